Context: an optimization exercise on an open-source flow, tuned for small area. The choices shown serve that exercise and are no tape-out recipe.
Where RTL was checked, it was by simulation tests only, not by an equivalence proof against the original.
The runs stand in the order in which they began. Some may have run side by side, so a run need not build on the results above it, and the first need not be the original design.
Some runs may be left out. An edit can pass the tests and still lose a function that they never use.
No functional check of the RTL was part of run 1.
The flow treats the clock pin as an ideal source. Dropping or thinning the clock tree relies on that and would not hold on a real chip.
Power and IR drop assume default switching activity.

==> design/flow/design.v <==
`timescale 1ns / 1ps
module parking_meter(
    input add1,
    input add2,
    input add3,
    input add4,
    input rst1,
    input rst2,
    input clk,
    input rst,
    output [6:0] led_seg,
    output a0,
    output a1,
    output a2,
    output a3,
    output [3:0] val0,
    output [3:0] val1,
    output [3:0] val2,
    output [3:0] val3
    );
	parameter ZERO = 2'b00;
	parameter LESSTHAN180 = 2'b01;
	parameter GREATERTHAN180 = 2'b10;
	reg [1:0] current_state;
	reg [1:0] next_state;
	reg OneHzClk;
	reg HalfHzClk;
	reg DisplayClk;
	reg [13:0] counter;
	reg [4:0] clkCounter;
	reg [1:0] digitCounter;
	wire OneHzTick = (clkCounter == 24) && (OneHzClk == 0);
	wire DisplayTick = (DisplayClk == 0);
	reg [3:0] valReg[0:3];
	assign val0 = valReg[0];
	assign val1 = valReg[1];
	assign val2 = valReg[2];
	assign val3 = valReg[3];
	reg [3:0] aReg;
	assign a0 = aReg[0];
	assign a1 = aReg[1];
	assign a2 = aReg[2];
	assign a3 = aReg[3];
	reg [6:0] sevenSeg;
	assign led_seg = sevenSeg;
	always@(posedge clk) begin
		if (rst) begin
			clkCounter <= 0;
			OneHzClk <= 0;
			HalfHzClk <= 0;
			DisplayClk <= 0;
		end
		else begin
			DisplayClk <= ~DisplayClk;
			if (clkCounter == 24) begin
				OneHzClk <= ~OneHzClk;
				clkCounter <= 0;
				if (OneHzClk == 0)
					HalfHzClk <= ~HalfHzClk;
			end
			else
				clkCounter <= clkCounter + 1;
		end
	end
	always @(*) begin
		if (counter == 0)
			next_state = ZERO;
		else if (counter <= 180)
			next_state = LESSTHAN180;
		else
			next_state = GREATERTHAN180;
	end
	function [13:0] min (input [13:0] a, input [13:0] b);
		begin
			if (a < b)
				min = a;
			else
				min = b;
		end
	endfunction
	always@(posedge clk) begin
		if (rst) begin
			current_state <= ZERO;
			counter <= 0;
		end 
		else if (rst1)
			counter <= 15;
		else if (rst2)
			counter <= 149;
		else if (OneHzTick) begin
			current_state <= next_state;
			if (add1) begin
				counter <= min(counter+59, 9999);
			end
			else if (add2) begin
				counter <= min(counter+119, 9999);
			end
			else if (add3) begin
				counter <= min(counter+179, 9999);
			end
			else if (add4) begin
				counter <= min(counter+299, 9999);
			end
			else if (counter != 0)
				counter <= counter - 1;
		end
	end
	function [6:0] numToSegment (input [3:0] a);
		begin
			 case(a)  
				 4'b0001: numToSegment = 7'b1001111;  
				 4'b0010: numToSegment = 7'b0010010;  
				 4'b0011: numToSegment = 7'b0000110;  
				 4'b0100: numToSegment = 7'b1001100;  
				 4'b0101: numToSegment = 7'b0100100;  
				 4'b0110: numToSegment = 7'b0100000;  
				 4'b0111: numToSegment = 7'b0001111;  
				 4'b1000: numToSegment = 7'b0000000;  
				 4'b1001: numToSegment = 7'b0000100;  
				 default: numToSegment = 7'b0000001;  
			endcase
		end
	endfunction
	function [3:0] stateToAVal(input [1:0] state);
		begin
			case (state)
				2'b00: stateToAVal = 4'b0001;
				2'b01: stateToAVal = 4'b0010;
				2'b10: stateToAVal = 4'b0100;
				2'b11: stateToAVal = 4'b1000;
				default: stateToAVal = 0;
			endcase
		end	
	endfunction
	always@(posedge clk) begin
		if (rst) begin
			digitCounter <= 0;
		end
		else if (DisplayTick) begin
			digitCounter <= digitCounter + 1;
		end
	end
	always @(*) begin 
		valReg[0] = (((counter % 1000) % 100) % 10);
		valReg[1] = ((counter % 1000) % 100) / 10;
		valReg[2] = (counter % 1000) / 100;
		valReg[3] = counter / 1000;
		case(current_state)
			ZERO : begin
				if (OneHzClk) begin
					aReg = stateToAVal(digitCounter);
					sevenSeg = numToSegment(valReg[digitCounter]);
				end else begin
					aReg = 4'b0000;
					sevenSeg = 0;
				end
			end
			LESSTHAN180 : begin
				if (HalfHzClk) begin
					aReg = stateToAVal(digitCounter);
					sevenSeg = numToSegment(valReg[digitCounter]);
				end else begin
					aReg = 0;
					sevenSeg = 0;
				end
			end
			default : begin
				aReg = stateToAVal(digitCounter);
				sevenSeg = numToSegment(valReg[digitCounter]);
			end
		endcase
	end
endmodule
==> design/flow/run.sh <==
#!/bin/bash
# synth_recipe.tcl (not shown) runs the flow's synth.tcl, then flattens the netlist and writes it again
# the make line also repeats each setting of config.mk as NAME=value (left out here)
make -C /OpenROAD-flow-scripts/flow DESIGN_CONFIG=/design/flow/config.mk WORK_HOME=/design/flow/orfs CLKGATE_MAP_FILE= SYNTH_SCRIPT=/design/flow/synth_recipe.tcl finish
==> design/flow/config.mk <==
export PLATFORM = sky130hd
export DESIGN_NAME = parking_meter
export DESIGN_NICKNAME = parking_meter
export VERILOG_FILES = /design/flow/design.v
export SDC_FILE = /design/flow/constraint.sdc
export NUM_CORES = 4
export LEC_CHECK = 0
export CAP_MARGIN = 20
export CORE_MARGIN = 2
export CORE_UTILIZATION = 40
export SLEW_MARGIN = 20
==> design/flow/constraint.sdc <==
create_clock -name core_clock -period 18.0 [get_ports {clk}]
set_input_delay 3.6000 -clock core_clock [delete_from_list [all_inputs] [get_ports {clk}]]
set_output_delay 3.6000 -clock core_clock [all_outputs]
set_load 0.01 [all_outputs]
==> notes.md, run 1 <==
residual DRC count=0; largest net degree at the start of global routing=36; area leader, netlist=dfxtp_1; Util after Layout=44.7%; via-per-instance ratio=6.36; Hold Crit Class=flop to flop; I/O Buffers=34; RR Endpoint=counter[4]; maxcap violations=0; synth unique cells=102; Hold Vio Cnt, Final=0; Post-Syn Nets=979; CP required=14.40 ns; final clock skew=0.00169 ns; post-CTS setup buffer count=0; synth warn=2; Clock Path Buffers=2; CP arrival=12.98 ns; hold path endpoint=clkCounter[0]; cell area after synthesis=0.00628 mm2; Die Y=129 um; proportion of layout cells with a drive suffix above 1=7.04%; # diodes=0; DRT iter0 DRCs=703; wirelength, routed=20.2 mm; synthesized area per cell=6.59 um2; most frequent cell after synthesis=nor2_1; via count=7306; TritonCTS clock tree=yes; endpoints failing setup=0; site row count=45; DIE WIDTH=129 um; ys flop type=dfxtp_1; first-pass GRT wire length=33.0 mm; run status=finished clean; most used cell, CP=a31oi_1; Synth async-reset ratio=0%; hold path depth=1; top cell type's share of synthesized area=8.29%; wire per inst=17.6 um; RD Place Congestion=0.885; EDFF count, synth=0; hold buffer count at cts=0; Critical Path Sink Type=primary output; CP Max Fanout=25; clock slew at reported path FFs=0.06 ns; total negative slack=0 ns; Detail Route Antenna Nets=0; Worst slew margin=38.7%; clk sinks=26; area delta synth->final=8.57%; Min Clock Period, post-route=16.58 ns; CP Launch Type=flop; final worst-path cycle share=92.1%; r2r startpoint=counter[2]; static leakage=2.28 nW; vias in the first global route=6430; initial antenna violation count=0; worst-skew pair later-pin latency=0.26 ns; CTS Buf Count=3; Final nets=966; Core ar.=0.0153 mm2; Pre-Repair DR Iteration Count=8; Initial Utilization=41.1%; post-DP HPWL=15.1 mm; worst r2r path cells=22; Max Slew Vio Count=0; CTS Root Cell=clkbuf_16; main area contributors after synthesis=dfxtp_1, nor2_1, a21oi_1; register area share after synthesis=8.29%; total grt overflow=0; die area=0.0167 mm2; worst slew pin tran=0.918 ns; Slowest cell on crit path=dfxtp_1; Syn Inst Count=952; Yosys reg bits=26; RSZ-0062 raised after global routing=false; GRT Util Overall=23.6%; Setup CP Type=flop to primary output; Commonest cells post-synth=nor2_1, nand2_1, a21oi_1, o21ai_0, clkbuf_1; Resize count post-CTS=0; power density cells=34.7 mW/mm2; crit-path max cell delay=0.93 ns; worst vdd ir=0.0000580 V; H-tree Lvls=1; fmax=60.3 MHz; hold path start=clkCounter[0]; Boundary Pins=35; internal reg-to-reg setup slack=13.19 ns
-- critical path, delay by kind of cell, from the launching register on --
kind | cells | cell delay, ns
fa+ha+maj | 2 | 0.46
compound gates | 19 | 6.26
buf+inv | 3 | 0.86
mux | 1 | 0.34
flops | 1 | 0.93
xor+xnor | 1 | 0.40
simple gates | 10 | 3.45
-- through the flow --
stage               std cells  total power [mW]  cell area, um2  hold WS, ns  setup WS (ns)
global placement         1145             0.172            6710        0.447           2.19
finish                   1149             0.237            6820        0.465           1.42
detailed placement       1145             0.171            6710        0.456           1.93
CTS                      1149             0.237            6820        0.471           1.59
global route             1149             0.252            6820        0.491          0.543
floorplan                 952             0.144            6280        0.430           4.48
-- registers in the layout, indices dropped and copies added, names as in the netlist --
signal / cells
DisplayClk: 1
HalfHzClk: 1
OneHzClk: 1
clkCounter: 5
counter: 14
current_state: 2
digitCounter: 2
-- how the worst max path moves through the flow --
| stage | startpoint | to | slack, ns | depth (start not counted) |
|---|---|---|---|---|
| final | counter[9] | led_seg[2] | 1.42 | 36 |
| after global placement | counter[9] | led_seg[2] | 2.19 | 36 |
| after global routing | counter[9] | led_seg[2] | 0.54 | 36 |
| after CTS | counter[9] | led_seg[2] | 1.59 | 36 |
| after detailed placement | counter[9] | led_seg[2] | 1.93 | 36 |
| after floorplan | counter[11] | led_seg[2] | 4.48 | 39 |
-- layer usage --
layer	up-vias	GRT usage, %	wire length [um]
met5	-	0	0
met4	0	4.86	364
met3	31	1.45	1130
met2	296	38.2	9020
met1	3386	34.5	9690
li1	3593	-	-
-- cell families after synthesis --
group	count (synthesis)	share of synthesized area, %
AOI/OAI and AO/OA	354	40.8
xor gates and xnor gates	50	6.98
adders and majority gates	21	4.11
buffers and inverters	93	5.90
DFF	26	8.29
muxes	10	1.81
and+or+nand+nor	398	32.1
-- area by class of cell --
class                           count  area, um2
Sequential cell                    26        520
Fill cell                        1573       8440
Clock buffer                        3       75.1
Tap cell                          211        264
Multi-Input combinational cell    833       5390
Timing Repair Buffer               46        430
Inverter                           29        109
Clock inverter                      1       30.0
-- layout by cell type (no fill, tap or decap), types with 5 or more instances in the layout --
| cell | n |
|---|---|
| nor2_1 | 119 |
| nand2_1 | 88 |
| a21oi_1 | 74 |
| o21ai_0 | 52 |
| nand3_1 | 38 |
| xnor2_1 | 36 |
| clkdlybuf4s50_1 | 34 |
| nor3_1 | 33 |
| a211oi_1 | 28 |
| dfxtp_1 | 26 |
| inv_1 | 25 |
| a31oi_1 | 21 |
| or3_1 | 20 |
| ha_1 | 19 |
| and2_1 | 14 |
| o22ai_1 | 14 |
| xor2_1 | 14 |
| o211ai_1 | 13 |
| o21a_1 | 12 |
| buf_4 | 12 |
| o221ai_1 | 11 |
| a21o_1 | 10 |
| and3_1 | 9 |
| nor4_1 | 9 |
| nand2b_1 | 9 |
| or2_2 | 8 |
| mux2i_1 | 8 |
| o31a_1 | 7 |
| o21ai_1 | 7 |
| a221oi_1 | 7 |
| nor2b_1 | 6 |
| o32ai_1 | 6 |
| or4_1 | 6 |
| a221o_1 | 6 |
| o311a_1 | 5 |
| a31o_2 | 5 |
| a41oi_1 | 5 |
| nand4_1 | 5 |
-- report_power, final --
group | switching (mW) | internal, mW | total, mW
clock | 0.0201 | 0.0442 | 0.0643
combinational | 0.0677 | 0.0425 | 0.110
sequential | 0.00240 | 0.0597 | 0.0621
total | 0.0902 | 0.146 | 0.237
==> run 2: changes to the inputs <==
==> design/flow/design.v (replaced) <==
`timescale 1ns / 1ps
module parking_meter(
    input add1,
    input add2,
    input add3,
    input add4,
    input rst1,
    input rst2,
    input clk,
    input rst,
    output [6:0] led_seg,
    output a0,
    output a1,
    output a2,
    output a3,
    output [3:0] val0,
    output [3:0] val1,
    output [3:0] val2,
    output [3:0] val3
    );
	reg [2:0] scan;
	reg [4:0] div;
	reg [1:0] mode;      
	reg [3:0] d0, d1, d2, d3;
	wire disp = ~scan[0];
	wire [1:0] digit = scan[2:1];
	wire [1:0] j = scan[1:0] - div[1:0] - 2'd1;
	wire one = j[0];
	wire half = j[1] ^ j[0];
	wire wrap = div[4] & div[3];
	wire tick = wrap & ~disp;
	always @(posedge clk) begin
		if (rst) begin
			scan <= 1;
			div <= 0;
		end else begin
			scan <= scan + 1;
			div <= wrap ? 5'd0 : div + 1;
		end
	end
	wire tz = (d0 == 0) && (d1 == 0) && (d2 == 0) && (d3 == 0);
	wire le180 = (d3 == 0) && ((d2 == 0) || ((d2 == 1) && ((d1 < 8) || ((d1 == 8) && (d0 == 0)))));
	wire add = add1 | add2 | add3 | add4;
	wire c0 = |d0;
	wire [3:0] k1a = add1 ? 4'd5 : add2 ? 4'd1 : add3 ? 4'd7 : 4'd9;
	wire [3:0] k2a = add1 ? 4'd0 : (add2 | add3) ? 4'd1 : add4 ? 4'd2 : 4'd9;
	wire [3:0] k3a = add ? 4'd0 : 4'd9;
	wire [4:0] s1 = d1 + k1a + c0;
	wire k1 = s1 >= 10;
	wire [3:0] r1 = k1 ? s1 - 10 : s1[3:0];
	wire [4:0] s2 = d2 + k2a + k1;
	wire k2 = s2 >= 10;
	wire [3:0] r2 = k2 ? s2 - 10 : s2[3:0];
	wire [4:0] s3 = d3 + k3a + k2;
	wire k3 = s3 >= 10;
	wire [3:0] r3 = k3 ? s3 - 10 : s3[3:0];
	wire [3:0] r0 = c0 ? d0 - 1 : 4'd9;
	wire sat = add & k3;
	wire stay0 = ~add & ~k3;
	always @(posedge clk) begin
		if (rst) begin
			mode <= 0;
			{d3, d2, d1, d0} <= 0;
		end else if (rst1)
			{d3, d2, d1, d0} <= 16'h0015;
		else if (rst2)
			{d3, d2, d1, d0} <= 16'h0149;
		else if (tick) begin
			mode <= tz ? 2'b00 : le180 ? 2'b01 : 2'b10;
			if (sat)
				{d3, d2, d1, d0} <= 16'h9999;
			else if (stay0)
				{d3, d2, d1, d0} <= 16'h0000;
			else
				{d3, d2, d1, d0} <= {r3, r2, r1, r0};
		end
	end
	wire on = mode[1] | (mode[0] ? half : one);
	reg [3:0] sel;
	always @(*) begin
		case (digit)
			2'd0: sel = d0;
			2'd1: sel = d1;
			2'd2: sel = d2;
			default: sel = d3;
		endcase
	end
	reg [6:0] seg;
	always @(*) begin
		case (sel)
			4'd1: seg = 7'b1001111;
			4'd2: seg = 7'b0010010;
			4'd3: seg = 7'b0000110;
			4'd4: seg = 7'b1001100;
			4'd5: seg = 7'b0100100;
			4'd6: seg = 7'b0100000;
			4'd7: seg = 7'b0001111;
			4'd8: seg = 7'b0000000;
			4'd9: seg = 7'b0000100;
			default: seg = 7'b0000001;
		endcase
	end
	assign led_seg = on ? seg : 7'b0;
	assign {a3, a2, a1, a0} = on ? (4'b0001 << digit) : 4'b0000;
	assign val0 = d0;
	assign val1 = d1;
	assign val2 = d2;
	assign val3 = d3;
endmodule
==> run 2 against run 1 <==
  * Still clean
  * Cell area decreased by 62%
  * Sequential share of layout area increased by 12 points
  * Global-route usage decreased by 5.5 points
  * Clock skew increased by 0.0055 ns
  * Routed wire length decreased by 74%
  * Cell count decreased by 69%
  * Sequential power increased by 3%
  * Non-clock buffer count decreased by 12
  * Utilization increased by 6.0 points
  * Maximum frequency increased by 76%
  * Combinational power decreased by 63%
  * Die area decreased by 64%
  * Critical path type is now input port to flop
==> notes.md, run 2 <==
Detail Route Antenna Nets=0 (unchanged); commonest non-fill, non-tap cells in the layout=clkdlybuf4s50_1, nor2_1, dfxtp_1; Core ar.=0.00517 mm2 (-66%); max FFs per register=5 (-9); via-per-instance ratio=5.46 (-14%); site row count=26 (-42%); I/O Buffers=34 (unchanged); residual DRC count=0 (unchanged); Die Y=77.6 um (-40%); Most Crowded Layer GR=met2; Commonest cells post-synth=nor2_1, dfxtp_1, inv_1, ha_1, a21oi_1; RD Place Congestion=0.846 (-4.4%); static leakage=1.04 nW (-54%); Setup CP Type=input port to flop; Max Slew Vio Count=0 (unchanged); Syn Inst Count=256 (-73%); RR Endpoint=d0[2]; CP required=18.18 ns (+3.78 ns); final worst-path cycle share=52.4% (-40 points); run status=finished clean; dpl cells=353 (-69%); GR met2 Demand/Resource=28.4% (-9.9 points); TritonCTS clock tree=yes; worst vdd ir=0.0000310 V (-46%); Hold Crit Class=flop to flop; Final nets=322 (-67%); Worst slew margin=62.2% (+23 points); worst-skew pair later-pin latency=0.27 ns (about the same); initial antenna violation count=0 (unchanged); GR Util met3=1.63% (+0.18 points); total grt overflow=0 (unchanged); clk sinks=26 (unchanged); maxcap violations=0 (unchanged); Yosys reg bits=26 (unchanged); top cell type's share of synthesized area=24.0% (+16 points); H-tree Lvls=1 (unchanged); Reg power frac=44.8% (+19 points); CP startpoint=add2; Post-Syn Nets=290 (-70%); CP Max Fanout=5 (-80%); Clock Path Buffers=2 (unchanged); DRT iter0 DRCs=170 (-76%); # diodes=0 (unchanged); internal power=101 uW (-31%); Fillers=488 (-69%); GRT Util Overall=18.1% (-5.5 points); Clock Power Share=26.4% (-0.8 points); vias in the first global route=1819 (-72%); proportion of layout cells with a drive suffix above 1=6.97% (-0.068 points); post-DP HPWL=4.08 mm (-73%); synthesized area per cell=8.47 um2 (+28%); internal reg-to-reg setup slack=11.32 ns (-1.87 ns); Pre-Repair DR Iteration Count=4 (-4); die area=0.00603 mm2 (-64%); Boundary Pins=35 (unchanged); synth unique cells=55 (-46%); cell area after synthesis=0.00217 mm2 (-65%); CP arrival=9.62 ns (-3.36 ns); first-pass GRT wire length=9.00 mm (-73%); worst setup path endpoint=d0[2]; Min Clock Period, post-route=9.44 ns (-7.15 ns); via count=1951 (-73%); Resize count post-CTS=0 (unchanged); synth warn=1 (-1); total negative slack=0 ns (unchanged); worst r2r path cells=30 (+36%); Reg with most FFs=div; most frequent cell after synthesis=nor2_1; DIE WIDTH=77.6 um (-40%); EDFF count, synth=0 (unchanged); final non-filler cell total=357 (-69%); CTS Root Cell=clkbuf_8; endpoints failing setup=0 (unchanged); largest net degree at the start of global routing=16 (-56%); power density cells=54.4 mW/mm2 (+57%); wire per inst=14.6 um (-17%); fmax=106 MHz (+76%); post-CTS setup buffer count=0 (unchanged); hold buffer count at cts=0 (unchanged); main area contributors after synthesis=dfxtp_1, ha_1, nor2_1; RSZ-0062 raised after global routing=false; met1 GRT Util=27.3% (-7.2 points); worst slew pin tran=0.565 ns (-0.352 ns); CP Launch Type=input port; Initial Utilization=41.9% (+0.78 points); wirelength, routed=5.23 mm (-74%); hold path depth=1 (unchanged); r2r startpoint=d0[0]; area leader, netlist=dfxtp_1; commonest non-fill, non-tap cell in the layout=clkdlybuf4s50_1; clock slew at reported path FFs=0.09 ns (+0.03 ns); switching component of the power=41.8 uW (-54%); Synth async-reset ratio=0% (unchanged); Comb pwr share=28.8% (-18 points); CTS Buf Count=3 (unchanged); Critical Path Sink Type=flop; ys flop type=dfxtp_1; final clock skew=0.00719 ns (+0.00550 ns); Hold Vio Cnt, Final=0 (unchanged); Switching Fraction=29.3% (-8.8 points); register area share after synthesis=24.0% (+16 points); area delta synth->final=20.8%
[run 2: cell types whose count changed in the layout (fill, tap and decap cells not counted), sizes merged, moves of 15 or more]
cell	previous run	this run
nand2	90	12
a21oi	75	18
nand3	39	5
a211oi	30	1
nor3	34	7
xnor2	36	8
a31oi	21	4
o211ai	15	0
o21ai	62	16
or3	20	2
nor2	122	32
[run 2: area by class of cell]
type / count / area (um2) / share of cell area, %
Clock buffer: 4 / 55.1 / 2.10
Timing Repair Buffer: 34 / 340 / 13.0
Tap cell: 70 / 87.6 / 3.34
Multi-Input combinational cell: 199 / 1530 / 58.2
Sequential cell: 26 / 520 / 19.9
Inverter: 24 / 90.1 / 3.44
[run 2: kinds of logic after synthesis]
group | after synthesis | share of synthesized area (%)
AO/OA/AOI/OAI | 65 | 20.0
AND/OR/NAND/NOR | 82 | 18.6
XOR/XNOR | 13 | 6.23
flip-flops | 26 | 24.0
adder cells (fa/ha/maj) | 28 | 17.3
buffers and inverters | 31 | 5.66
multiplexers | 11 | 8.19
[run 2: power groups by stage]
stage	clock, mW	sequential, mW	combinational, mW
2_1_floorplan	0	0.0630	0.0291
3_3_place_gp	0	0.0650	0.0409
3_5_place_dp	0	0.0651	0.0412
4_1_cts	0.0385	0.0638	0.0414
5_1_grt	0.0406	0.0643	0.0463
6_report	0.0376	0.0638	0.0411
[run 2: layer usage]
metal / up-vias / routed length (um) / part of all wire (%)
met5: - / 0 / 0
met4: 0 / 40 / 0.77
met3: 4 / 202 / 3.9
met2: 52 / 2350 / 45
met1: 928 / 2630 / 50
li1: 967 / - / -
[run 2: how the worst min path moves through the flow]
stage	to	start	slack [ns]
floorplan	scan[0]	scan[0]	0.41
global placement	scan[0]	scan[0]	0.44
detailed placement	scan[0]	scan[0]	0.45
CTS	scan[0]	scan[0]	0.47
global route	scan[0]	scan[0]	0.49
finish	scan[0]	scan[0]	0.46
[run 2: critical path, cell delays in order]
cell and delay [ns]:
clkdlybuf4s50_1 0.47, nor2_1 0.12, nand2_1 0.09, fa_1 0.44
xor2_1 0.30, ha_1 0.27, inv_1 0.07, a31o_2 0.22
nand3b_1 0.10, o2111ai_2 0.19, fa_1 0.43, inv_1 0.08
fa_1 0.21, xor2_1 0.23, ha_1 0.22, a21boi_0 0.17
o21ai_0 0.20, fa_1 0.45, ha_1 0.24, xnor2_2 0.18
ha_1 0.20, inv_1 0.06, a31oi_1 0.22, o21a_2 0.25
mux2i_4 0.32, o21ai_2 0.09, a221oi_2 0.21
[run 2: stage by stage]
step / power (mW) / hold WS (ns) / cell area, um2 / worst slack [ns] / util [%]
2_1_floorplan: 0.0921 / 0.412 / 2170 / 9.33 / -
3_5_place_dp: 0.106 / 0.448 / 2560 / 8.33 / 49.6
4_1_cts: 0.144 / 0.472 / 2620 / 8.58 / 50.6
5_1_grt: 0.151 / 0.489 / 2620 / 8.04 / 50.6
6_report: 0.142 / 0.465 / 2620 / 8.56 / 50.6
3_3_place_gp: 0.106 / 0.442 / 2560 / 8.52 / 49.6
==> run 3: changes to the inputs <==
==> design/flow/design.v (replaced) <==
`timescale 1ns / 1ps
module parking_meter(
    input add1,
    input add2,
    input add3,
    input add4,
    input rst1,
    input rst2,
    input clk,
    input rst,
    output [6:0] led_seg,
    output a0,
    output a1,
    output a2,
    output a3,
    output [3:0] val0,
    output [3:0] val1,
    output [3:0] val2,
    output [3:0] val3
    );
	reg [2:0] scan;
	reg [4:0] div;
	reg [1:0] mode;      
	reg [3:0] d0, d1, d2, d3;
	wire [1:0] j = scan[1:0] + ~div[1:0];
	wire one = j[0];
	wire half = j[1] ^ j[0];
	wire wrap = div[4] & div[3];
	wire tick = wrap & scan[0];
	wire [4:0] div_n;
	assign div_n[0] = ~div[0] & ~wrap;
	assign div_n[1] = div[0] ^ div[1];
	assign div_n[2] = div[2] ^ (div[1] & div[0]);
	assign div_n[3] = (div[0] & div[1] & div[2] & ~div[3]) | (~div[1] & div[3] & ~div[4]) | (div[1] & ~div[2] & div[3]) | (~div[0] & div[1] & div[3]);
	assign div_n[4] = (div[0] & div[1] & div[2] & div[3]) | (~div[3] & div[4]);
	always @(posedge clk) begin
		if (rst) begin
			scan <= 3'd1;
			div <= 5'd0;
		end else begin
			scan <= {scan[2] ^ (scan[1] & scan[0]), scan[1] ^ scan[0], ~scan[0]};
			div <= div_n;
		end
	end
	wire z0 = ~|d0, z1 = ~|d1, z2 = ~|d2, z3 = ~|d3;
	wire tz = z0 & z1 & z2 & z3;
	wire le180 = z3 & ~d2[3] & ~d2[2] & ~d2[1] & (~d2[0] | ~d1[3] | (~d1[0] & z0));
	wire add = add1 | add2 | add3 | add4;
	wire c0 = ~z0;
	wire [3:0] k1a = add1 ? 4'd5 : add2 ? 4'd1 : add3 ? 4'd7 : 4'd9;
	wire [3:0] k2a = add1 ? 4'd0 : (add2 | add3) ? 4'd1 : add4 ? 4'd2 : 4'd9;
	wire [3:0] k3a = add ? 4'd0 : 4'd9;
	wire [4:0] s1 = d1 + k1a + c0;
	wire k1 = s1 >= 10;
	wire [3:0] r1 = k1 ? s1 - 10 : s1[3:0];
	wire [4:0] s2 = d2 + k2a + k1;
	wire k2 = s2 >= 10;
	wire [3:0] r2 = k2 ? s2 - 10 : s2[3:0];
	wire [4:0] s3 = d3 + k3a + k2;
	wire k3 = s3 >= 10;
	wire [3:0] r3 = k3 ? s3 - 10 : s3[3:0];
	wire [3:0] r0;
	assign r0[0] = ~d0[0];
	assign r0[1] = (~d0[0] & d0[3]) | (d0[0] & d0[1]) | (~d0[0] & ~d0[1] & d0[2]);
	assign r0[2] = (~d0[0] & d0[3]) | (d0[0] & d0[2]) | (d0[1] & d0[2]);
	assign r0[3] = z0 | (d0[0] & d0[3]);
	wire sat = add & k3;
	wire stay0 = ~add & ~k3;
	wire [15:0] r = {r3, r2, r1, r0};
	wire [15:0] nine = 16'h9999;
	wire [15:0] tn = sat ? nine : (r & ~{16{stay0}});
	always @(posedge clk) begin
		if (rst) begin
			mode <= 2'b00;
			{d3, d2, d1, d0} <= 16'h0000;
		end else if (rst1)
			{d3, d2, d1, d0} <= 16'h0015;
		else if (rst2)
			{d3, d2, d1, d0} <= 16'h0149;
		else if (tick) begin
			mode <= {~le180, le180 & ~tz};
			{d3, d2, d1, d0} <= tn;
		end
	end
	wire on = mode[1] | (j[0] ^ (mode[0] & j[1]));
	wire [3:0] an;
	assign an[0] = on & ~scan[2] & ~scan[1];
	assign an[1] = on & ~scan[2] & scan[1];
	assign an[2] = on & scan[2] & ~scan[1];
	assign an[3] = on & scan[2] & scan[1];
	wire [3:0] sel = ({4{an[0]}} & d0) | ({4{an[1]}} & d1) | ({4{an[2]}} & d2) | ({4{an[3]}} & d3);
	wire [6:0] sg;
	assign sg[0] = on & ((~sel[1] & ~sel[2] & ~sel[3]) | (sel[0] & sel[1] & sel[2]));
	assign sg[1] = (sel[0] & ~sel[2] & ~sel[3]) | (sel[1] & ~sel[2]) | (sel[0] & sel[1]);
	assign sg[2] = sel[0] | (~sel[1] & sel[2]);
	assign sg[3] = (sel[0] & ~sel[1] & ~sel[2] & ~sel[3]) | (~sel[0] & ~sel[1] & sel[2]) | (sel[0] & sel[1] & sel[2]);
	assign sg[4] = ~sel[0] & sel[1] & ~sel[2];
	assign sg[5] = (sel[0] & ~sel[1] & sel[2]) | (~sel[0] & sel[1] & sel[2]);
	assign sg[6] = (sel[0] & ~sel[1] & ~sel[2] & ~sel[3]) | (~sel[0] & ~sel[1] & sel[2]);
	assign led_seg = sg;
	assign {a3, a2, a1, a0} = an;
	assign val0 = d0;
	assign val1 = d1;
	assign val2 = d2;
	assign val3 = d3;
endmodule
==> design/flow/flow/run.sh (new file) <==
#!/bin/bash
# Standard synthesis, then the combinational logic re-mapped for area with a
# deeper ABC script (registers untouched), then the standard layout with
# minimum-size port buffers.
set -euo pipefail
W=$(pwd)
R=$W/orfs/results/$FLOW_PLATFORM/parking_meter/base
LIB=$FLOW_HOME/platforms/$FLOW_PLATFORM/lib/sky130_fd_sc_hd__tt_025C_1v80.lib

bash standard.sh synth > std_synth.log 2>&1

mkdir -p resyn
cp $R/1_2_yosys.v resyn/std_synth.v
cp $LIB resyn/lib.lib
python3 flow/lib2v.py $LIB resyn/cells.v > resyn/lib2v.log 2>&1
DU=""; for c in $(cat flow/dontuse.txt); do DU="$DU -dont_use $c"; done
echo "yosys abc -liberty lib.lib $DU -script $W/flow/abc.script" > resyn/resyn_abc.tcl
( cd resyn && yosys -s $W/flow/resyn.ys ) > resyn.log 2>&1
cp resyn/resyn.v $R/1_2_yosys.v
rm -f $R/1_synth.odb $R/1_synth.sdc

bash standard.sh "BUFFER_PORTS_ARGS=-buffer_cell sky130_fd_sc_hd__buf_1" finish > layout.log 2>&1
==> design/flow/flow/abc.script (new file) <==
strash
&get -n
&deepsyn -T 60
&put
dch -f
amap
topo
==> design/flow/flow/dontuse.txt (new file) <==
sky130_fd_sc_hd__probe_p_8 sky130_fd_sc_hd__probec_p_8 sky130_fd_sc_hd__lpflow_bleeder_1 sky130_fd_sc_hd__lpflow_clkbufkapwr_1 sky130_fd_sc_hd__lpflow_clkbufkapwr_16 sky130_fd_sc_hd__lpflow_clkbufkapwr_2 sky130_fd_sc_hd__lpflow_clkbufkapwr_4 sky130_fd_sc_hd__lpflow_clkbufkapwr_8 sky130_fd_sc_hd__lpflow_clkinvkapwr_1 sky130_fd_sc_hd__lpflow_clkinvkapwr_16 sky130_fd_sc_hd__lpflow_clkinvkapwr_2 sky130_fd_sc_hd__lpflow_clkinvkapwr_4 sky130_fd_sc_hd__lpflow_clkinvkapwr_8 sky130_fd_sc_hd__lpflow_decapkapwr_12 sky130_fd_sc_hd__lpflow_decapkapwr_3 sky130_fd_sc_hd__lpflow_decapkapwr_4 sky130_fd_sc_hd__lpflow_decapkapwr_6 sky130_fd_sc_hd__lpflow_decapkapwr_8 sky130_fd_sc_hd__lpflow_inputiso0n_1 sky130_fd_sc_hd__lpflow_inputiso0p_1 sky130_fd_sc_hd__lpflow_inputiso1n_1 sky130_fd_sc_hd__lpflow_inputiso1p_1 sky130_fd_sc_hd__lpflow_inputisolatch_1 sky130_fd_sc_hd__lpflow_isobufsrc_1 sky130_fd_sc_hd__lpflow_isobufsrc_16 sky130_fd_sc_hd__lpflow_isobufsrc_2 sky130_fd_sc_hd__lpflow_isobufsrc_4 sky130_fd_sc_hd__lpflow_isobufsrc_8 sky130_fd_sc_hd__lpflow_isobufsrckapwr_16 sky130_fd_sc_hd__lpflow_lsbuf_lh_hl_isowell_tap_1 sky130_fd_sc_hd__lpflow_lsbuf_lh_hl_isowell_tap_2 sky130_fd_sc_hd__lpflow_lsbuf_lh_hl_isowell_tap_4 sky130_fd_sc_hd__lpflow_lsbuf_lh_isowell_4 sky130_fd_sc_hd__lpflow_lsbuf_lh_isowell_tap_1 sky130_fd_sc_hd__lpflow_lsbuf_lh_isowell_tap_2 sky130_fd_sc_hd__lpflow_lsbuf_lh_isowell_tap_4 sky130_fd_sc_hd__fill_1 sky130_fd_sc_hd__fill_2 sky130_fd_sc_hd__fill_4 sky130_fd_sc_hd__fill_8 
==> design/flow/flow/lib2v.py (new file) <==
# Write Verilog models of the combinational cells of a liberty file.
import re, sys
txt = open(sys.argv[1]).read()
out = []
for p in re.split(r'\n\s*cell\s*\(', txt)[1:]:
    name = re.match(r'\s*"?(\w+)"?', p).group(1)
    seq = re.search(r'\b(ff|latch|statetable)\s*\(', p)
    pins = []
    for m in re.finditer(r'\n\s*pin\s*\(\s*"?(\w+)"?\s*\)\s*\{', p):
        body = p[m.end():]
        # find end of this pin group (balanced braces)
        d = 1; i = 0
        while d:
            if body[i] == '{': d += 1
            elif body[i] == '}': d -= 1
            i += 1
        body = body[:i]
        dirm = re.search(r'direction\s*:\s*"?(\w+)"?', body)
        fm = re.search(r'function\s*:\s*"([^"]*)"', body)
        tri = re.search(r'three_state', body)
        pins.append((m.group(1), dirm.group(1) if dirm else None, fm.group(1) if fm else None, tri))
    seen = set(); pins = [x for x in pins if not (x[0] in seen or seen.add(x[0]))]
    if seq:
        ps = [x for x in pins if x[1] in ('input', 'output')]
        s = "(* blackbox *)\nmodule %s(%s);\n" % (name, ', '.join(x[0] for x in ps))
        for x in ps: s += "  %s %s;\n" % (x[1], x[0])
        out.append(s + "endmodule\n"); continue
    seen = set(); pins = [x for x in pins if not (x[0] in seen or seen.add(x[0]))]
    outs = [x for x in pins if x[1] == 'output']
    ins = [x for x in pins if x[1] == 'input']
    if not outs or any(o[2] is None or o[3] for o in outs): continue
    if any('VPWR' in (o[2] or '') for o in outs): continue
    ports = [x[0] for x in ins] + [o[0] for o in outs]
    s = f"module {name}({', '.join(ports)});\n"
    for x in ins: s += f"  input {x[0]};\n"
    for o in outs:
        f = o[2].replace('!', '~').replace('*', '&').replace('+', '|')
        s += f"  output {o[0]};\n  assign {o[0]} = {f};\n"
    s += "endmodule\n"
    out.append(s)
open(sys.argv[2], 'w').write("".join(out))
print(len(out), "cells")
==> design/flow/flow/resyn.ys (new file) <==
# re-map the combinational logic of the standard synthesis; registers are kept as they are
read_verilog cells.v
read_verilog std_synth.v
hierarchy -top parking_meter
flatten
proc
techmap
opt -fast
opt_clean -purge
tcl resyn_abc.tcl
opt_clean -purge
hilomap -singleton -hicell sky130_fd_sc_hd__conb_1 HI -locell sky130_fd_sc_hd__conb_1 LO
splitnets
opt_clean -purge
tee -o resyn_stat.txt stat -liberty lib.lib
write_verilog -noattr -noexpr -nohex -nodec resyn.v
==> design/flow/standard.sh (new file) <==
#!/bin/bash
# synth_recipe.tcl (not shown) runs the flow's synth.tcl, then flattens the netlist and writes it again
# the make line also repeats each setting of config.mk as NAME=value (left out here)
make -C /OpenROAD-flow-scripts/flow DESIGN_CONFIG=/design/flow/config.mk WORK_HOME=/design/flow/orfs CLKGATE_MAP_FILE= SYNTH_SCRIPT=/design/flow/synth_recipe.tcl "${@:-finish}"
removed: design/flow/run.sh
==> run 3 against run 2 <==
  * Sequential power fell by 3.4%
  * Power fell by 5.8%
  * Maximum frequency rose by 31%
  * Die area fell by 26%
  * Cell count fell by 8.7%
  * Critical endpoint is now d3[3]
  * Clock power rose by about 30%
  * Synthesized area fell by 28%
  * Clock skew fell by 0.0011 ns
==> notes.md, run 3 <==
residual DRC count=0 (unchanged); hold path start=scan[0]; r2r startpoint=d0[2]; Critical Path Sink Type=flop; post-DP HPWL=3.31 mm (-19%); Final nets=287 (-11%); CTS Buf Count=3 (unchanged); Worst slew margin=36.7% (-25 points); crit-path max cell delay=0.50 ns (+0.03 ns); hold buffer count at cts=0 (unchanged); static leakage=0.614 nW (-41%); die area=0.00444 mm2 (-26%); total grt overflow=0 (unchanged); Pre-Repair DR Iteration Count=4 (unchanged); proportion of layout cells with a drive suffix above 1=1.44% (-5.5 points); worst vdd ir=0.0000584 V (+88%); largest net degree at the start of global routing=16 (unchanged); Resize count post-CTS=0 (unchanged); top layer in use=met4; RSZ-0062 raised after global routing=false; final clock skew=0.00605 ns (-0.00114 ns); dpl cells=322 (-8.8%); worst r2r path cells=15 (-50%); H-tree Lvls=1 (unchanged); Setup CP Type=input port to flop; area delta synth->final=16.5%; CTS Root Cell=clkbuf_8; post-CTS setup buffer count=0 (unchanged); Min Clock Period, post-route=7.19 ns (-2.25 ns); Boundary Pins=35 (unchanged); final non-filler cell total=326 (-8.7%); first-pass GRT wire length=6.80 mm (-24%); Syn Inst Count=240 (-6.3%); Crit path max-delay family=compound AO/OA/AOI/OAI gates; maxcap violations=0 (unchanged); commonest non-fill, non-tap cell in the layout=nor2_1; DRT iter0 DRCs=90 (-47%); CP required=18.23 ns (+0.05 ns); final worst-path cycle share=39.9% (-12 points); Util after Layout=49.2% (-1.5 points); wire per inst=12.8 um (-13%); RD Place Congestion=0.882 (+4.2%); synth warn=1 (unchanged); worst path bufs/invs=2 (-2); critical path, cell by cell=buf_1 > or2_0 > nor2b_1 > nor2_1 > a21oi_1 > a21oi_1 > nand2_1 > nor2_1 > o21ai_0 > nor2_1 > o21ai_0 > clkinv_1 > a21oi_1 > o21ai_0 > o21bai_1 > nor4_1 > o22ai_1 > nor2_1 > o221a_1; CP arrival=7.41 ns (-2.21 ns); commonest non-fill, non-tap cells in the layout=nor2_1, buf_1, clkinv_1; synthesized area per cell=6.53 um2 (-23%); GRT Util Overall=20.1% (+2.0 points); DIE WIDTH=66.6 um (-14%); Max Slew Vio Count=0 (unchanged); cell area after synthesis=0.00157 mm2 (-28%); worst-skew pair later-pin latency=0.28 ns (about the same); run status=finished clean; clk sinks=26 (unchanged); Clock Path Buffers=2 (unchanged); Slowest cell on crit path=nor4_1; # diodes=0 (unchanged); Hold Crit Class=flop to flop; Die Y=66.6 um (-14%); Detail Route Antenna Nets=0 (unchanged); CP Launch Type=input port; CP Max Fanout=5 (unchanged); Post-Syn Nets=248 (-14%); met3 WL=176 um (-13%); clock slew at reported path FFs=0.09 ns (about the same); hold path endpoint=scan[0]; wirelength, routed=4.17 mm (-20%); via count=1731 (-11%); site row count=22 (-15%); total negative slack=0 ns (unchanged); Core ar.=0.00372 mm2 (-28%); most used cell, CP=nor2_1; power density cells=73.4 mW/mm2 (+35%); via-per-instance ratio=5.31 (-2.8%); vias in the first global route=1491 (-18%); hold path depth=1 (unchanged); worst slew pin tran=0.942 ns (+0.376 ns); Initial Utilization=42.2% (+0.27 points); initial antenna violation count=0 (unchanged); Hold Vio Cnt, Final=0 (unchanged); endpoints failing setup=0 (unchanged); TritonCTS clock tree=yes; RR Endpoint=d3[3]; wl on met1=1.93 mm (-26%); fmax=139 MHz (+31%); WHS=0.418 ns (-0.0471 ns); WL met2=1.93 mm (-18%); I/O Buffers=34 (unchanged); internal reg-to-reg setup slack=13.96 ns (+2.64 ns)
-- run 3: changes by cell type in the layout (fill, tap and decap cells not counted), sizes merged, moves of 8 or more --
cell           previous run  this run
nand2                    12        24
clkdlybuf4s50            34         0
nor3                      7        16
buf                       0        34
nor2                     32        53
a211oi                    1         9
ha                       22         0
inv                      24         0
clkinv                    0        33
xnor2                     8         0
-- run 3: worst max path at each step --
stage	start	endpoint	slack, ns	cells after the start
floorplan	add1	d3[3]	11.22	17
global route	add1	d3[3]	10.23	19
global placement	add1	d3[3]	10.63	19
finish	add1	d3[3]	10.81	19
CTS	add1	d3[3]	10.87	19
detailed placement	add1	d3[3]	10.59	19
-- run 3: metal layers --
layer	global-route usage (%)	vias up
li1	-	917
met1	25.6	763
met2	32.9	40
met3	3.89	11
met4	8.42	0
met5	0	-
-- run 3: power breakdown --
part	internal (mW)	switching (mW)	leakage (nW)	total [mW]
logic	0.00813	0.0154	0.366	0.0235
registers	0.0594	0.00225	0.212	0.0616
clock network	0.0298	0.0193	0.0357	0.0490
-- run 3: cell type report --
class                   instances  area, um2
flip-flops and latches         26        520
repair buffers                 34        128
clock inverters                 1       30.0
well taps                      48       60.1
inverters                      33        124
clock buffers                   3       41.3
fillers                       416       1890
multi-input cells             181        923
-- run 3: per-stage QoR --
step	power, mW	instance area (um2)	setup WS [ns]
2_1_floorplan	0.0792	1570	11.22
3_3_place_gp	0.0864	1760	10.63
3_5_place_dp	0.0864	1760	10.59
4_1_cts	0.135	1830	10.87
5_1_grt	0.142	1830	10.23
6_report	0.134	1830	10.81
==> run 4: changes to the inputs <==
--- a/design/flow/flow/run.sh
+++ b/design/flow/flow/run.sh
@@ -19,4 +19,4 @@
 cp resyn/resyn.v $R/1_2_yosys.v
 rm -f $R/1_synth.odb $R/1_synth.sdc
 
-bash standard.sh "BUFFER_PORTS_ARGS=-buffer_cell sky130_fd_sc_hd__buf_1" finish > layout.log 2>&1
+bash standard.sh "BUFFER_PORTS_ARGS=-buffer_cell sky130_fd_sc_hd__buf_1" "CTS_ARGS=-sink_clustering_enable -repair_clock_nets -dont_use_dummy_load" finish > layout.log 2>&1
==> run 4 against run 3 <==
  * Still clean
  * Clock power down 33%
  * Synthesized cell count unchanged
  * Die area stayed put
  * Cell count shrank 0.31%
  * Cell area shrank 1.6%
  * Power decreased by 12%
  * Routed wire length down 1.5%
  * Largest power group unchanged
  * Highest routed layer unchanged
==> notes.md, run 4 <==
RR Endpoint=d3[3]; residual DRC count=0 (unchanged); hold buffer count at cts=0 (unchanged); internal reg-to-reg setup slack=13.97 ns (about the same); Hold Crit Class=flop to flop; CP arrival=7.41 ns (about the same); total negative slack=0 ns (unchanged); r2r startpoint=d0[2]; RD Place Congestion=0.882 (unchanged); H-tree Lvls=1 (unchanged); vias in the first global route=1484 (-0.47%); worst vdd ir=0.0000584 V (about the same); via count=1730 (-0.058%); endpoints failing setup=0 (unchanged); proportion of layout cells with a drive suffix above 1=1.08% (-0.36 points); Hold Vio Cnt, Final=0 (unchanged); Die Y=66.6 um (unchanged); final clock skew=0.00692 ns (+0.000868 ns); Initial Utilization=42.2% (unchanged); hold path start=scan[0]; site row count=22 (unchanged); power density cells=65.6 mW/mm2 (-11%); total power=118 uW (-12%); commonest non-fill, non-tap cell in the layout=nor2_1; design area=0.00180 mm2 (-1.6%); dpl cell area=0.00176 mm2 (unchanged); hold path depth=1 (unchanged); Fillers=420 (+0.96%); dpl cells=322 (unchanged); static leakage=0.600 nW (-2.3%); synthesized area per cell=6.53 um2 (unchanged); CTS Root Cell=clkbuf_8; wirelength, routed=4.11 mm (-1.5%); Final nets=287 (unchanged); post-CTS setup buffer count=0 (unchanged); Syn Inst Count=240 (unchanged); CTS Buf Count=3 (unchanged); area delta synth->final=14.6%; CP required=18.21 ns (-0.02 ns); wire per inst=12.6 um (-1.2%); Detail Route Antenna Nets=0 (unchanged); total grt overflow=0 (unchanged); CP Launch Type=input port; Core ar.=0.00372 mm2 (unchanged); maxcap violations=0 (unchanged); clk sinks=26 (unchanged); clock slew at reported path FFs=0.09 ns (about the same); Resize count post-CTS=0 (unchanged); hold path endpoint=scan[0]; DIE WIDTH=66.6 um (unchanged); DRT iter0 DRCs=113 (+26%); first-pass GRT wire length=6.72 mm (-1.2%); via-per-instance ratio=5.32 (+0.25%); post-DP HPWL=3.31 mm (unchanged); Setup CP Type=input port to flop; Post-Syn Nets=248 (unchanged); commonest non-fill, non-tap cells in the layout=nor2_1, buf_1, clkinv_1; Min Clock Period, post-route=7.20 ns (+0.0103 ns); Max Slew Vio Count=0 (unchanged); Worst slew margin=37.0% (+0.28 points); synth warn=1 (unchanged); TritonCTS clock tree=yes; Pre-Repair DR Iteration Count=4 (unchanged); run status=finished clean; initial antenna violation count=0 (unchanged); Boundary Pins=35 (unchanged); fmax=139 MHz (-0.14%); I/O Buffers=34 (unchanged); worst-skew pair later-pin latency=0.27 ns (about the same); final worst-path cycle share=40.0% (+0.057 points); final non-filler cell total=325 (-0.31%); largest net degree at the start of global routing=16 (unchanged); die area=0.00444 mm2 (unchanged); worst r2r path cells=16 (+1); Critical Path Sink Type=flop; # diodes=0 (unchanged); cell area after synthesis=0.00157 mm2 (unchanged); CP Max Fanout=5 (unchanged); RSZ-0062 raised after global routing=false; worst slew pin tran=0.937 ns (-0.00418 ns); Clock Path Buffers=2 (unchanged); GRT Util Overall=19.8% (-0.32 points)
run 4: critical path, cell delays in order:
cell and delay, ns:
buf_1 0.10, or2_0 0.26, nor2b_1 0.16, nor2_1 0.07, a21oi_1 0.18, a21oi_1 0.11
nand2_1 0.11, nor2_1 0.06, o21ai_0 0.32, nor2_1 0.09, o21ai_0 0.49, clkinv_1 0.24
a21oi_1 0.17, o21ai_0 0.15, o21bai_1 0.26, nor4_1 0.51, o22ai_1 0.19, nor2_1 0.15
o221a_1 0.18
run 4: worst max path at each step:
| stage | start | end | depth (start not counted) |
|---|---|---|---|
| global route | add1 | d3[3] | 19 |
| CTS | add1 | d3[3] | 19 |
| global placement | add1 | d3[3] | 19 |
| finish | add1 | d3[3] | 19 |
| floorplan | add1 | d3[3] | 17 |
| detailed placement | add1 | d3[3] | 19 |
run 4: routing by layer:
| layer | track usage, % | vias to the layer above | part of all wire (%) |
|---|---|---|---|
| met5 | 0 | - | 0 |
| met4 | 7.40 | 0 | 2.9 |
| met3 | 3.89 | 12 | 4.6 |
| met2 | 32.3 | 43 | 45 |
| met1 | 25.6 | 758 | 47 |
| li1 | - | 917 | - |
run 4: power by group:
part	switching [mW]	internal, mW	leakage, nW
logic	0.0154	0.00813	0.366
registers	0.00224	0.0594	0.212
clock network	0.0177	0.0150	0.0216
total	0.0353	0.0825	0.600
run 4: final cells by class:
| class | instances | area (um2) | share of cell area, % |
|---|---|---|---|
| Sequential cell | 26 | 520 | 29.0 |
| Inverter | 33 | 124 | 6.89 |
| Multi-Input combinational cell | 181 | 923 | 51.4 |
| Tap cell | 48 | 60.1 | 3.34 |
| Clock buffer | 3 | 41.3 | 2.30 |
| Timing Repair Buffer | 34 | 128 | 7.10 |
run 4: through the flow:
stage / util [%] / hold WS, ns / worst slack, ns
after global placement: 47.2 / 0.396 / 10.63
after CTS: 48.4 / 0.422 / 10.86
after global routing: 48.4 / 0.469 / 10.22
final: 48.4 / 0.418 / 10.80
after floorplan: - / 0.375 / 11.22
after detailed placement: 47.2 / 0.399 / 10.59
==> run 5: changes to the inputs <==
--- a/design/flow/design.v
+++ b/design/flow/design.v
@@ -46,29 +46,24 @@
 	wire tz = z0 & z1 & z2 & z3;
 	wire le180 = z3 & ~d2[3] & ~d2[2] & ~d2[1] & (~d2[0] | ~d1[3] | (~d1[0] & z0));
 	wire add = add1 | add2 | add3 | add4;
-	wire c0 = ~z0;
-	wire [3:0] k1a = add1 ? 4'd5 : add2 ? 4'd1 : add3 ? 4'd7 : 4'd9;
+	wire [3:0] r0;
+	assign r0[0] = ~d0[0];
+	assign r0[1] = ~(d0[1] ^ d0[0]) & ~z0;
+	assign r0[2] = (d0[2] & (d0[1] | d0[0])) | (d0[3] & ~d0[0]);
+	assign r0[3] = z0 | (d0[3] & d0[0]);
+	wire cc = d1[0] | ~z0;
+	wire [2:0] ap = add1 ? 3'd2 : add2 ? 3'd0 : add3 ? 3'd3 : 3'd4;
+	wire [3:0] hs = d1[3:1] + ap + cc;
+	wire k1 = hs >= 5;
+	wire [2:0] hr = k1 ? hs - 5 : hs[2:0];
+	wire [3:0] r1 = {hr, d1[0] ^ z0};
 	wire [3:0] k2a = add1 ? 4'd0 : (add2 | add3) ? 4'd1 : add4 ? 4'd2 : 4'd9;
-	wire [3:0] k3a = add ? 4'd0 : 4'd9;
-	wire [4:0] s1 = d1 + k1a + c0;
-	wire k1 = s1 >= 10;
-	wire [3:0] r1 = k1 ? s1 - 10 : s1[3:0];
 	wire [4:0] s2 = d2 + k2a + k1;
 	wire k2 = s2 >= 10;
 	wire [3:0] r2 = k2 ? s2 - 10 : s2[3:0];
-	wire [4:0] s3 = d3 + k3a + k2;
-	wire k3 = s3 >= 10;
-	wire [3:0] r3 = k3 ? s3 - 10 : s3[3:0];
-	wire [3:0] r0;
-	assign r0[0] = ~d0[0];
-	assign r0[1] = (~d0[0] & d0[3]) | (d0[0] & d0[1]) | (~d0[0] & ~d0[1] & d0[2]);
-	assign r0[2] = (~d0[0] & d0[3]) | (d0[0] & d0[2]) | (d0[1] & d0[2]);
-	assign r0[3] = z0 | (d0[0] & d0[3]);
-	wire sat = add & k3;
-	wire stay0 = ~add & ~k3;
-	wire [15:0] r = {r3, r2, r1, r0};
-	wire [15:0] nine = 16'h9999;
-	wire [15:0] tn = sat ? nine : (r & ~{16{stay0}});
+	wire [3:0] r3 = add ? d3 + k2 : d3 - !k2;
+	wire sat = add & k2 & d3[3] & d3[0];
+	wire upd = add | ~tz;
 	always @(posedge clk) begin
 		if (rst) begin
 			mode <= 2'b00;
@@ -79,7 +74,10 @@
 			{d3, d2, d1, d0} <= 16'h0149;
 		else if (tick) begin
 			mode <= {~le180, le180 & ~tz};
-			{d3, d2, d1, d0} <= tn;
+			if (sat)
+				{d3, d2, d1, d0} <= 16'h9999;
+			else if (upd)
+				{d3, d2, d1, d0} <= {r3, r2, r1, r0};
 		end
 	end
 	wire on = mode[1] | (j[0] ^ (mode[0] & j[1]));
==> design/flow/flow/run.sh (replaced) <==
#!/bin/bash
# Standard synthesis, then the combinational logic re-mapped for area with
# ABC's deepsyn (four seeds, the smallest mapping is kept; registers are
# untouched), then the standard layout with minimum-size port buffers and no
# CTS dummy loads.
set -euo pipefail
W=$(pwd)
R=$W/orfs/results/$FLOW_PLATFORM/parking_meter/base
LIB=$FLOW_HOME/platforms/$FLOW_PLATFORM/lib/sky130_fd_sc_hd__tt_025C_1v80.lib

bash standard.sh synth > std_synth.log 2>&1

DU=""; for c in $(cat flow/dontuse.txt); do DU="$DU -dont_use $c"; done
for S in 1 2 3 4; do
  D=$W/resyn$S
  mkdir -p $D
  cp $R/1_2_yosys.v $D/std_synth.v
  cp $LIB $D/lib.lib
  python3 flow/lib2v.py $LIB $D/cells.v > $D/lib2v.log 2>&1
  printf 'strash\n&get -n\n&deepsyn -T 90 -S %d\n&put\ndch -f\namap\ntopo\n' $S > $D/abc.script
  echo "yosys abc -liberty lib.lib $DU -script $D/abc.script" > $D/resyn_abc.tcl
  ( cd $D && yosys -s $W/flow/resyn.ys > $W/resyn$S.log 2>&1 ) &
done
wait
best=""; besta=""
for S in 1 2 3 4; do
  a=$(awk '/Chip area/ {print $NF}' $W/resyn$S/resyn_stat.txt 2>/dev/null || true)
  echo "seed $S: $a" >> resyn_summary.log
  if [[ -n "$a" ]] && { [[ -z "$besta" ]] || awk -v a="$a" -v b="$besta" 'BEGIN{exit !(a<b)}'; }; then best=$S; besta=$a; fi
done
echo "kept seed $best: $besta" >> resyn_summary.log
cp $W/resyn$best/resyn.v $R/1_2_yosys.v
rm -f $R/1_synth.odb $R/1_synth.sdc

bash standard.sh "BUFFER_PORTS_ARGS=-buffer_cell sky130_fd_sc_hd__buf_1" "CTS_ARGS=-sink_clustering_enable -repair_clock_nets -dont_use_dummy_load" finish > layout.log 2>&1
removed: design/flow/flow/abc.script
==> run 5 against run 4 <==
  * Still clean
  * First-iteration DRC count rose by 35%
  * Die area shrank 2.1%
  * Count of clock-buffer cells in the layout did not move
  * Critical endpoint is now d3[2]
  * Largest cell class unchanged
  * Largest power group unchanged
  * Highest routed layer unchanged
==> notes.md, run 5 <==
first-pass GRT wire length=6.71 mm (-0.10%); # diodes=0 (unchanged); wire per inst=12.8 um (+1.7%); via count=1739 (+0.52%); WHS=0.441 ns (+0.0236 ns); final non-filler cell total=319 (-1.8%); r2r startpoint=d0[1]; hold path depth=1 (unchanged); worst slew pin tran=0.703 ns (-0.234 ns); final worst-path cycle share=38.4% (-1.6 points); Clock Power Share=27.4% (-0.4 points); post-CTS setup buffer count=0 (unchanged); Comb pwr share=19.6% (-0.3 points); hold path endpoint=scan[0]; commonest non-fill, non-tap cell in the layout=nor2_1; Final nets=281 (-2.1%); critical path, cell by cell=buf_1 > or3_1 > o21a_1 > o21ai_0 > nor2_1 > nor2_1 > clkinv_1 > nor2_1 > nor2_1 > a21oi_1 > nor3_1 > nor2_1 > nor2_1 > a21oi_1 > nand3_1 > clkinv_1 > nand2_1 > clkinv_1 > nor2_1 > clkinv_1 > nor3_1 > a31o_1; fmax=145 MHz (+4.2%); CTS Buf Count=3 (unchanged); Boundary Pins=35 (unchanged); Max Slew Vio Count=0 (unchanged); CP required=18.16 ns (-0.05 ns); crit-path max cell delay=0.44 ns (-0.07 ns); Hold Crit Class=flop to flop; Syn Inst Count=234 (-2.5%); clock slew at reported path FFs=0.09 ns (about the same); site row count=22 (unchanged); RD Place Congestion=0.900 (+2.0%); Min Clock Period, post-route=6.90 ns (-0.293 ns); Die Y=65.9 um (-1.1%); total negative slack=0 ns (unchanged); Resize count post-CTS=0 (unchanged); endpoints failing setup=0 (unchanged); maxcap violations=0 (unchanged); Setup CP Type=input port to flop; worst r2r path cells=22 (+6); proportion of layout cells with a drive suffix above 1=1.11% (+0.024 points); Worst slew margin=53.1% (+16 points); post-DP HPWL=3.26 mm (-1.5%); run status=finished clean; largest net degree at the start of global routing=15 (-1); RR Endpoint=d3[2]; via-per-instance ratio=5.45 (+2.4%); static leakage=0.606 nW (+1.1%); worst path bufs/invs=5 (+3); design area=0.00176 mm2 (-1.9%); internal power=82.4 uW (-0.15%); residual DRC count=0 (unchanged); Switching Fraction=29.2% (-0.73 points); power density cells=66.1 mW/mm2 (+0.78%); Post-Syn Nets=242 (-2.4%); Critical Path Sink Type=flop; commonest non-fill, non-tap cells in the layout=nor2_1, buf_1, clkinv_1; DIE WIDTH=65.9 um (-1.1%); switching component of the power=34.0 uW (-3.6%); internal reg-to-reg setup slack=13.82 ns (-0.15 ns); TritonCTS clock tree=yes; GRT Util Overall=20.0% (+0.23 points); cell area after synthesis=0.00153 mm2 (-2.2%); worst-skew pair later-pin latency=0.27 ns (about the same); most used cell, CP=nor2_1; Detail Route Antenna Nets=0 (unchanged); die area=0.00434 mm2 (-2.1%); clk sinks=26 (unchanged); Crit path max-delay family=simple AND/OR/NAND/NOR gates; worst vdd ir=0.0000575 V (-1.6%); total grt overflow=0 (unchanged); synth warn=1 (unchanged); CP Max Fanout=5 (unchanged); vias in the first global route=1459 (-1.7%); CP Launch Type=input port; wirelength, routed=4.10 mm (-0.15%); hold buffer count at cts=0 (unchanged); synthesized area per cell=6.55 um2 (+0.27%); RSZ-0062 raised after global routing=false; initial antenna violation count=0 (unchanged); I/O Buffers=34 (unchanged); Slowest cell on crit path=or3_1; hold path start=scan[0]; Pre-Repair DR Iteration Count=5 (+1); dpl cells=316 (-1.9%); Reg power frac=53.0% (+0.7 points); H-tree Lvls=1 (unchanged); Clock Path Buffers=2 (unchanged); Initial Utilization=41.9% (-0.32 points); CTS Root Cell=clkbuf_8; CP arrival=7.07 ns (-0.34 ns); Hold Vio Cnt, Final=0 (unchanged); dpl cell area=0.00172 mm2 (-2.0%); Core ar.=0.00366 mm2 (-1.5%); final clock skew=0.00685 ns (-0.0000664 ns); DRT iter0 DRCs=152 (+35%); area delta synth->final=14.9%
-- run 5: cell types whose count changed in the layout (fill, tap and decap cells not counted), sizes merged, moves of 4 or more --
cell    previous run  this run
a211oi             9         3
a21oi             16        24
nand2             24        16
nand3              1         5
nor2              53        62
nor3              16        24
o21ai             18         5
or2                6         1
-- run 5: power groups by stage --
stage | clock, mW | combinational (mW) | sequential (mW)
floorplan | 0 | 0.0161 | 0.0627
global placement | 0 | 0.0226 | 0.0631
detailed placement | 0 | 0.0226 | 0.0630
CTS | 0.0330 | 0.0228 | 0.0617
global route | 0.0354 | 0.0261 | 0.0621
finish | 0.0319 | 0.0228 | 0.0617
-- run 5: worst max-delay path by stage --
stage,start,slack (ns),depth (start not counted),endpoint
final,add1,11.10,22,d3[2]
after CTS,add1,11.15,22,d3[2]
after detailed placement,add1,10.88,22,d3[2]
after global placement,add1,10.96,22,d3[2]
after floorplan,add1,11.56,21,d3[2]
after global routing,add1,10.68,22,d3[2]
-- run 5: layer usage --
| metal | part of all wire, % | vias up | wire (um) | global-route usage (%) |
|---|---|---|---|---|
| li1 | - | 897 | - | - |
| met5 | 0 | - | 0 | 0 |
| met1 | 49 | 773 | 2010 | 28.7 |
| met4 | 1.1 | 0 | 47 | 6.51 |
| met2 | 43 | 64 | 1760 | 30.4 |
| met3 | 7.0 | 5 | 285 | 3.07 |
-- run 5: final cells by class --
| type | instances | area, um2 |
|---|---|---|
| multi-input combinational | 178 | 900 |
| fill | 408 | 1900 |
| tap | 48 | 60.1 |
| sequential | 26 | 520 |
| inverter | 30 | 113 |
| timing repair buffer | 34 | 128 |
| clock buffer | 3 | 41.3 |
-- run 5: worst register-to-register path, delay by kind of cell (launching register included) --
family / cells / cell delay [ns]
flops: 1 / 0.36
compound gates: 5 / 0.61
simple gates: 13 / 2.54
buf+inv: 4 / 0.61
-- run 5: per-stage QoR --
| step | total power, mW | setup WS (ns) | util (%) |
|---|---|---|---|
| floorplan | 0.0788 | 11.56 | - |
| global placement | 0.0857 | 10.96 | 47.0 |
| detailed placement | 0.0857 | 10.88 | 47.0 |
| CTS | 0.117 | 11.15 | 48.1 |
| global route | 0.124 | 10.68 | 48.1 |
| finish | 0.116 | 11.10 | 48.1 |
==> run 6: changes to the inputs <==
==> design/flow/flow/run.sh (replaced) <==
#!/bin/bash
# Standard synthesis, then the combinational logic re-mapped for area with
# ABC's deepsyn (eight seeds, the smallest mapping is kept; registers are
# untouched), then the standard layout with minimum-size port buffers, and
# the clock tree replaced by a single clock buffer after CTS.
set -euo pipefail
W=$(pwd)
R=$W/orfs/results/$FLOW_PLATFORM/parking_meter/base
LIB=$FLOW_HOME/platforms/$FLOW_PLATFORM/lib/sky130_fd_sc_hd__tt_025C_1v80.lib
ARGS=("BUFFER_PORTS_ARGS=-buffer_cell sky130_fd_sc_hd__buf_1" "CTS_ARGS=-sink_clustering_enable -repair_clock_nets -dont_use_dummy_load")

bash standard.sh synth > std_synth.log 2>&1

DU=""; for c in $(cat flow/dontuse.txt); do DU="$DU -dont_use $c"; done
resyn() {
  local S=$1 D=$W/resyn$1
  mkdir -p $D
  cp $R/1_2_yosys.v $D/std_synth.v
  cp $LIB $D/lib.lib
  python3 flow/lib2v.py $LIB $D/cells.v > $D/lib2v.log 2>&1
  printf 'strash\n&get -n\n&deepsyn -T 90 -S %d\n&put\ndch -f\namap\ntopo\n' $S > $D/abc.script
  echo "yosys abc -liberty lib.lib $DU -script $D/abc.script" > $D/resyn_abc.tcl
  ( cd $D && yosys -s $W/flow/resyn.ys > $W/resyn$S.log 2>&1 ) || true
}
for S in 1 2 3 4; do resyn $S & done; wait
for S in 5 6 7 8; do resyn $S & done; wait
best=""; besta=""
for S in 1 2 3 4 5 6 7 8; do
  a=$(awk '/Chip area/ {print $NF}' $W/resyn$S/resyn_stat.txt 2>/dev/null || true)
  echo "seed $S: $a" >> resyn_summary.log
  if [[ -n "$a" ]] && { [[ -z "$besta" ]] || awk -v a="$a" -v b="$besta" 'BEGIN{exit !(a<b)}'; }; then best=$S; besta=$a; fi
done
echo "kept seed $best: $besta" >> resyn_summary.log
cp $W/resyn$best/resyn.v $R/1_2_yosys.v
rm -f $R/1_synth.odb $R/1_synth.sdc

bash standard.sh "${ARGS[@]}" cts > layout_cts.log 2>&1
IN_ODB=$R/4_cts.odb OUT_ODB=$R/4_cts_merged.odb ROOT_CELL=sky130_fd_sc_hd__clkbuf_16 \
  openroad -no_init -exit flow/clk_merge.tcl > clk_merge.log 2>&1
cp $R/4_cts_merged.odb $R/4_cts.odb
bash standard.sh "${ARGS[@]}" finish > layout.log 2>&1
==> design/flow/flow/clk_merge.tcl (new file) <==
# Replace the clock tree that CTS built (a root buffer and two leaf buffers)
# by one larger buffer at the root that drives every clock sink directly.
read_db $::env(IN_ODB)
set db [ord::get_db]
set block [ord::get_db_block]
set root ""
set leaves {}
foreach inst [$block getInsts] {
  set m [[$inst getMaster] getName]
  if {![string match "sky130_fd_sc_hd__clkbuf*" $m]} continue
  set net [[$inst findITerm A] getNet]
  if {[llength [$net getBTerms]] > 0} { set root $inst } else { lappend leaves $inst }
}
set rootnet [[$root findITerm X] getNet]
foreach leaf $leaves {
  set onet [[$leaf findITerm X] getNet]
  foreach it [$onet getITerms] {
    if {[$it isOutputSignal]} continue
    $it disconnect
    $it connect $rootnet
  }
  [$leaf findITerm A] disconnect
  [$leaf findITerm X] disconnect
  odb::dbInst_destroy $leaf
  odb::dbNet_destroy $onet
}
$root swapMaster [$db findMaster $::env(ROOT_CELL)]
puts "root [$root getName] -> $::env(ROOT_CELL), removed [llength $leaves] leaf buffers"
detailed_placement
check_placement
write_db $::env(OUT_ODB)
==> run 6 against run 5 <==
  * Hold slack gained 0.0040 ns
  * Count of clock-buffer cells in the layout decreased by 2
  * Cell count is 0.63% lower
  * Clock skew barely moved
  * Sequential power is essentially flat
  * Setup slack worse by 0.079 ns
  * Sequential share of layout area is 0.28 points higher
  * Cell area down 0.92%
  * Synthesized cell count unchanged
  * Largest cell class unchanged
==> notes.md, run 6 <==
die area=0.00434 mm2 (unchanged); GRT Util Overall=21.4% (+1.4 points); hold buffer count at cts=0 (unchanged); post-CTS setup buffer count=0 (unchanged); power density cells=62.7 mW/mm2 (-5.2%); # diodes=0 (unchanged); Initial Utilization=41.9% (unchanged); run status=finished clean; CP Max Fanout=5 (unchanged); endpoints failing setup=0 (unchanged); worst slew pin tran=0.704 ns (+0.000423 ns); residual DRC count=0 (unchanged); design area=0.00175 mm2 (-0.92%); Final nets=279 (-0.71%); Hold Crit Class=flop to flop; Setup WS post-layout=11.02 ns (-0.0794 ns); vias in the first global route=1444 (-1.0%); Syn Inst Count=234 (unchanged); I/O Buffers=34 (unchanged); Post-Syn Nets=242 (unchanged); Die Y=65.9 um (unchanged); Core ar.=0.00366 mm2 (unchanged); commonest non-fill, non-tap cells in the layout=nor2_1, buf_1, clkinv_1; final clock skew=0.00664 ns (-0.000211 ns); area delta synth->final=13.9%; dpl cell area=0.00172 mm2 (unchanged); hold path depth=1 (unchanged); cell area after synthesis=0.00153 mm2 (unchanged); CP required=18.06 ns (-0.10 ns); first-pass GRT wire length=6.64 mm (-1.1%); final worst-path cycle share=38.8% (+0.44 points); total grt overflow=0 (unchanged); Worst slew margin=53.1% (about the same); proportion of layout cells with a drive suffix above 1=0.372% (-0.74 points); most used cell, CP=nor2_1; DRT iter0 DRCs=204 (+34%); Boundary Pins=35 (unchanged); synth warn=1 (unchanged); pre-CTS WS=10.88 ns (unchanged); RSZ-0062 raised after global routing=false; site row count=22 (unchanged); via-per-instance ratio=5.57 (+2.3%); RD Place Congestion=0.900 (unchanged); fmax=143 MHz (-1.1%); Critical Path Sink Type=flop; total negative slack=0 ns (unchanged); wirelength, routed=4.12 mm (+0.51%); DIE WIDTH=65.9 um (unchanged); Setup CP Type=input port to flop; crit-path max cell delay=0.44 ns (about the same); Hold Vio Cnt, Final=0 (unchanged); worst r2r path cells=22 (unchanged); synthesized area per cell=6.55 um2 (unchanged); Min Clock Period, post-route=6.98 ns (+0.0794 ns); via count=1767 (+1.6%); Max Slew Vio Count=0 (unchanged); Util after Layout=47.7% (-0.44 points); largest net degree at the start of global routing=27 (+12); worst vdd ir=0.0000411 V (-29%); Resize count post-CTS=0 (unchanged); maxcap violations=0 (unchanged); commonest non-fill, non-tap cell in the layout=nor2_1; worst-skew pair later-pin latency=0.16 ns (-0.11 ns); Pre-Repair DR Iteration Count=6 (+1); CP Launch Type=input port; clk sinks=26 (unchanged); clock slew at reported path FFs=0.10 ns (about the same); post-DP HPWL=3.26 mm (unchanged); initial antenna violation count=0 (unchanged); critical path, cell by cell=buf_1 > or3_1 > o21a_1 > o21ai_0 > nor2_1 > nor2_1 > clkinv_1 > nor2_1 > nor2_1 > a21oi_1 > nor3_1 > nor2_1 > nor2_1 > a21oi_1 > nand3_1 > clkinv_1 > nand2_1 > clkinv_1 > nor2_1 > clkinv_1 > nor3_1 > a31o_1; Detail Route Antenna Nets=0 (unchanged); CP arrival=7.05 ns (-0.02 ns); static leakage=0.597 nW (-1.5%); wire per inst=13.0 um (+1.1%); Slowest cell on crit path=or3_1
run 6: metrics by stage:
step	cells	total power [mW]	hold slack (ns)
final	317	0.109	0.445
after global routing	317	0.116	0.470
after CTS	319	0.117	0.443
after detailed placement	316	0.0857	0.423
after global placement	316	0.0857	0.414
after floorplan	234	0.0788	0.401
run 6: final timing paths:
kind / start / to / slack [ns]
setup reg to reg: d0[1] / d3[3] / 13.81
setup / recovery: add1 / d3[2] / 11.02
hold reg to reg: scan[0] / scan[0] / 0.45
hold / removal: scan[0] / scan[0] / 0.45
run 6: report_power, final:
group | internal, mW | switching (mW) | total (mW)
clock network | 0.0103 | 0.0146 | 0.0249
registers | 0.0594 | 0.00234 | 0.0617
logic | 0.00804 | 0.0148 | 0.0228
run 6: per-layer routing:
metal | vias to the layer above | global-route usage [%] | share of wire (%)
li1 | 897 | - | -
met2 | 86 | 33.5 | 43
met5 | - | 0 | 0
met1 | 778 | 32.0 | 47
met3 | 6 | 1.53 | 8.8
met4 | 0 | 4.17 | 1.1
run 6: worst max-delay path, delay by kind of cell:
kind            cells  cell delay (ns)
buf+inv             5             0.62
simple gates       12             1.72
compound gates      5             1.08
run 6: area by class of cell:
type                            count  area, um2
Tap cell                           48       60.1
Fill cell                         408       1920
Sequential cell                    26        520
Timing Repair Buffer               34        128
Multi-Input combinational cell    178        900
Clock buffer                        1       25.0
Inverter                           30        113
==> run 7: changes to the inputs <==
--- a/design/flow/design.v
+++ b/design/flow/design.v
@@ -86,15 +86,17 @@
 	assign an[1] = on & ~scan[2] & scan[1];
 	assign an[2] = on & scan[2] & ~scan[1];
 	assign an[3] = on & scan[2] & scan[1];
-	wire [3:0] sel = ({4{an[0]}} & d0) | ({4{an[1]}} & d1) | ({4{an[2]}} & d2) | ({4{an[3]}} & d3);
+	wire [3:0] sel = ~(~(({4{an[0]}} & d0) | ({4{an[1]}} & d1)) & ~(({4{an[2]}} & d2) | ({4{an[3]}} & d3)));
+	wire t1 = sel[0] & sel[1] & sel[2];
+	wire u = ~(sel[1] | sel[2] | sel[3]);
 	wire [6:0] sg;
-	assign sg[0] = on & ((~sel[1] & ~sel[2] & ~sel[3]) | (sel[0] & sel[1] & sel[2]));
+	assign sg[6] = (sel[0] & u) | (~sel[0] & ~sel[1] & sel[2]);
+	assign sg[5] = sel[2] & (sel[0] ^ sel[1]);
+	assign sg[4] = ~sel[0] & sel[1] & ~sel[2];
+	assign sg[3] = sg[6] | t1;
+	assign sg[2] = sel[0] | (~sel[1] & sel[2]);
 	assign sg[1] = (sel[0] & ~sel[2] & ~sel[3]) | (sel[1] & ~sel[2]) | (sel[0] & sel[1]);
-	assign sg[2] = sel[0] | (~sel[1] & sel[2]);
-	assign sg[3] = (sel[0] & ~sel[1] & ~sel[2] & ~sel[3]) | (~sel[0] & ~sel[1] & sel[2]) | (sel[0] & sel[1] & sel[2]);
-	assign sg[4] = ~sel[0] & sel[1] & ~sel[2];
-	assign sg[5] = (sel[0] & ~sel[1] & sel[2]) | (~sel[0] & sel[1] & sel[2]);
-	assign sg[6] = (sel[0] & ~sel[1] & ~sel[2] & ~sel[3]) | (~sel[0] & ~sel[1] & sel[2]);
+	assign sg[0] = on & (u | t1);
 	assign led_seg = sg;
 	assign {a3, a2, a1, a0} = an;
 	assign val0 = d0;
==> run 7 against run 6 <==
  * Utilization down 0.51 points
  * Critical endpoint is now d2[3]
  * Sequential power hardly changed
  * Hold slack improved by 0.032 ns
  * Routed wire length decreased by 2.5%
  * Die area is 1.1% lower
  * Largest power group unchanged
  * First-iteration DRC count is 16% lower
  * Maximum frequency fell by 4.0%
  * Cell area shrank 1.1%
  * Setup slack worse by 0.29 ns
  * Highest routed layer unchanged
==> notes.md, run 7 <==
post-CTS setup buffer count=0 (unchanged); Clock Power Share=22.3% (-0.4 points); maxcap violations=0 (unchanged); CP Max Fanout=8 (+3); Detail Route Antenna Nets=0 (unchanged); site row count=22 (unchanged); cell area after synthesis=0.00151 mm2 (-1.2%); worst vdd ir=0.0000311 V (-24%); Resize count post-CTS=0 (unchanged); Boundary Pins=35 (unchanged); Die Y=65.5 um (-0.58%); synthesized area per cell=6.50 um2 (-0.80%); internal power=79.0 uW (+1.8%); I/O Buffers=34 (unchanged); Fillers=409 (+0.25%); vias in the first global route=1481 (+2.6%); via-per-instance ratio=5.53 (-0.76%); final non-filler cell total=316 (-0.32%); clk sinks=26 (unchanged); hold buffer count at cts=0 (unchanged); final worst-path cycle share=40.4% (+1.6 points); Util after Layout=47.2% (-0.51 points); run status=finished clean; multi-input logic area=900 um2 (unchanged); RSZ-0062 raised after global routing=false; # diodes=0 (unchanged); static leakage=0.585 nW (-2.0%); post-DP HPWL=3.17 mm (-2.9%); Initial Utilization=41.4% (-0.51 points); worst-skew pair later-pin latency=0.16 ns (about the same); wire per inst=12.7 um (-2.2%); Core ar.=0.00366 mm2 (unchanged); area delta synth->final=14.0%; commonest non-fill, non-tap cells in the layout=nor2_1, buf_1, nand2_1; clock slew at reported path FFs=0.10 ns (about the same); worst slew pin tran=0.791 ns (+0.0875 ns); proportion of layout cells with a drive suffix above 1=0.373% (+0.0014 points); wirelength, routed=4.02 mm (-2.5%); initial antenna violation count=0 (unchanged); Setup WS post-layout=10.72 ns (-0.294 ns); Switching Fraction=30.8% (+1.8 points); Comb pwr share=23.8% (+3.0 points); Max Slew Vio Count=0 (unchanged); pre-CTS WS=10.62 ns (-0.255 ns); Syn Inst Count=233 (-0.43%); Setup CP Type=input port to flop; CP required=18.06 ns (about the same); via count=1748 (-1.1%); fmax=137 MHz (-4.0%); total negative slack=0 ns (unchanged); Pre-Repair DR Iteration Count=6 (unchanged); FF/Latch Area=520 um2 (unchanged); Critical Path Sink Type=flop; endpoints failing setup=0 (unchanged); GRT Util Overall=21.6% (+0.26 points); hold path depth=1 (unchanged); final clock skew=0.00367 ns (-0.00298 ns); worst r2r path cells=25 (+14%); total grt overflow=0 (unchanged); RD Place Congestion=0.856 (-4.8%); Reg power frac=53.9% (-2.5 points); Post-Syn Nets=241 (-0.41%); DRT iter0 DRCs=172 (-16%); Final nets=278 (-0.36%); residual DRC count=0 (unchanged); Hold Crit Class=flop to flop; largest net degree at the start of global routing=27 (unchanged); dpl cells=315 (-0.32%); switching component of the power=35.2 uW (+11%); CP arrival=7.33 ns (+0.28 ns); commonest non-fill, non-tap cell in the layout=nor2_1; Hold Vio Cnt, Final=0 (unchanged); synth warn=1 (unchanged); CP Launch Type=input port; Min Clock Period, post-route=7.28 ns (+0.294 ns); WHS=0.477 ns (+0.0321 ns); DIE WIDTH=65.5 um (-0.58%); Worst slew margin=46.8% (-6.2 points); power density cells=66.2 mW/mm2 (+5.6%); die area=0.00429 mm2 (-1.1%); first-pass GRT wire length=6.71 mm (+1.1%)
## run 7: area by class of cell
type / count / area share (%)
inverter: 25 / 5.43
multi-input combinational: 182 / 52.1
tap: 48 / 3.48
timing repair buffer: 34 / 7.39
sequential: 26 / 30.1
clock buffer: 1 / 1.45
## run 7: through the flow
step                area [um2]  power [mW]
global route              1730       0.121
floorplan                 1510      0.0817
finish                    1730       0.114
detailed placement        1700      0.0899
global placement          1700      0.0899
CTS                       1740       0.123
## run 7: worst paths after layout
kind / start / endpoint / slack (ns)
min reg2reg: flop / div[3] / 0.48
max reg2reg: d0[1] / d2[3] / 13.33
min: flop / div[3] / 0.48
max: add1 / d2[3] / 10.72
## run 7: routing by layer
metal	track usage, %	vias to the layer above	share of wire (%)
li1	-	886	-
met1	32.4	784	47
met2	33.9	72	45
met3	2.91	6	7.5
met4	2.34	0	0.72
met5	0	-	0
## run 7: worst max-delay path: stages
cell	delay (ns)
buf_1	0.12
nor2_1	0.19
clkinv_1	0.14
nor2_1	0.18
nand2_1	0.09
clkinv_1	0.06
nor2_1	0.05
nor2_1	0.09
a21oi_1	0.06
nand2_1	0.09
o21ai_0	0.10
nand2_1	0.13
nor3_1	0.08
a31oi_1	0.15
o21ai_0	0.13
nor2_1	0.22
clkinv_1	0.12
nor2_1	0.19
nand2_1	0.09
nand3_1	0.28
clkinv_1	0.23
nand2_1	0.15
nand3_1	0.22
a211oi_1	0.33
nor2_1	0.08
nor2_1	0.09
nor2_1	0.04
## run 7: power groups by stage
stage / logic (mW) / registers (mW) / clock network [mW]
after floorplan: 0.0190 / 0.0627 / 0
after CTS: 0.0271 / 0.0615 / 0.0340
after detailed placement: 0.0270 / 0.0629 / 0
after global placement: 0.0270 / 0.0629 / 0
final: 0.0272 / 0.0616 / 0.0255
after global routing: 0.0309 / 0.0619 / 0.0283
==> run 8: changes to the inputs <==
--- a/design/flow/flow/run.sh
+++ b/design/flow/flow/run.sh
@@ -1,6 +1,7 @@
 #!/bin/bash
 # Standard synthesis, then the combinational logic re-mapped for area with
-# ABC's deepsyn (eight seeds, the smallest mapping is kept; registers are
+# ABC's deepsyn (24 runs: 12 seeds from the standard netlist and 12 from it
+# restructured by &synch2; the smallest mapping is kept; registers are
 # untouched), then the standard layout with minimum-size port buffers, and
 # the clock tree replaced by a single clock buffer after CTS.
 set -euo pipefail
@@ -16,16 +17,19 @@
   local S=$1 D=$W/resyn$1
   mkdir -p $D
   cp $R/1_2_yosys.v $D/std_synth.v
-  cp $LIB $D/lib.lib
+  ln -sf $LIB $D/lib.lib
   python3 flow/lib2v.py $LIB $D/cells.v > $D/lib2v.log 2>&1
-  printf 'strash\n&get -n\n&deepsyn -T 90 -S %d\n&put\ndch -f\namap\ntopo\n' $S > $D/abc.script
+  local PRE=""
+  if (( S > 12 )); then PRE='&synch2\n'; fi
+  printf "strash\n&get -n\n${PRE}&deepsyn -T 60 -S $(( (S - 1) % 12 + 1 ))\n&put\ndch -f\namap\ntopo\n" > $D/abc.script
   echo "yosys abc -liberty lib.lib $DU -script $D/abc.script" > $D/resyn_abc.tcl
   ( cd $D && yosys -s $W/flow/resyn.ys > $W/resyn$S.log 2>&1 ) || true
 }
-for S in 1 2 3 4; do resyn $S & done; wait
-for S in 5 6 7 8; do resyn $S & done; wait
+for B in 0 4 8 12 16 20; do
+  for S in $((B + 1)) $((B + 2)) $((B + 3)) $((B + 4)); do resyn $S & done; wait
+done
 best=""; besta=""
-for S in 1 2 3 4 5 6 7 8; do
+for S in $(seq 1 24); do
   a=$(awk '/Chip area/ {print $NF}' $W/resyn$S/resyn_stat.txt 2>/dev/null || true)
   echo "seed $S: $a" >> resyn_summary.log
   if [[ -n "$a" ]] && { [[ -z "$besta" ]] || awk -v a="$a" -v b="$besta" 'BEGIN{exit !(a<b)}'; }; then best=$S; besta=$a; fi
==> run 8 against run 7 <==
  * Still clean on timing, DRC and antenna
  * Register-to-register slack is essentially flat
  * Sequential share of layout area is the same
  * Count of clock-buffer cells in the layout is the same
  * Via count is the same
  * Combinational power is essentially flat
  * Synthesized cell count is the same
  * Critical path type unchanged
==> notes.md, run 8 <==
run status=finished clean; Comb pwr share=23.8% (about the same); vias in the first global route=1481 (unchanged); post-DP HPWL=3.17 mm (unchanged); Boundary Pins=35 (unchanged); final clock skew=0.00367 ns (unchanged); wirelength, routed=4.02 mm (unchanged); endpoints failing setup=0 (unchanged); Fillers=409 (unchanged); residual DRC count=0 (unchanged); total grt overflow=0 (unchanged); Worst slew margin=46.8% (unchanged); clock slew at reported path FFs=0.10 ns (about the same); CP Max Fanout=8 (unchanged); die area=0.00429 mm2 (unchanged); Hold Crit Class=flop to flop; clk sinks=26 (unchanged); DIE WIDTH=65.5 um (unchanged); post-CTS setup buffer count=0 (unchanged); worst r2r path cells=25 (unchanged); proportion of layout cells with a drive suffix above 1=0.373% (unchanged); dpl cell area=0.00170 mm2 (unchanged); design area=0.00173 mm2 (unchanged); static leakage=0.585 nW (unchanged); Switching Fraction=30.8% (unchanged); Util after Layout=47.2% (unchanged); synthesized area per cell=6.50 um2 (unchanged); worst vdd ir=0.0000311 V (unchanged); Initial Utilization=41.4% (unchanged); Reg power frac=53.9% (about the same); first-pass GRT wire length=6.71 mm (unchanged); Hold Vio Cnt, Final=0 (unchanged); GRT Util Overall=21.6% (unchanged); Final nets=278 (unchanged); Syn Inst Count=233 (unchanged); CP Launch Type=input port; Max Slew Vio Count=0 (unchanged); crit-path max cell delay=0.33 ns (about the same); Pre-Repair DR Iteration Count=6 (unchanged); CP required=18.06 ns (about the same); commonest non-fill, non-tap cells in the layout=nor2_1, buf_1, nand2_1; Min Clock Period, post-route=7.28 ns (unchanged); largest net degree at the start of global routing=27 (unchanged); Die Y=65.5 um (unchanged); worst-skew pair later-pin latency=0.16 ns (about the same); commonest non-fill, non-tap cell in the layout=nor2_1; initial antenna violation count=0 (unchanged); CP Depth=27 (unchanged); synth warn=1 (unchanged); total negative slack=0 ns (unchanged); DRT iter0 DRCs=172 (unchanged); GR Util met3=2.91% (unchanged); internal power=79.0 uW (unchanged); maxcap violations=0 (unchanged); Most Crowded Layer GR=met2; Resize count post-CTS=0 (unchanged); GR met2 Demand/Resource=33.9% (unchanged); Detail Route Antenna Nets=0 (unchanged); Crit path max-delay family=simple AND/OR/NAND/NOR gates; worst slew pin tran=0.791 ns (unchanged); final worst-path cycle share=40.4% (unchanged); # diodes=0 (unchanged); Post-Syn Nets=241 (unchanged); Core ar.=0.00366 mm2 (unchanged); Critical Path Sink Type=flop; cell area after synthesis=0.00151 mm2 (unchanged); Clock Power Share=22.3% (about the same); Setup CP Type=input port to flop; hold path depth=1 (unchanged); worst path bufs/invs=5 (unchanged); via-per-instance ratio=5.53 (unchanged); switching component of the power=35.2 uW (unchanged); met1 GRT Util=32.4% (unchanged); CP arrival=7.33 ns (about the same); via count=1748 (unchanged); Slowest cell on crit path=a211oi_1; fmax=137 MHz (unchanged); most used cell, CP=nor2_1; hold buffer count at cts=0 (unchanged); RSZ-0062 raised after global routing=false; internal reg-to-reg setup slack=13.33 ns (about the same); RD Place Congestion=0.856 (unchanged); site row count=22 (unchanged); I/O Buffers=34 (unchanged); wire per inst=12.7 um (unchanged); power density cells=66.2 mW/mm2 (unchanged); area delta synth->final=14.0% (unchanged)
[run 8: cell counts in the layout (fill, tap and decap cells not counted)]
Identical to the previous run, type by type.
[run 8: path summary, 6_finish.rpt]
path                            endpoint   from
worst max-delay path               d2[3]   add1
worst min-delay path              div[3]   flop
worst min register to register    div[3]   flop
worst max register to register     d2[3]  d0[1]
[run 8: power by group through the flow]
stage               Combinational (mW)  Clock, mW  Sequential [mW]
detailed placement              0.0270          0           0.0629
floorplan                       0.0190          0           0.0627
finish                          0.0272     0.0255           0.0616
global placement                0.0270          0           0.0629
CTS                             0.0271     0.0340           0.0615
global route                    0.0309     0.0283           0.0619
[run 8: area by class of cell]
cell class | count | area, um2 | area share (%)
inverters | 25 | 93.8 | 5.43
flip-flops and latches | 26 | 520 | 30.1
repair buffers | 34 | 128 | 7.39
multi-input cells | 182 | 900 | 52.1
clock buffers | 1 | 25.0 | 1.45
well taps | 48 | 60.1 | 3.48
[run 8: metal layers]
layer  vias up  routed length [um]
li1        886                   -
met1       784                1890
met2        72                1800
met3         6                 300
met4         0                  29
met5         -                   0
[run 8: stage by stage]
stage	setup slack, ns	power, mW	cells	hold WS, ns
2_1_floorplan	11.47	0.0817	233	0.420
3_3_place_gp	10.62	0.0899	315	0.455
3_5_place_dp	10.62	0.0899	315	0.454
4_1_cts	10.89	0.123	318	0.473
5_1_grt	10.16	0.121	316	0.499
6_report	10.72	0.114	316	0.477
==> run 9: changes to the inputs <==
--- a/design/flow/flow/run.sh
+++ b/design/flow/flow/run.sh
@@ -1,8 +1,7 @@
 #!/bin/bash
 # Standard synthesis, then the combinational logic re-mapped for area with
-# ABC's deepsyn (24 runs: 12 seeds from the standard netlist and 12 from it
-# restructured by &synch2; the smallest mapping is kept; registers are
-# untouched), then the standard layout with minimum-size port buffers, and
+# ABC's deepsyn (seeds 1..32, four at a time; the smallest mapping is kept;
+# registers are untouched), then the standard layout with minimum-size port buffers, and
 # the clock tree replaced by a single clock buffer after CTS.
 set -euo pipefail
 W=$(pwd)
@@ -19,17 +18,15 @@
   cp $R/1_2_yosys.v $D/std_synth.v
   ln -sf $LIB $D/lib.lib
   python3 flow/lib2v.py $LIB $D/cells.v > $D/lib2v.log 2>&1
-  local PRE=""
-  if (( S > 12 )); then PRE='&synch2\n'; fi
-  printf "strash\n&get -n\n${PRE}&deepsyn -T 60 -S $(( (S - 1) % 12 + 1 ))\n&put\ndch -f\namap\ntopo\n" > $D/abc.script
+  printf "strash\n&get -n\n&deepsyn -T 60 -S $S\n&put\ndch -f\namap\ntopo\n" > $D/abc.script
   echo "yosys abc -liberty lib.lib $DU -script $D/abc.script" > $D/resyn_abc.tcl
   ( cd $D && yosys -s $W/flow/resyn.ys > $W/resyn$S.log 2>&1 ) || true
 }
-for B in 0 4 8 12 16 20; do
+for B in 0 4 8 12 16 20 24 28; do
   for S in $((B + 1)) $((B + 2)) $((B + 3)) $((B + 4)); do resyn $S & done; wait
 done
 best=""; besta=""
-for S in $(seq 1 24); do
+for S in $(seq 1 32); do
   a=$(awk '/Chip area/ {print $NF}' $W/resyn$S/resyn_stat.txt 2>/dev/null || true)
   echo "seed $S: $a" >> resyn_summary.log
   if [[ -n "$a" ]] && { [[ -z "$besta" ]] || awk -v a="$a" -v b="$besta" 'BEGIN{exit !(a<b)}'; }; then best=$S; besta=$a; fi
==> run 9 against run 8 <==
  * Still clean on timing, DRC and antenna
  * Sequential power barely moved
  * Via count fell by 1.8%
  * Sequential cell count did not move
  * Synthesized area fell by 1.4%
  * Synthesized cell count fell by 4.3%
  * Critical endpoint unchanged
==> notes.md, run 9 <==
final worst-path cycle share=41.0% (+0.60 points); RSZ-0062 raised after global routing=false; worst-skew pair later-pin latency=0.16 ns (about the same); crit-path max cell delay=0.43 ns (+0.10 ns); Hold Crit Class=flop to flop; commonest non-fill, non-tap cells in the layout=nor2_1, clkinv_1, buf_1; clk sinks=26 (unchanged); synth warn=1 (unchanged); Min Clock Period, post-route=7.39 ns (+0.108 ns); run status=finished clean; wire per inst=13.1 um (+3.2%); wirelength, routed=4.03 mm (+0.22%); CP arrival=7.43 ns (+0.10 ns); fmax=135 MHz (-1.5%); RD Place Congestion=0.812 (-5.1%); hold buffer count at cts=0 (unchanged); clock slew at reported path FFs=0.10 ns (about the same); Setup CP Type=input port to flop; design area=0.00171 mm2 (-0.80%); Resize count post-CTS=0 (unchanged); site row count=22 (unchanged); DRT iter0 DRCs=213 (+24%); power density cells=65.0 mW/mm2 (-1.7%); residual DRC count=0 (unchanged); worst setup path endpoint=d2[3]; GRT Util Overall=22.6% (+1.0 points); Post-Syn Nets=231 (-4.1%); worst vdd ir=0.0000342 V (+10%); I/O Buffers=34 (unchanged); maxcap violations=0 (unchanged); worst slew pin tran=0.526 ns (-0.265 ns); via count=1717 (-1.8%); endpoints failing setup=0 (unchanged); Syn Inst Count=223 (-4.3%); worst r2r path cells=24 (-4.0%); GR Util met3=3.13% (+0.21 points); Hold Vio Cnt, Final=0 (unchanged); final clock skew=0.00711 ns (+0.00344 ns); commonest non-fill, non-tap cell in the layout=nor2_1; Critical Path Sink Type=flop; total grt overflow=0 (unchanged); first-pass GRT wire length=6.86 mm (+2.2%); synthesized area per cell=6.69 um2 (+3.0%); total power=111 uW (-2.5%); Max Slew Vio Count=0 (unchanged); Pre-Repair DR Iteration Count=7 (+1); area delta synth->final=14.8%; proportion of layout cells with a drive suffix above 1=0.772% (+0.40 points); Util after Layout=47.1% (about the same); r2r startpoint=d0[1]; DIE WIDTH=65.1 um (-0.66%); cell area after synthesis=0.00149 mm2 (-1.4%); GR met2 Demand/Resource=36.9% (+2.9 points); CP required=18.05 ns (about the same); dpl cell area=0.00169 mm2 (-0.81%); Detail Route Antenna Nets=0 (unchanged); Final nets=269 (-3.2%); Die Y=65.1 um (-0.66%); RR Endpoint=d2[3]; CP Launch Type=input port; static leakage=0.557 nW (-4.8%); CP Max Fanout=6 (-2); internal reg-to-reg setup slack=12.73 ns (-0.60 ns); critical path, cell by cell=buf_1 > clkinv_1 > nand3_1 > nand2_1 > o21a_1 > nand2_1 > nor3_1 > o21ai_0 > clkinv_1 > nand2_1 > o21ai_0 > nor2b_1 > o21ai_0 > nor2_1 > a21oi_1 > clkinv_1 > nor2_1 > clkinv_1 > or3_1 > nor2_1 > nor2_1 > a2111oi_0; post-CTS setup buffer count=0 (unchanged); vias in the first global route=1534 (+3.6%); # diodes=0 (unchanged); total negative slack=0 ns (unchanged); largest net degree at the start of global routing=27 (unchanged); via-per-instance ratio=5.59 (+1.1%); met1 GRT Util=31.4% (-1.0 points); initial antenna violation count=0 (unchanged); Core ar.=0.00363 mm2 (-0.75%); CP startpoint=add1; post-DP HPWL=3.18 mm (+0.30%); die area=0.00424 mm2 (-1.3%); Most Crowded Layer GR=met2; Worst slew margin=64.7% (+18 points); Initial Utilization=41.1% (-0.27 points); Slowest cell on crit path=or3_1; Boundary Pins=35 (unchanged)
## run 9: area by class of cell
class                   instances  area, um2
clock buffers                   1       25.0
fillers                       424       1920
inverters                      34        128
multi-input cells             163        845
flip-flops and latches         26        520
well taps                      48       60.1
repair buffers                 35        135
## run 9: routing by layer
metal | part of all wire [%] | vias to the layer above | wire [um]
met5 | 0 | - | 0
met4 | 1.9 | 0 | 77
met3 | 7.0 | 9 | 282
met2 | 45 | 55 | 1810
met1 | 46 | 778 | 1850
li1 | - | 875 | -
## run 9: worst min path at each step
stage               startpoint       to  slack [ns]  depth (start not counted)
floorplan              scan[0]  scan[0]        0.40                          1
global placement       scan[0]  scan[0]        0.42                          1
detailed placement     scan[0]  scan[0]        0.42                          1
CTS                    scan[0]  scan[0]        0.44                          1
global route           scan[0]  scan[0]        0.46                          1
finish                 scan[0]  scan[0]        0.45                          1
## run 9: power by group
group | internal, mW | switching, mW | leakage [nW]
Sequential | 0.0594 | 0.00224 | 0.212
Combinational | 0.00816 | 0.0162 | 0.332
Clock | 0.0103 | 0.0152 | 0.0123
## run 9: worst max-delay path, delay by kind of cell
kind | cells | cell delay [ns]
buf+inv | 5 | 0.88
simple gates | 11 | 1.69
compound gates | 6 | 1.25
## run 9: through the flow
stage | setup slack [ns] | instances | hold slack, ns
2_1_floorplan | 11.27 | 223 | 0.395
3_3_place_gp | 10.64 | 306 | 0.417
3_5_place_dp | 10.46 | 306 | 0.423
4_1_cts | 10.72 | 309 | 0.441
5_1_grt | 10.02 | 307 | 0.461
6_report | 10.61 | 307 | 0.446
==> run 10: changes to the inputs <==
--- a/design/flow/flow/run.sh
+++ b/design/flow/flow/run.sh
@@ -1,6 +1,6 @@
 #!/bin/bash
 # Standard synthesis, then the combinational logic re-mapped for area with
-# ABC's deepsyn (seeds 1..32, four at a time; the smallest mapping is kept;
+# ABC's deepsyn (seeds 1..100, eight at a time; the smallest mapping is kept;
 # registers are untouched), then the standard layout with minimum-size port buffers, and
 # the clock tree replaced by a single clock buffer after CTS.
 set -euo pipefail
@@ -22,11 +22,12 @@
   echo "yosys abc -liberty lib.lib $DU -script $D/abc.script" > $D/resyn_abc.tcl
   ( cd $D && yosys -s $W/flow/resyn.ys > $W/resyn$S.log 2>&1 ) || true
 }
-for B in 0 4 8 12 16 20 24 28; do
-  for S in $((B + 1)) $((B + 2)) $((B + 3)) $((B + 4)); do resyn $S & done; wait
+NSEED=100; PAR=8
+for B in $(seq 1 $PAR $NSEED); do
+  for S in $(seq $B $((B + PAR - 1))); do (( S <= NSEED )) && resyn $S & done; wait
 done
 best=""; besta=""
-for S in $(seq 1 32); do
+for S in $(seq 1 $NSEED); do
   a=$(awk '/Chip area/ {print $NF}' $W/resyn$S/resyn_stat.txt 2>/dev/null || true)
   echo "seed $S: $a" >> resyn_summary.log
   if [[ -n "$a" ]] && { [[ -z "$besta" ]] || awk -v a="$a" -v b="$besta" 'BEGIN{exit !(a<b)}'; }; then best=$S; besta=$a; fi
==> run 10 against run 9 <==
  * Sequential power hardly changed
  * Power is 1.8% higher
  * First-iteration DRC count is 47% lower
  * Global-route usage is 0.18 points higher
  * Hold slack better by 0.027 ns
  * Utilization hardly changed
  * Synthesized cell count is 0.90% higher
  * Via count is 1.6% lower
  * Routed wire length is 2.8% lower
  * Cell area is 0.66% lower
==> notes.md, run 10 <==
clk sinks=26 (unchanged); Boundary Pins=35 (unchanged); first-pass GRT wire length=6.75 mm (-1.6%); residual DRC count=0 (unchanged); pre-CTS WS=10.59 ns (+0.128 ns); via-per-instance ratio=5.48 (-2.0%); synthesized area per cell=6.62 um2 (-1.1%); total negative slack=0 ns (unchanged); Pre-Repair DR Iteration Count=7 (unchanged); CP required=18.07 ns (+0.02 ns); Die Y=65.0 um (-0.12%); Hold Vio Cnt, Final=0 (unchanged); Hold Crit Class=flop to flop; RD Place Congestion=0.872 (+7.4%); # diodes=0 (unchanged); commonest non-fill, non-tap cells in the layout=nor2_1, buf_1, clkinv_1; met1 GRT Util=33.5% (+2.1 points); post-CTS setup buffer count=0 (unchanged); CP Max Fanout=7 (+1); area delta synth->final=14.3%; DIE WIDTH=65.0 um (-0.12%); worst-skew pair later-pin latency=0.17 ns (about the same); Worst slew margin=57.9% (-6.8 points); Critical Path Sink Type=flop; run status=finished clean; site row count=22 (unchanged); final worst-path cycle share=40.5% (-0.50 points); Setup CP Type=input port to flop; static leakage=0.542 nW (-2.7%); commonest non-fill, non-tap cell in the layout=nor2_1; Max Slew Vio Count=0 (unchanged); maxcap violations=0 (unchanged); total power=113 uW (+1.8%); GR met2 Demand/Resource=35.3% (-1.5 points); power density cells=66.6 mW/mm2 (+2.5%); Min Clock Period, post-route=7.30 ns (-0.0901 ns); synth warn=1 (unchanged); die area=0.00423 mm2 (-0.23%); Most Crowded Layer GR=met2; vias in the first global route=1498 (-2.3%); post-DP HPWL=3.11 mm (-2.1%); clock slew at reported path FFs=0.11 ns (about the same); proportion of layout cells with a drive suffix above 1=0.385% (-0.39 points); cell area after synthesis=0.00149 mm2 (-0.25%); Resize count post-CTS=0 (unchanged); initial antenna violation count=0 (unchanged); fmax=137 MHz (+1.2%); CP Launch Type=input port; worst slew pin tran=0.626 ns (+0.100 ns); via count=1689 (-1.6%); DRT iter0 DRCs=112 (-47%); Final nets=270 (+0.37%); Initial Utilization=41.3% (+0.21 points); Syn Inst Count=225 (+0.90%); GR Util met3=2.08% (-1.0 points); endpoints failing setup=0 (unchanged); Detail Route Antenna Nets=0 (unchanged); internal reg-to-reg setup slack=13.25 ns (+0.52 ns); RSZ-0062 raised after global routing=false; worst vdd ir=0.0000390 V (+14%); Post-Syn Nets=233 (+0.87%); largest net degree at the start of global routing=27 (unchanged); wire per inst=12.7 um (-3.1%); I/O Buffers=34 (unchanged); total grt overflow=0 (unchanged); Setup WS post-layout=10.71 ns (+0.0901 ns); CP arrival=7.37 ns (-0.06 ns); hold buffer count at cts=0 (unchanged); Core ar.=0.00361 mm2 (-0.76%); final clock skew=0.00204 ns (-0.00507 ns); wirelength, routed=3.92 mm (-2.8%); GRT Util Overall=22.8% (+0.18 points)
==> run 10: layout make-up <==
type                            instances  area [um2]
Sequential cell                        26         520
Clock buffer                            1        25.0
Tap cell                               48        60.1
Multi-Input combinational cell        166         845
Inverter                               33         124
Timing Repair Buffer                   34         128
Fill cell                             395        1900
==> run 10: routing by layer <==
layer | part of all wire, % | wire [um] | vias up
met5 | 0 | 0 | -
met4 | 2.1 | 83 | 0
met3 | 6.1 | 238 | 10
met2 | 45 | 1750 | 61
met1 | 47 | 1840 | 748
li1 | - | - | 870
==> run 10: worst max-delay path, stage by stage <==
cell      delay, ns
buf_1          0.14
nor2_1         0.16
nand2_1        0.09
nor2_1         0.14
or3_1          0.15
nand2_1        0.07
o21a_1         0.11
o21ai_0        0.23
clkinv_1       0.19
nand2_1        0.13
a22oi_1        0.09
nor2_1         0.21
nor2_1         0.11
nor3_1         0.15
nor2_1         0.06
a31oi_1        0.22
o21ai_0        0.23
nand4_1        0.16
nor2_1         0.09
nand2_1        0.18
nand2_1        0.24
a211oi_1       0.32
o21ai_0        0.12
and3_1         0.20
==> run 10: worst paths after layout <==
path                from  endpoint  cells after the start
hold / removal    div[0]    div[0]                      1
hold reg to reg   div[0]    div[0]                      1
setup reg to reg   d0[1]     d3[3]                     24
setup / recovery    add1     d3[3]                     24
==> run 10: report_power, final <==
part | total [mW] | switching (mW) | internal (mW)
clock | 0.0270 | 0.0167 | 0.0104
combinational | 0.0249 | 0.0166 | 0.00834
sequential | 0.0615 | 0.00200 | 0.0595
==> run 10: through the flow <==
stage | util (%) | instance area, um2 | cells | hold WS, ns
after floorplan | - | 1490 | 225 | 0.420
after global placement | 46.5 | 1680 | 307 | 0.455
after detailed placement | 46.5 | 1680 | 307 | 0.458
after CTS | 47.6 | 1720 | 310 | 0.473
after global routing | 47.2 | 1700 | 308 | 0.501
final | 47.2 | 1700 | 308 | 0.473
==> run 11: changes to the inputs <==
--- a/design/flow/flow/run.sh
+++ b/design/flow/flow/run.sh
@@ -1,13 +1,15 @@
 #!/bin/bash
 # Standard synthesis, then the combinational logic re-mapped for area with
-# ABC's deepsyn (seeds 1..100, eight at a time; the smallest mapping is kept;
+# ABC's deepsyn (a few seeds that did best in a scan of seeds 1..100; the
+# smallest mapping is kept;
 # registers are untouched), then the standard layout with minimum-size port buffers, and
-# the clock tree replaced by a single clock buffer after CTS.
+# the clock tree replaced by a single clock buffer after CTS; placement is
+# not timing-driven (the 18 ns clock leaves ample slack).
 set -euo pipefail
 W=$(pwd)
 R=$W/orfs/results/$FLOW_PLATFORM/parking_meter/base
 LIB=$FLOW_HOME/platforms/$FLOW_PLATFORM/lib/sky130_fd_sc_hd__tt_025C_1v80.lib
-ARGS=("BUFFER_PORTS_ARGS=-buffer_cell sky130_fd_sc_hd__buf_1" "CTS_ARGS=-sink_clustering_enable -repair_clock_nets -dont_use_dummy_load")
+ARGS=("BUFFER_PORTS_ARGS=-buffer_cell sky130_fd_sc_hd__buf_1" "CTS_ARGS=-sink_clustering_enable -repair_clock_nets -dont_use_dummy_load" "GPL_TIMING_DRIVEN=0")
 
 bash standard.sh synth > std_synth.log 2>&1
 
@@ -22,12 +24,10 @@
   echo "yosys abc -liberty lib.lib $DU -script $D/abc.script" > $D/resyn_abc.tcl
   ( cd $D && yosys -s $W/flow/resyn.ys > $W/resyn$S.log 2>&1 ) || true
 }
-NSEED=100; PAR=8
-for B in $(seq 1 $PAR $NSEED); do
-  for S in $(seq $B $((B + PAR - 1))); do (( S <= NSEED )) && resyn $S & done; wait
-done
+SEEDS="68 21 3 6"
+for S in $SEEDS; do resyn $S & done; wait
 best=""; besta=""
-for S in $(seq 1 $NSEED); do
+for S in $SEEDS; do
   a=$(awk '/Chip area/ {print $NF}' $W/resyn$S/resyn_stat.txt 2>/dev/null || true)
   echo "seed $S: $a" >> resyn_summary.log
   if [[ -n "$a" ]] && { [[ -z "$besta" ]] || awk -v a="$a" -v b="$besta" 'BEGIN{exit !(a<b)}'; }; then best=$S; besta=$a; fi
==> run 11 against run 10 <==
  * Setup slack got worse by 0.028 ns
  * Register-to-register slack got worse by 0.10 ns
  * Clock skew is 0.0012 ns higher
  * Synthesized cell count stayed put
  * Global-route usage is 1.6 points lower
  * Count of clock-buffer cells in the layout unchanged
  * Critical path type unchanged
  * Critical endpoint unchanged
==> notes.md, run 11 <==
dpl cell area=0.00168 mm2 (unchanged); Util after Layout=47.2% (unchanged); worst setup path endpoint=d3[3]; Syn Inst Count=225 (unchanged); synthesized area per cell=6.62 um2 (unchanged); Reg power frac=54.6% (+0.4 points); Clock Power Share=23.0% (-0.8 points); Pre-Repair DR Iteration Count=8 (+1); power density cells=66.1 mW/mm2 (-0.77%); wirelength, routed=3.94 mm (+0.54%); final worst-path cycle share=40.7% (+0.15 points); Comb pwr share=22.4% (+0.4 points); post-CTS setup buffer count=0 (unchanged); total grt overflow=0 (unchanged); clock slew at reported path FFs=0.10 ns (about the same); clk sinks=26 (unchanged); DRT iter0 DRCs=105 (-6.3%); Hold Vio Cnt, Final=0 (unchanged); CP Launch Type=input port; Min Clock Period, post-route=7.32 ns (+0.0278 ns); # diodes=0 (unchanged); Worst slew margin=60.6% (+2.7 points); design area=0.00170 mm2 (unchanged); via-per-instance ratio=5.40 (-1.5%); CP startpoint=add1; total negative slack=0 ns (unchanged); worst vdd ir=0.0000458 V (+17%); first-pass GRT wire length=6.35 mm (-5.9%); internal power=78.1 uW (about the same); CP Max Fanout=7 (unchanged); Fillers=414 (+4.8%); Max Slew Vio Count=0 (unchanged); Core ar.=0.00361 mm2 (unchanged); proportion of layout cells with a drive suffix above 1=0.385% (unchanged); RSZ-0062 raised after global routing=false; worst r2r path cells=24 (unchanged); internal reg-to-reg setup slack=13.15 ns (-0.10 ns); cell area after synthesis=0.00149 mm2 (unchanged); endpoints failing setup=0 (unchanged); Boundary Pins=35 (unchanged); final clock skew=0.00324 ns (+0.00120 ns); r2r startpoint=d0[1]; Detail Route Antenna Nets=0 (unchanged); die area=0.00423 mm2 (unchanged); commonest non-fill, non-tap cell in the layout=nor2_1; Initial Utilization=41.3% (unchanged); initial antenna violation count=0 (unchanged); vias in the first global route=1417 (-5.4%); I/O Buffers=34 (unchanged); largest net degree at the start of global routing=27 (unchanged); worst slew pin tran=0.588 ns (-0.0381 ns); post-DP HPWL=3.10 mm (-0.35%); residual DRC count=0 (unchanged); synth warn=1 (unchanged); fmax=137 MHz (-0.38%); maxcap violations=0 (unchanged); Resize count post-CTS=0 (unchanged); commonest non-fill, non-tap cells in the layout=nor2_1, buf_1, clkinv_1; Switching Fraction=30.6% (-0.49 points); via count=1664 (-1.5%); Post-Syn Nets=233 (unchanged); CP required=18.07 ns (about the same); CP arrival=7.39 ns (+0.02 ns); run status=finished clean; worst-skew pair later-pin latency=0.16 ns (about the same); GRT Util Overall=21.2% (-1.6 points); Final nets=270 (unchanged); Setup CP Type=input port to flop; DIE WIDTH=65.0 um (unchanged); area delta synth->final=14.3% (unchanged); switching component of the power=34.4 uW (-2.3%); Critical Path Sink Type=flop; Die Y=65.0 um (unchanged); RD Place Congestion=0.853 (-2.2%); site row count=22 (unchanged); RR Endpoint=d3[3]; static leakage=0.542 nW (unchanged); wire per inst=12.8 um (+0.54%); hold buffer count at cts=0 (unchanged); Hold Crit Class=flop to flop
==> run 11: per-stage QoR <==
step           worst slack (ns)  hold WS (ns)  total power, mW  std cells
2_1_floorplan             11.32         0.420           0.0800        225
3_3_place_gp              10.59         0.452           0.0877        307
3_5_place_dp              10.62         0.452           0.0878        307
4_1_cts                   10.87         0.467            0.120        310
5_1_grt                   10.14         0.498            0.119        308
6_report                  10.68         0.465            0.113        308
==> run 11: worst max-delay path: stages <==
cell and delay (ns):
buf_1 0.14, nor2_1 0.17, nand2_1 0.09, nor2_1 0.13
or3_1 0.15, nand2_1 0.07, o21a_1 0.11, o21ai_0 0.26
clkinv_1 0.22, nand2_1 0.13, a22oi_1 0.08, nor2_1 0.20
nor2_1 0.10, nor3_1 0.14, nor2_1 0.06, a31oi_1 0.23
o21ai_0 0.23, nand4_1 0.16, nor2_1 0.09, nand2_1 0.16
nand2_1 0.26, a211oi_1 0.32, o21ai_0 0.11, and3_1 0.19
==> run 11: power by group through the flow <==
| stage | logic (mW) | clock network (mW) | registers [mW] |
|---|---|---|---|
| detailed placement | 0.0249 | 0 | 0.0628 |
| floorplan | 0.0173 | 0 | 0.0627 |
| global placement | 0.0249 | 0 | 0.0628 |
| global route | 0.0288 | 0.0287 | 0.0618 |
| CTS | 0.0251 | 0.0331 | 0.0614 |
| finish | 0.0252 | 0.0259 | 0.0614 |
==> run 11: layer usage <==
layer | vias to the layer above | global-route usage [%] | wire length [um]
met4 | 0 | 2.34 | 17
met2 | 47 | 35.4 | 1800
met5 | - | 0 | 0
li1 | 866 | - | -
met3 | 2 | 2.08 | 196
met1 | 749 | 30.5 | 1920
==> run 11: cell type report <==
type / count / area (um2) / share of cell area [%]
clock buffer: 1 / 25.0 / 1.47
inverter: 33 / 124 / 7.28
multi-input combinational: 166 / 845 / 49.6
sequential: 26 / 520 / 30.6
tap: 48 / 60.1 / 3.53
timing repair buffer: 34 / 128 / 7.50
==> run 11: worst min path at each step <==
stage | from | endpoint | slack (ns) | cells after the start
global placement | div[0] | div[0] | 0.45 | 1
detailed placement | div[0] | div[0] | 0.45 | 1
floorplan | scan[0] | scan[0] | 0.42 | 1
global route | div[0] | div[0] | 0.50 | 1
finish | div[0] | div[0] | 0.47 | 1
CTS | div[0] | div[0] | 0.47 | 1
==> run 12: changes to the inputs <==
--- a/design/flow/flow/run.sh
+++ b/design/flow/flow/run.sh
@@ -2,7 +2,9 @@
 # Standard synthesis, then the combinational logic re-mapped for area with
 # ABC's deepsyn (a few seeds that did best in a scan of seeds 1..100; the
 # smallest mapping is kept;
-# registers are untouched), then the standard layout with minimum-size port buffers, and
+# registers are untouched); the cells that only feed the display outputs are
+# then re-mapped once more on their own (16 seeds, kept only if smaller);
+# then the standard layout with minimum-size port buffers, and
 # the clock tree replaced by a single clock buffer after CTS; placement is
 # not timing-driven (the 18 ns clock leaves ample slack).
 set -euo pipefail
@@ -33,7 +35,40 @@
   if [[ -n "$a" ]] && { [[ -z "$besta" ]] || awk -v a="$a" -v b="$besta" 'BEGIN{exit !(a<b)}'; }; then best=$S; besta=$a; fi
 done
 echo "kept seed $best: $besta" >> resyn_summary.log
-cp $W/resyn$best/resyn.v $R/1_2_yosys.v
+cp $W/resyn$best/resyn.v $W/resyn_best.v
+
+# the display part on its own
+DP=$W/disp
+mkdir -p $DP
+ln -sf $LIB $DP/lib.lib
+cp $W/resyn$best/cells.v $DP/cells.v
+final=$W/resyn_best.v
+if python3 flow/split_disp.py $W/resyn_best.v $DP/disp.v $DP/disp_cells.txt $DP/rest.v > split_disp.log 2>&1; then
+  dsyn() {
+    local S=$1
+    printf "strash\n&get -n\n&deepsyn -T 30 -S $S\n&put\ndch -f\namap\ntopo\n" > $DP/s$S.script
+    ( cd $DP && yosys -p "read_verilog cells.v; read_verilog disp.v; hierarchy -top disp_part; flatten; proc; techmap; opt -fast; opt_clean -purge; abc -liberty lib.lib $DU -script s$S.script; opt_clean -purge; tee -o st$S.txt stat -liberty lib.lib; write_verilog -noattr -noexpr -nohex -nodec d$S.v" > $W/disp$S.log 2>&1 ) || true
+  }
+  for B in 1 9; do
+    for S in $(seq $B $((B + 7))); do dsyn $S & done; wait
+  done
+  ( cd $DP && yosys -p "read_verilog cells.v; read_verilog disp.v; hierarchy -top disp_part; tee -o st0.txt stat -liberty lib.lib" > $W/disp0.log 2>&1 ) || true
+  dbest=""; dbesta=$(awk '/Chip area for module/ {print $NF}' $DP/st0.txt 2>/dev/null || true)
+  echo "display part as mapped: $dbesta" >> resyn_summary.log
+  for S in $(seq 1 16); do
+    a=$(awk '/Chip area for module/ {print $NF}' $DP/st$S.txt 2>/dev/null || true)
+    echo "display seed $S: $a" >> resyn_summary.log
+    if [[ -n "$a" && -n "$dbesta" ]] && awk -v a="$a" -v b="$dbesta" 'BEGIN{exit !(a<b)}'; then dbest=$S; dbesta=$a; fi
+  done
+  if [[ -n "$dbest" ]]; then
+    echo "kept display seed $dbest: $dbesta" >> resyn_summary.log
+    if ( cd $DP && yosys -p "read_verilog -lib cells.v; read_verilog rest.v; read_verilog d$dbest.v; hierarchy -top parking_meter; flatten; opt_clean -purge; hilomap -singleton -hicell sky130_fd_sc_hd__conb_1 HI -locell sky130_fd_sc_hd__conb_1 LO; splitnets; opt_clean -purge; tee -o merged_stat.txt stat -liberty lib.lib; write_verilog -noattr -noexpr -nohex -nodec merged.v" > $W/disp_merge.log 2>&1 ); then
+      final=$DP/merged.v
+    fi
+  fi
+fi
+echo "netlist: $final" >> resyn_summary.log
+cp $final $R/1_2_yosys.v
 rm -f $R/1_synth.odb $R/1_synth.sdc
 
 bash standard.sh "${ARGS[@]}" cts > layout_cts.log 2>&1
==> design/flow/flow/split_disp.py (new file) <==
# Split a mapped netlist (yosys write_verilog -noattr) into the display part
# (cells that only feed the display outputs) and the rest.
# usage: split.py in.v disp.v rest_cells.txt
import re, sys
src = open(sys.argv[1]).read()
m = re.search(r'module\s+parking_meter\s*\((.*?)\);(.*)endmodule', src, re.S)
body = m.group(2)
cells = []
for cm in re.finditer(r'^\s*(sky130_fd_sc_hd__\w+)\s+(\S+)\s*\((.*?)\);', body, re.S | re.M):
    typ, name, conns = cm.groups()
    pins = [(a, b.strip()) for a, b in re.findall(r'\.(\w+)\(([^()]*)\)', conns)]
    cells.append((typ, name, pins))
assigns = re.findall(r'^\s*assign\s+(.*?)\s*=\s*(.*?);', body, re.M)
OUTP = {'X', 'Y', 'Q', 'Q_N', 'COUT', 'SUM', 'HI', 'LO'}
drv = {}
for c in cells:
    for p, n in c[2]:
        if p in OUTP: drv[n] = c[1]
alias = {a: b for a, b in assigns}
byname = {c[1]: c for c in cells}
disp_out = ['led_seg[%d]' % i for i in range(7)] + ['a0', 'a1', 'a2', 'a3']
def resolve(n):
    seen = set()
    while n in alias and n not in drv and n not in seen:
        seen.add(n); n = alias[n]
    return n
def cone(roots):
    out = set(); st = [resolve(r) for r in roots]
    while st:
        n = st.pop(); c = drv.get(n)
        if c is None or c in out or 'df' in byname[c][0]: continue
        out.add(c)
        for p, m2 in byname[c][2]:
            if p not in OUTP: st.append(resolve(m2))
    return out
dcone = cone(disp_out)
other_roots = [p for c in cells if 'df' in c[0] for q, p in c[2] if q == 'D']
other_roots += ['val%d[%d]' % (i, b) for i in range(4) for b in range(4)]
ocone = cone(other_roots)
D = dcone - ocone
# nets into and out of the display part
ins, outs = set(), set()
dnets_driven = set()
for name in D:
    for p, n in byname[name][2]:
        if p in OUTP: dnets_driven.add(n)
for name in D:
    for p, n in byname[name][2]:
        if p not in OUTP and n not in dnets_driven: ins.add(n)
used_outside = set()
for c in cells:
    if c[1] in D: continue
    for p, n in c[2]:
        if p not in OUTP: used_outside.add(n)
for a, b in assigns: used_outside.add(b)
for n in dnets_driven:
    if n in used_outside or n in disp_out: outs.add(n)
def port(n): return 'p_' + re.sub(r'[^A-Za-z0-9_]', '_', n)
pi = sorted(ins); po = sorted(outs)
lines = ['module disp_part(%s);' % ', '.join([port(n) for n in pi] + [port(n) for n in po])]
lines += ['  input %s;' % port(n) for n in pi] + ['  output %s;' % port(n) for n in po]
internal = sorted(dnets_driven - outs)
lines += ['  wire %s;' % port(n) for n in internal]
for name in sorted(D):
    typ, _, pins = byname[name]
    lines.append('  %s %s (%s);' % (typ, re.sub(r'[^A-Za-z0-9_]', '_', name), ', '.join('.%s(%s)' % (p, port(n)) for p, n in pins)))
lines.append('endmodule')
open(sys.argv[2], 'w').write('\n'.join(lines) + '\n')
open(sys.argv[3], 'w').write('\n'.join(sorted(D)) + '\n')
print(len(D), 'display cells,', len(pi), 'inputs,', len(po), 'outputs')
# the rest: the input netlist without the display cells, with an instance of
# disp_part in their place
def esc(n): return n + ' ' if n.startswith('\\') else n
text = src
for name in D:
    pat = re.compile(r'^\s*sky130_fd_sc_hd__\w+\s+' + re.escape(name) + r'\s*\(.*?\);\n', re.S | re.M)
    text, k = pat.subn('', text, count=1)
    assert k == 1, name
inst = '  disp_part u_disp (%s);\n' % ', '.join('.%s(%s)' % (port(n), esc(n)) for n in pi + po)
i = text.rindex('endmodule')
text = text[:i] + inst + text[i:]
open(sys.argv[4], 'w').write(text)
==> run 12 against run 11 <==
  * Still clean
  * Sequential power about the same
  * First-iteration DRC count increased by 32%
  * Power decreased by 0.77%
  * Critical path depth unchanged
  * Synthesized cell count decreased by 0.44%
  * Via count decreased by 0.30%
  * Register-to-register slack about the same
  * Hold slack improved by 0.0076 ns
  * Setup slack improved by 0.024 ns
  * Cell area decreased by 0.44%
  * Largest power group unchanged
  * Highest routed layer unchanged
==> notes.md, run 12 <==
run status=finished clean; Min Clock Period, post-route=7.30 ns (-0.0244 ns); proportion of layout cells with a drive suffix above 1=0.386% (+0.0015 points); commonest non-fill, non-tap cell in the layout=nor2_1; CP arrival=7.37 ns (-0.02 ns); RR Endpoint=d3[3]; hold path start=div[0]; post-DP HPWL=3.12 mm (+0.74%); Switching Fraction=30.4% (-0.24 points); Setup WS post-layout=10.70 ns (+0.0244 ns); cell area after synthesis=0.00148 mm2 (-0.50%); RSZ-0062 raised after global routing=false; # diodes=0 (unchanged); fmax=137 MHz (+0.33%); DRT iter0 DRCs=139 (+32%); final non-filler cell total=307 (-0.32%); Syn Inst Count=224 (-0.44%); synthesized area per cell=6.61 um2 (about the same); Boundary Pins=35 (unchanged); post-CTS setup buffer count=0 (unchanged); pre-CTS WS=10.58 ns (-0.0462 ns); internal reg-to-reg setup slack=13.15 ns (about the same); WL met2=1.65 mm (-8.7%); maxcap violations=0 (unchanged); Hold Vio Cnt, Final=0 (unchanged); static leakage=0.543 nW (+0.11%); Resize count post-CTS=0 (unchanged); wl on met1=1.82 mm (-5.1%); worst vdd ir=0.0000473 V (+3.3%); residual DRC count=0 (unchanged); top layer in use=met4; worst-skew pair later-pin latency=0.16 ns (about the same); r2r startpoint=d0[1]; dpl cells=306 (-0.33%); RD Place Congestion=0.872 (+2.2%); Hold Crit Class=flop to flop; wirelength, routed=3.88 mm (-1.4%); Max Slew Vio Count=0 (unchanged); worst slew pin tran=0.793 ns (+0.205 ns); design area=0.00169 mm2 (-0.44%); largest net degree at the start of global routing=27 (unchanged); Critical Path Sink Type=flop; total negative slack=0 ns (unchanged); Clock Power Share=23.3% (+0.3 points); CP required=18.07 ns (about the same); endpoints failing setup=0 (unchanged); clock slew at reported path FFs=0.10 ns (about the same); Comb pwr share=21.6% (-0.8 points); met3 WL=335 um (+71%); via count=1659 (-0.30%); Core ar.=0.00361 mm2 (unchanged); Initial Utilization=41.1% (-0.21 points); first-pass GRT wire length=6.28 mm (-1.1%); power density cells=65.9 mW/mm2 (-0.33%); I/O Buffers=34 (unchanged); vias in the first global route=1348 (-4.9%); CP Max Fanout=7 (unchanged); Fillers=400 (-3.4%); site row count=22 (unchanged); switching component of the power=33.9 uW (-1.6%); WHS=0.473 ns (+0.00762 ns); internal power=77.8 uW (-0.42%); hold path depth=1 (unchanged); Setup CP Type=input port to flop; via-per-instance ratio=5.40 (about the same); Detail Route Antenna Nets=0 (unchanged); Worst slew margin=46.7% (-14 points); Reg power frac=55.1% (+0.5 points); clk sinks=26 (unchanged); die area=0.00421 mm2 (-0.48%); hold path endpoint=div[0]; final clock skew=0.00198 ns (-0.00126 ns); initial antenna violation count=0 (unchanged); dpl cell area=0.00167 mm2 (-0.45%); worst r2r path cells=24 (unchanged); total grt overflow=0 (unchanged); area delta synth->final=14.4% (about the same); Util after Layout=47.0% (-0.21 points); final worst-path cycle share=40.5% (-0.14 points); Final nets=269 (-0.37%); hold buffer count at cts=0 (unchanged); synth warn=1 (unchanged); GRT Util Overall=21.0% (-0.18 points); Die Y=64.9 um (-0.24%); Pre-Repair DR Iteration Count=5 (-3); commonest non-fill, non-tap cells in the layout=nor2_1, buf_1, clkinv_1; DIE WIDTH=64.9 um (-0.24%); wire per inst=12.6 um (-1.1%); CP Launch Type=input port; total power=112 uW (-0.77%); Post-Syn Nets=232 (-0.43%)
run 12: changes by cell type in the layout (fill, tap and decap cells not counted), sizes merged, moves of 2 or more:
cell    previous run  this run
a32oi              2         0
o21ai             18        20
o32ai              2         0
a21oi             14        12
nand2             22        24
nor2              53        50
o221ai             3         1
a221oi             0         2
run 12: layer usage:
layer  global-route usage, %  vias to the layer above
met2                    31.7                       80
li1                        -                      859
met3                    1.74                        9
met1                    32.4                      711
met5                       0                        -
met4                    3.99                        0
run 12: cell type report:
cell class,count,area [um2],share of cell area [%]
clock buffer,1,25.0,1.48
inverter,32,120,7.09
multi-input combinational,166,841,49.6
sequential,26,520,30.7
tap,48,60.1,3.55
timing repair buffer,34,128,7.53
run 12: worst max path at each step:
stage | startpoint | to | slack, ns | depth (start not counted)
floorplan | add1 | d2[3] | 11.32 | 22
global placement | add1 | d3[3] | 10.57 | 24
detailed placement | add1 | d3[3] | 10.58 | 24
CTS | add1 | d3[3] | 10.84 | 24
global route | add1 | d3[3] | 10.20 | 24
finish | add1 | d3[3] | 10.70 | 24
run 12: power groups by stage:
stage	registers (mW)	clock network (mW)	logic (mW)
after floorplan	0.0627	0	0.0165
after global placement	0.0629	0	0.0239
after detailed placement	0.0628	0	0.0240
after CTS	0.0615	0.0334	0.0241
after global routing	0.0618	0.0282	0.0275
final	0.0615	0.0260	0.0241
run 12: critical path, stage by stage:
cell and delay [ns]:
buf_1 0.14, nor2_1 0.16, nand2_1 0.09, nor2_1 0.13
or3_1 0.16, nand2_1 0.08, o21a_1 0.12, o21ai_0 0.23
clkinv_1 0.19, nand2_1 0.13, a22oi_1 0.09, nor2_1 0.20
nor2_1 0.10, nor3_1 0.13, nor2_1 0.06, a31oi_1 0.22
o21ai_0 0.21, nand4_1 0.18, nor2_1 0.10, nand2_1 0.15
nand2_1 0.25, a211oi_1 0.33, o21ai_0 0.12, and3_1 0.20

## static timing again, ports no longer ideal
No port has a modelled driver above. Below, the same layouts with a new extraction and two added sets of constraints.
Step 1, drivers: a clkbuf_16 drives clk and a buf_2 each remaining input, both assumed.
Step 2 also shifts input and output timing later by t, the mid clock arrival at the registers, as if the neighbouring blocks saw the same clock.
Three values: no drivers, after step 1, after step 2; two values: the first two.
| run | t (ns) | setup slack, ns | slew at the worst register clock pin (ns) |
|---|---|---|---|
| run 1 | 0.289 | 1.417 / 1.385 / 1.674 | 0.06 / 0.06 |
| run 2 | 0.288 | 8.565 / 8.568 / 8.280 | 0.09 / 0.09 |
| run 3 | 0.298 | 10.814 / 10.819 / 10.521 | 0.09 / 0.09 |
| run 4 | 0.292 | 10.804 / 10.809 / 10.517 | 0.09 / 0.09 |
| run 5 | 0.292 | 11.097 / 11.105 / 10.812 | 0.09 / 0.09 |
| run 6 | 0.190 | 11.017 / 11.029 / 10.840 | 0.10 / 0.10 |
| run 7 | 0.190 | 10.723 / 10.729 / 10.540 | 0.10 / 0.10 |
| run 8 | 0.190 | 10.723 / 10.729 / 10.540 | 0.10 / 0.10 |
| run 9 | 0.195 | 10.615 / 10.626 / 10.432 | 0.10 / 0.10 |
| run 10 | 0.198 | 10.705 / 10.716 / 10.518 | 0.11 / 0.11 |
| run 11 | 0.193 | 10.677 / 10.683 / 10.490 | 0.10 / 0.10 |
| run 12 | 0.193 | 10.702 / 10.713 / 10.520 | 0.10 / 0.10 |
After both steps setup and hold are still met in every run listed. For run 3, which loses most, drivers alone change the setup slack by +0.005 ns; drivers and shift together by -0.293 ns.
